Source: an optimization exercise on an open RTL-to-GDS flow (aim: small area). Production flows keep margins and buffers that such runs may drop. RTL that was checked went through simulation tests only; none was proved equivalent to the original. Order is by start time. A run may have started before the one above it ended, and the first run may already hold edits. The series may have gaps, and a smaller design here may also do less where the tests do not look. No functional check of the RTL was part of run 3. In runs 8 to 11 the design's own scripts or RTL, not TritonCTS, make the clock network. The clock input has no modelled driver; a real chip could not lean on it and would need a root buffer or a full tree. No activity file was given, so power comes from the tool's default toggle rates.

==> flow/constraint.sdc <==
create_clock -name core_clock -period 10.0 [get_ports {clk}]
set_input_delay 2.0000 -clock core_clock [delete_from_list [all_inputs] [get_ports {clk}]]
set_output_delay 2.0000 -clock core_clock [all_outputs]
set_load 0.01 [all_outputs]
==> flow/design.v <==
module div_clk #(
    parameter DIVISOR = 100
)(
    input wire clk_in,
    input wire rst,          
    output reg clk_out       
);
    reg [9:0] counter;
    always @(posedge clk_in) begin
        if (rst) begin
            counter <= 0;
            clk_out <= 0;
        end else begin
            if (counter == (DIVISOR/2 - 1)) begin
                clk_out <= ~clk_out;
                counter <= 0;
            end else begin
                counter <= counter + 1;
            end
        end
    end
endmodule
module debounce(
    input clk,
    input rst,
    input key,
    output reg key_pulse,
    output key_rise
);
    reg [3:0] cnt;
    reg flag ;
    reg key_pulse_d;
always @(posedge clk) begin
    if (rst) begin
        cnt <= 4'b0000;
        key_pulse <= 1'b0;
        flag <= 1'b0;
    end else if (key) begin
        if (cnt == 4'b1111 && flag == 1'b0 ) begin
            key_pulse <= 1'b1;
            flag <= 1'b1;
            cnt <= 4'b0000;
        end else if (cnt != 4'b1111) begin
            cnt <= cnt + 4'b0001;
            key_pulse <= 1'b0;
        end else begin
            key_pulse <= 1'b0;
            flag <= 1'b1;
        end
    end else begin
        flag <= 1'b0;
    end
end
always @(posedge clk) begin
    if (rst)
        key_pulse_d <= 1'b0;
    else
        key_pulse_d <= key_pulse;
end
assign key_rise = key_pulse & ~key_pulse_d;
endmodule
module key_input(
    input wire clk,
    input wire rst,
    input wire [3:0] row,
    output reg [3:0] col,
    output reg [3:0] key  
);
    reg [3:0] key_unconfirmed;
    reg [31:0] counter;
    reg [3:0] key_pre;
always @(posedge clk) begin
    if (rst)
        col <= 4'b1110;
    else
        col <= {col[2:0],col[3]};
end
always @(posedge clk) begin
    if (rst) begin
        key_unconfirmed <= 4'b1111;
    end else begin
    case(row)
        4'b1110: begin
            case(col)
                4'b1110: key_unconfirmed <= 4'b0000;
                4'b1101: key_unconfirmed <= 4'b0001;
                4'b1011: key_unconfirmed <= 4'b0010;
                4'b0111: key_unconfirmed <= 4'b0011;
            endcase
        end
        4'b1101: begin
            case(col)
                4'b1110: key_unconfirmed <= 4'b0100;
                4'b1101: key_unconfirmed <= 4'b0101;
                4'b1011: key_unconfirmed <= 4'b0110;
                4'b0111: key_unconfirmed <= 4'b0111;
            endcase
        end
        4'b1011: begin
            case(col)
                4'b1110: key_unconfirmed <= 4'b1000;
                4'b1101: key_unconfirmed <= 4'b1001;
                4'b1011: key_unconfirmed <= 4'b1010;
                4'b0111: key_unconfirmed <= 4'b1011;
            endcase
        end
        4'b0111: begin
            case(col)
                4'b1110: key_unconfirmed <= 4'b1100;
                4'b1101: key_unconfirmed <= 4'b1101;
                4'b1011: key_unconfirmed <= 4'b1110;
                4'b0111: key_unconfirmed <= 4'b1111;
            endcase
        end
        default: key_unconfirmed <= 4'b1111;
    endcase
    end
end
always @(posedge clk) begin
    if (rst) begin
        counter <= 0;
        key_pre <= 4'b1111;
        key <= 4'b1111;
    end else if (key_unconfirmed != 4'b1111) begin
        if (key_pre == key_unconfirmed) begin
            if (counter == 60) begin
                key <= key_unconfirmed;
                counter <= 0;
            end else begin
                counter <= counter + 1;
            end
        end else begin
            counter <= 0;
            key_pre <= key_unconfirmed;
        end
    end else begin
        key <= 4'b1111;
    end
end
endmodule
module kv_map(
    input [3:0] key,
    output reg [3:0] value   
);
always @(*) begin
    case(key)
        4'b0000: value = 4'b0000;  
        4'b1100: value = 4'b0001;  
        4'b1101: value = 4'b0010;  
        4'b1110: value = 4'b0011;  
        4'b1000: value = 4'b0100;  
        4'b1001: value = 4'b0101;  
        4'b1010: value = 4'b0110;  
        4'b0100: value = 4'b0111;  
        4'b0101: value = 4'b1000;  
        4'b0110: value = 4'b1001;  
        4'b0001: value = 4'b1010;  
        4'b0010: value = 4'b1011;  
        default: value = 4'b1111;
    endcase
end
endmodule
module select_disp (     
    input wire clk,
    input wire rst,        
    output reg [3:0] out
);
always @(posedge clk) begin
    if (rst) begin
        out <= 4'b0111;
    end else begin
        out <= {out[2:0], out[3]};  
    end
end
endmodule
module segment7(
	input [3:0] num,
    input dp_in,
	output reg [6:0] seg7,
    output reg dp
);
	always @(num) begin
		case(num)
			4'b0000:seg7=7'b1111110;
			4'b0001:seg7=7'b0110000;
			4'b0010:seg7=7'b1101101;
			4'b0011:seg7=7'b1111001;
			4'b0100:seg7=7'b0110011;
			4'b0101:seg7=7'b1011011;
			4'b0110:seg7=7'b1011111;
			4'b0111:seg7=7'b1110000;
			4'b1000:seg7=7'b1111111;
			4'b1001:seg7=7'b1111011;
			default:seg7=7'b0000001;
		endcase
	end
    always @(dp_in) begin
        dp = dp_in;
    end
endmodule
module led_disp(
    input clk,
    input rst,
    input [3:0] key,
    output [7:0] select,
    output [6:0] segment7x,
    output [7:0] number_out,
    output dp,
    input [1:0] Anime_state,
    input [2:0] state
);
    reg [3:0] num;
    reg [11:0] number;
    reg dp_in;
    wire [3:0] select_n;
    always @(posedge clk) begin
        if (rst) begin
            number <= 12'hfff;
        end else if (key != 4'b1111) begin
            if (key == 4'b1011) begin
                number <= 12'hfff;
            end else begin
                number <= {number[7:0],key};
            end
        end
    end
    select_disp slct(
        .clk(clk),
        .rst(rst),
        .out(select_n)
    );
    segment7 decoder(
        .dp_in(dp_in),
        .num(num),
        .seg7(segment7x),
        .dp(dp)
    );
    assign number_out = number[11:4];
    assign select = {select_n[3],4'b1111,select_n[2:0]};
    always @(*) begin
        case(select_n)
        4'b1110:begin
            num = number[3:0];
            dp_in = 1'b0;
        end
        4'b1101:begin
            num = number[7:4];
            dp_in = 1'b1;
        end
        4'b1011:begin
            num = number[11:8];
            dp_in = 1'b0;
        end
        4'b0111:begin
            if (state == 3'b111) begin
                case(Anime_state)
                2'b00:begin num = 4'b0001; dp_in = 1'b0;end
                2'b01:begin num = 4'b0010; dp_in = 1'b0;end
                2'b10:begin num = 4'b0011; dp_in = 1'b0;end
                default:begin num = 4'b1111; dp_in = 1'b0;end
                endcase
            end else begin
                num = 4'b1111;
                dp_in = 1'b0;
            end
        end
        default: begin num = 4'b1111; dp_in = 1'b0;end
        endcase
    end
endmodule
module controller(
    input wire clk,
    input wire rst,
    input [7:0] number,
    input wire btn0,
    output reg [2:0] state
);
    wire key;
    reg [6:0] integer_value;
    reg mode;  
    debounce dbs (
        .clk(clk),
        .rst(rst),
        .key(btn0),
        .key_pulse(),
        .key_rise(key)
    );
    always @(posedge clk) begin
        if (rst)
            mode <= 1'b0;
        else if (key)
            mode <= ~mode;
    end
    always @(*) begin
        integer_value = number[7:4] * 10 + number[3:0];
        if (mode && integer_value >= 14) begin
            state = 3'b111;
        end else begin
            if (integer_value < 6) begin
                state = 3'b000;
            end else if (integer_value < 8) begin
                state = 3'b001;
            end else if (integer_value < 10) begin
                state = 3'b010;
            end else if (integer_value < 12) begin
                state = 3'b011;
            end else if (integer_value < 13) begin
                state = 3'b100;
            end else if (integer_value < 14) begin
                state = 3'b101;
            end else begin
                state = 3'b110;
            end
        end
    end
endmodule
module digi_screen
(
    input wire clk,
    input wire rst,
    input [63:0] PICTURE_G,  
    input [63:0] PICTURE_R,  
    output reg [7:0] row,
    output reg [7:0] col_r,
    output reg [7:0] col_g
);
    always@(posedge clk) begin  
        if (rst)
            row <= 8'b0111_1111;
        else
            row <= {row[6:0], row[7]};
    end
    always@(posedge clk) begin  
        if (rst) begin
            col_r <= 8'h00;
            col_g <= 8'h00;
        end else begin
        case(row)
        8'b1111_1110: begin
            col_r <= PICTURE_R[15:8];
            col_g <= PICTURE_G[15:8];
        end
        8'b1111_1101: begin
            col_r <= PICTURE_R[23:16];
            col_g <= PICTURE_G[23:16];
        end
        8'b1111_1011: begin
            col_r <= PICTURE_R[31:24];
            col_g <= PICTURE_G[31:24];
        end
        8'b1111_0111: begin
            col_r <= PICTURE_R[39:32];
            col_g <= PICTURE_G[39:32];
        end
        8'b1110_1111: begin
            col_r <= PICTURE_R[47:40];
            col_g <= PICTURE_G[47:40];
        end
        8'b1101_1111: begin
            col_r <= PICTURE_R[55:48];
            col_g <= PICTURE_G[55:48];
        end
        8'b1011_1111: begin
            col_r <= PICTURE_R[63:56];
            col_g <= PICTURE_G[63:56];
        end
        8'b0111_1111: begin
            col_r <= PICTURE_R[7:0];
            col_g <= PICTURE_G[7:0];
        end
        default: begin
            col_r <= 8'h00;
            col_g <= 8'h00;
        end
        endcase
        end
    end
endmodule
module led_matrix( 
    input clk,
    input rst,
    input [2:0] state,
    input btn7,
    output [7:0] red_led,
    output [7:0] green_led,
    output [7:0] row,
    output reg beeper,
    output reg [1:0] Anime_state
);
    wire clk_div_r2;
    wire clk_low;
    wire clk_middle;
    wire clk_high;
    wire key_pulse;
    div_clk #(
        .DIVISOR(1000)
    )
    div_clk_low (
        .clk_in(clk),
        .rst(rst),
        .clk_out(clk_low)
    );
    debounce dbsa(
        .clk(clk),
        .rst(rst),
        .key(btn7),
        .key_pulse(),
        .key_rise(key_pulse)
    );
    div_clk #(
        .DIVISOR(500)
    )
    div_clk_mid (
        .clk_in(clk),
        .rst(rst),
        .clk_out(clk_middle)
    );
    div_clk #(
        .DIVISOR(250)
    )
    div_clk_high (
        .clk_in(clk),
        .rst(rst),
        .clk_out(clk_high)
    );
    div_clk #(
        .DIVISOR(500)
    ) div_clk_2Hz (
        .clk_in(clk),
        .rst(rst),
        .clk_out(clk_div_r2)
    );
    reg [63:0] r_led;
    reg [63:0] g_led;
    always@(posedge clk) begin
        if (rst)
            Anime_state <= 2'b00;
        else if (key_pulse) begin
            if (Anime_state == 2'b10)
                Anime_state <= 2'b00;
            else
                Anime_state <= Anime_state + 1;
        end
    end
    digi_screen digi_screen_red (
        .PICTURE_G(g_led),
        .PICTURE_R(r_led),
        .clk(clk),
        .rst(rst),
        .row(row),
        .col_r(red_led),
        .col_g(green_led)
    );
    always@(posedge clk)begin
        if (rst) begin
            g_led <= 64'h0; r_led <= 64'h0; beeper <= 1'b0;
        end else
        case(state)
            3'b000:begin g_led <=64'hffff000000000000;r_led <= 64'h0000000000000000; beeper <= 1'b0;end
            3'b001:begin g_led <=64'hffffff0000000000;r_led <= 64'hffffff0000000000; beeper <= 1'b1;end
            3'b010:begin g_led <=64'hffffffff00000000;r_led <= 64'hffffffff00000000; beeper <= 1'b1;end
            3'b011:begin g_led <=64'hffffffffff000000;r_led <= 64'hffffffffff000000; beeper <= 1'b1;end
            3'b100:begin g_led <=64'h0000000000000000;r_led <= 64'hffffffffffff0000; beeper <= 1'b1;end
            3'b101:begin g_led <=64'h0000000000000000;r_led <= 64'hffffffffffffff00; beeper <= 1'b1;end
            3'b110:begin 
                case(clk_div_r2)
                1'b0:begin g_led <=64'h0000000000000000;r_led <= 64'h0000000000000000; end
                1'b1:begin g_led <=64'h0000000000000000;r_led <= 64'hffffffffffffffff; end
                endcase
                beeper <= 1'b1;
                end
            3'b111:begin
                case(Anime_state)
                2'b00:begin 
                case(clk_low)
                    1'b0:begin g_led <=64'h0000000000000000;r_led <= 64'ha4e4ffe4e4bf1e3f; end
                    1'b1:begin g_led <=64'h0000000000000000;r_led <= 64'hb1eae4eaf1bf1e3f; end
                endcase
                beeper <= 1'b1;
                end
                2'b01:begin
                case(clk_middle)
                    1'b0:begin g_led <=64'h0000000000000000;r_led <= 64'ha4e4ffe4e4bf1e3f; end
                    1'b1:begin g_led <=64'h0000000000000000;r_led <= 64'hb1eae4eaf1bf1e3f; end
                endcase
                beeper <= 1'b1;
                end
                2'b10:begin
                case(clk_high)
                    1'b0:begin g_led <=64'h0000000000000000;r_led <= 64'ha4e4ffe4e4bf1e3f; end
                    1'b1:begin g_led <=64'h0000000000000000;r_led <= 64'hb1eae4eaf1bf1e3f; end
                endcase
                beeper <= 1'b1;
                end
                endcase
             end
        endcase
    end          
endmodule
module beep(
    input clk,
    input rst,
    input beep_en,
    input [2:0] state,
    output beep_out
);
wire beep_out_state0,beep_out_state1,beep_out_state2,beep_out_state3,beep_out_state4,beep_out_state5;
div_clk #(.DIVISOR(12)) div_clk_beep1 (.clk_in(clk),.rst(rst),.clk_out(beep_out_state0));
div_clk #(.DIVISOR(10)) div_clk_beep2 (.clk_in(clk),.rst(rst),.clk_out(beep_out_state1));
div_clk #(.DIVISOR(8)) div_clk_beep3 (.clk_in(clk),.rst(rst),.clk_out(beep_out_state2));
div_clk #(.DIVISOR(6)) div_clk_beep4 (.clk_in(clk),.rst(rst),.clk_out(beep_out_state3));
div_clk #(.DIVISOR(4)) div_clk_beep5 (.clk_in(clk),.rst(rst),.clk_out(beep_out_state4));
div_clk #(.DIVISOR(2)) div_clk_beep6 (.clk_in(clk),.rst(rst),.clk_out(beep_out_state5));
assign beep_out = (state == 3'b000) ? 1'b0 :
                  (state == 3'b001) ? beep_out_state0 :
                  (state == 3'b010) ? beep_out_state1 :
                  (state == 3'b011) ? beep_out_state2 :
                  (state == 3'b100) ? beep_out_state3 :
                  (state == 3'b101) ? beep_out_state4 :
                  (state == 3'b110) ? beep_out_state5 :
                  (state == 3'b111) ? beep_out_state5 :
                  1'b0;
endmodule
module water_detection(
    input wire clk,
    input wire rst,
    input btn7,
    input btn0,
    input [3:0] row_in,
    output [3:0] col,
    output [6:0] segment7,
    output [7:0] row,
    output [7:0] green_led,
    output [7:0] red_led,
    output [7:0] select,
    output beep,
	output dp
);
    wire [3:0] key;
    wire [3:0] value;
    wire [7:0] number;
    wire [2:0] state;
    wire [1:0] Anime_state;
    wire beeper;
key_input key_input1(
    .clk(clk),
    .rst(rst),
    .row(row_in),
    .col(col),
    .key(key)
);
kv_map kv_map1(
    .key(key),
    .value(value)
);
led_disp led_disp1(
    .clk(clk),
    .rst(rst),
    .key(value),
    .select(select),
    .segment7x(segment7),
    .number_out(number),
	.dp(dp),
    .Anime_state(Anime_state),
    .state(state)
);
controller controller1(
    .clk(clk),
    .rst(rst),
    .number(number),
    .btn0(btn0),
    .state(state)
);
led_matrix led_matrix1(
    .clk(clk),
    .rst(rst),
    .state(state),
    .btn7(btn7),
    .red_led(red_led),
    .green_led(green_led),
    .row(row),
    .beeper(beeper),
    .Anime_state(Anime_state)
);
beep beep1(
    .clk(clk),
    .rst(rst),
    .beep_en(beeper),
    .state(state),
    .beep_out(beep)
);
endmodule
==> flow/run.sh <==
#!/bin/bash
# synth_recipe.tcl (not shown) runs the flow's synth.tcl, then flattens the netlist and writes it again
# the make line also repeats each setting of config.mk as NAME=value (left out here)
make -C /OpenROAD-flow-scripts/flow DESIGN_CONFIG=/design/flow/config.mk WORK_HOME=/design/flow/orfs CLKGATE_MAP_FILE= SYNTH_SCRIPT=/design/flow/synth_recipe.tcl finish
==> flow/config.mk <==
export PLATFORM = sky130hd
export DESIGN_NAME = water_detection
export DESIGN_NICKNAME = water_detection
export VERILOG_FILES = /design/flow/design.v
export SDC_FILE = /design/flow/constraint.sdc
export NUM_CORES = 4
export LEC_CHECK = 0
export CAP_MARGIN = 20
export CORE_MARGIN = 2
export CORE_UTILIZATION = 40
export SLEW_MARGIN = 20
==> results of run 1 <==
[synthesized netlist by cell type, types with 12 or more instances]
cell type | n | area [sq um]
nor2_1 | 205 | 769
ha_1 | 45 | 563
nand2_1 | 71 | 267
o21ai_0 | 45 | 225
a31oi_1 | 13 | 81.3
buf_4 | 12 | 90.1
nor4_1 | 14 | 87.6
nor2b_1 | 17 | 106
xnor2_1 | 58 | 508
and3_1 | 16 | 100
nand3_1 | 83 | 415
nand2b_1 | 28 | 175
clkbuf_1 | 38 | 143
nor3_1 | 16 | 80.1
or2_2 | 15 | 93.8
xor2_1 | 69 | 604
nand4_1 | 19 | 119
or3_1 | 14 | 87.6
inv_1 | 54 | 203
a21oi_1 | 52 | 260
dfxtp_1 | 233 | 4660
[metrics by stage]
stage               std cells  setup slack, ns  cell area, sq um  utilization [%]  hold slack (ns)
finish                   1652             3.11             12400             46.1            0.449
global route             1652             2.72             12400             46.1            0.468
CTS                      1652             3.10             12400             46.1            0.452
detailed placement       1608             3.69             11600             43.2            0.442
global placement         1608             3.73             11600             43.2            0.429
floorplan                1270             4.67             11000                -            0.418
[final cells by class]
type / instances / area share (%)
clock inverter: 5 / 0.252
timing repair buffer: 51 / 4.03
inverter: 54 / 1.63
multi-input combinational: 929 / 46.9
tap: 341 / 3.43
sequential: 233 / 37.5
clock buffer: 39 / 6.20
[placed cells by master (no fill, tap or decap), drive strengths merged, types with 10 or more instances in the layout]
cell type	count
a211oi	11
a21oi	52
a31oi	13
and3	16
and4	10
clkbuf	39
clkdlybuf4s50	47
dfxtp	233
ha	45
inv	55
mux2i	10
nand2	71
nand2b	28
nand3	83
nand3b	10
nand4	20
nor2	205
nor2b	17
nor3	16
nor3b	11
nor4	16
o211ai	10
o21ai	45
or2	15
or3	14
xnor2	58
xor2	69
[power groups by stage]
stage	sequential, mW	combinational (mW)	clock, mW
2_1_floorplan	0.988	0.0894	0
3_3_place_gp	0.994	0.119	0
3_5_place_dp	0.994	0.121	0
4_1_cts	0.974	0.122	0.922
5_1_grt	0.977	0.137	0.960
6_report	0.974	0.120	0.895
[layer usage]
metal / routed length [microns] / part of all wire [%]
met4: 340 / 1.6
met2: 9130 / 42
met1: 11200 / 52
met3: 925 / 4.3
met5: 0 / 0
[worst min-delay path by stage]
| stage | startpoint | to | slack, ns | cells after the start |
|---|---|---|---|---|
| after floorplan | led_matrix1.div_clk_low.counter[0] | led_matrix1.div_clk_low.counter[0] | 0.42 | 1 |
| after global placement | led_matrix1.div_clk_low.counter[0] | led_matrix1.div_clk_low.counter[0] | 0.43 | 1 |
| after detailed placement | led_matrix1.div_clk_low.counter[0] | led_matrix1.div_clk_low.counter[0] | 0.44 | 1 |
| after CTS | led_matrix1.div_clk_low.counter[0] | led_matrix1.div_clk_low.counter[0] | 0.45 | 1 |
| after global routing | led_matrix1.div_clk_low.counter[0] | led_matrix1.div_clk_low.counter[0] | 0.47 | 1 |
| final | led_matrix1.div_clk_low.counter[0] | led_matrix1.div_clk_low.counter[0] | 0.45 | 1 |
[kinds of logic (layout without fill, tap and decap cells)]
| kind of cell | Yosys count | in the layout | share of synthesized area [%] |
|---|---|---|---|
| multiplexers | 10 | 10 | 0.914 |
| buffers and inverters | 108 | 149 | 4.26 |
| adder cells (fa/ha/maj) | 47 | 47 | 5.50 |
| XOR/XNOR | 127 | 127 | 10.2 |
| AO/OA/AOI/OAI | 188 | 188 | 11.3 |
| other | 1 | 4 | 0.0342 |
| flip-flops | 233 | 233 | 42.6 |
| AND/OR/NAND/NOR | 553 | 553 | 25.3 |
[critical path, stage by stage (launching register included)]
cell and delay (ns):
dfxtp_1 0.43, ha_1 0.27, ha_1 0.21, fa_1 0.37, xor2_1 0.19, or3_1 0.36
o31ai_1 0.62, nor3b_1 0.13, o21ai_0 0.35, inv_1 0.17, ha_1 0.23, a21o_1 0.15
a21oi_1 0.28, clkdlybuf4s50_1 0.61
==> results.txt, run 1 <==
- Outcome: no timing/DRC/antenna violations
- CP Class: register to output port
- Antenna diodes: 0
- NumNets Final: 1351
- Worst r2r src: led_disp1.number[9]
- CP Capture Type: output port
- Ports: 53
- Required @ worst endpoint: ~8 ns
- Largest net degree at the start of global routing: 71
- Comb power frac: 6.0%
- Largest registers: key_input1.counter: 32 flops, led_matrix1.r_led: 18 flops, led_disp1.number: 12 flops
- FF+latch area: 4660 sq um
- CTS Buf Count: 27
- Final TNS setup: 0 ns
- Seq pwr share: 49.0%
- Layout cell share with drive strength beyond 1: 5.42%
- Syn Area/Cell: 8.65 sq um
- Post-synth EDFFs: 0
- Max IR drop VDD: 0.000104 V
- Yosys reg bits: 233
- Reg2Reg Capture Point: led_matrix1.g_led[62]
- Initial drt markers: 542
- Flip-flop count of the largest register after layout: 32
- Hold Vio Cnt, Final: 0
- RSZ-0062 raised after global routing: false
- Antenna violations before repair: 0
- Clk pwr share: 45.0%
- Met3 usage: approximately 2.4%
- Clock H-tree levels: 1
- R2R Setup Slk: 6.79 ns
- First-pass GRT wire length: 37.1 mm
- Total power: between 1.5 and 2 mW
- Worst-margin pin slew: 1.05 ns
- Yosys warnings: 18
- Fin crit share: 68.9%
- # fillers: 2608
- Global route overflow: 0
- Number of global-route vias before repair: ~7800
- # Post-CTS Setup Buffers: 0
- Period minus WS final: 6.89 ns
- CP Capture Point: segment7[4]
- Area occupied by multi-input gates: 5840 sq um
- Met2 global-route usage: 23.5%
- Core area: about 27000 sq um
- R2R depth: 10
- Final Skew: 0.0179 ns
- Clock latency (worst-skew pair): ~0.54 ns
- Initial Util: about 40%
- Highest fanout seen on the critical path: 7
- Top_reg_cell synth: dfxtp_1
- Sequential share of the synthesized area: 42.6%
- Fmax: 145 MHz
- Die height: 169 microns
- Max cap viols: 0
- P_int: approximately 1.5 mW
- DR vias: 8410
- Async set-reset flop share out of synthesis: 0%
- LEAKAGE: about 4.6 nW
- Synth cell types: 69
- Routed Antenna Nets: 0
- Total Routing Usage GR: 15.1%
- Psw: between 0.4 and 0.5 mW
- # clock sinks: 233
- Min-Delay Path Class: register to register
- DRC Markers: 0
- Chip width: 169 microns
- CTS tree: yes
- I/O Buffers: 48
- Synthesized area: 11000 sq um
- Area growth from synthesis to layout: 13.5%
- GRT busiest layer: met2
- Row cnt: 60
- Routability Congestion: 0.776
- Die ar.: 28700 sq um
- CP startpoint kind: register
- Hpwl dp: 15.1 mm
- Bufs on Longest Clock Path: 3
- Post-Route WL: 21.6 mm
- Power Dens Cells: ~160 nW/um^2
- Cells resized by post-CTS repair: 0
- Wire length per cell: 13.1 microns
- Switching Fraction: 23.2%
- Max-slew violation count: 0
- Hold-fix buffers at CTS: 0
- Critical Path Start: led_disp1.number[9]
- Clk pin slew, worst setup/hold paths: 0.06 ns
- Slew headroom: 30.3%
- Grt met1 use: about 22%
- Reg with most FFs: key_input1.counter
- Final setup viols: 0
- Via density: 5.09
- Arrival time worst endpoint: 4.89 ns
- Root Driver: clkbuf_16
- Post-synthesis cell count: 1267
- DR pass1 iterations: 5
==> run 2, diff against run 1 <==
==> flow/design.v (replaced) <==
module debounce(
    input  clk,
    input  rst,
    input  key,
    output rise
);
    reg [3:0] cnt;
    reg flag;
    always @(posedge clk) begin
        if (rst) begin
            cnt  <= 4'd0;
            flag <= 1'b0;
        end else if (key) begin
            if (&cnt) begin
                if (!flag) cnt <= 4'd0;
                flag <= 1'b1;
            end else begin
                cnt <= cnt + 4'd1;
            end
        end else begin
            flag <= 1'b0;
        end
    end
    assign rise = flag & (cnt == 4'd0);
endmodule
module water_detection(
    input wire clk,
    input wire rst,
    input btn7,
    input btn0,
    input [3:0] row_in,
    output [3:0] col,
    output [6:0] segment7,
    output [7:0] row,
    output [7:0] green_led,
    output [7:0] red_led,
    output [7:0] select,
    output beep,
    output dp
);
    reg [2:0] k;
    reg [1:0] m3;
    reg [2:0] r5;
    reg [4:0] q25;
    reg [2:0] j;
    wire r5_wrap = (r5 == 3'd4);
    wire q_wrap  = (q25 == 5'd24);
    always @(posedge clk) begin
        if (rst) begin
            k   <= 3'd0;
            m3  <= 2'd0;
            r5  <= 3'd0;
            q25 <= 5'd0;
            j   <= 3'd0;
        end else begin
            k  <= k + 3'd1;
            m3 <= (m3 == 2'd2) ? 2'd0 : m3 + 2'd1;
            r5 <= r5_wrap ? 3'd0 : r5 + 3'd1;
            if (r5_wrap) begin
                q25 <= q_wrap ? 5'd0 : q25 + 5'd1;
                if (q_wrap) j <= j + 3'd1;
            end
        end
    end
    wire [1:0] km1 = k[1:0] - 2'd1;
    wire [2:0] m   = k - 3'd1;           
    assign col = ~(4'b0001 << k[1:0]);
    wire [3:0] sel_n = ~(4'b0001 << km1);
    assign select = {sel_n[3], 4'b1111, sel_n[2:0]};
    assign row = ~(8'b0000_0001 << m);
    reg [3:0] ku;                        
    reg [2:0] rdec;
    always @(*) begin
        case (row_in)
            4'b1110: rdec = 3'b100;
            4'b1101: rdec = 3'b101;
            4'b1011: rdec = 3'b110;
            4'b0111: rdec = 3'b111;
            default: rdec = 3'b011;
        endcase
    end
    always @(posedge clk) begin
        if (rst)
            ku <= 4'hf;
        else
            ku <= rdec[2] ? {rdec[1:0], k[1:0]} : 4'hf;
    end
    reg [3:0] kv;
    always @(*) begin
        case (ku)
            4'b0000: kv = 4'd0;
            4'b1100: kv = 4'd1;
            4'b1101: kv = 4'd2;
            4'b1110: kv = 4'd3;
            4'b1000: kv = 4'd4;
            4'b1001: kv = 4'd5;
            4'b1010: kv = 4'd6;
            4'b0100: kv = 4'd7;
            4'b0101: kv = 4'd8;
            4'b0110: kv = 4'd9;
            4'b0001: kv = 4'd10;
            4'b0010: kv = 4'd11;
            default: kv = 4'd15;
        endcase
    end
    reg [3:0] kpre;
    reg [5:0] kcnt;
    reg [3:0] val;                       
    always @(posedge clk) begin
        if (rst) begin
            kcnt <= 6'd0;
            kpre <= 4'hf;
            val  <= 4'hf;
        end else if (ku != 4'hf) begin
            if (kpre == ku) begin
                if (kcnt == 6'd60) begin
                    val  <= kv;
                    kcnt <= 6'd0;
                end else begin
                    kcnt <= kcnt + 6'd1;
                end
            end else begin
                kcnt <= 6'd0;
                kpre <= ku;
            end
        end else begin
            val <= 4'hf;
        end
    end
    reg [11:0] number;
    always @(posedge clk) begin
        if (rst)
            number <= 12'hfff;
        else if (val != 4'hf)
            number <= (val == 4'hb) ? 12'hfff : {number[7:0], val};
    end
    wire b0_rise, b7_rise;
    debounce dbs0 (.clk(clk), .rst(rst), .key(btn0), .rise(b0_rise));
    debounce dbs7 (.clk(clk), .rst(rst), .key(btn7), .rise(b7_rise));
    reg mode;
    reg [1:0] anim;
    always @(posedge clk) begin
        if (rst) begin
            mode <= 1'b0;
            anim <= 2'd0;
        end else begin
            if (b0_rise) mode <= ~mode;
            if (b7_rise) anim <= (anim == 2'd2) ? 2'd0 : anim + 2'd1;
        end
    end
    wire [6:0] level = number[11:8] * 7'd10 + number[7:4];
    reg [2:0] state;
    always @(*) begin
        if (mode && level >= 14)      state = 3'd7;
        else if (level < 6)           state = 3'd0;
        else if (level < 8)           state = 3'd1;
        else if (level < 10)          state = 3'd2;
        else if (level < 12)          state = 3'd3;
        else if (level < 13)          state = 3'd4;
        else if (level < 14)          state = 3'd5;
        else                          state = 3'd6;
    end
    reg [3:0] digit;
    always @(*) begin
        case (k[1:0])
            2'd0: digit = (state == 3'd7 && anim != 2'd3) ? {2'b00, anim} + 4'd1 : 4'hf;
            2'd1: digit = number[3:0];
            2'd2: digit = number[7:4];
            default: digit = number[11:8];
        endcase
    end
    assign dp = (k[1:0] == 2'd2);
    reg [6:0] seg;
    always @(*) begin
        case (digit)
            4'd0: seg = 7'b1111110;
            4'd1: seg = 7'b0110000;
            4'd2: seg = 7'b1101101;
            4'd3: seg = 7'b1111001;
            4'd4: seg = 7'b0110011;
            4'd5: seg = 7'b1011011;
            4'd6: seg = 7'b1011111;
            4'd7: seg = 7'b1110000;
            4'd8: seg = 7'b1111111;
            4'd9: seg = 7'b1111011;
            default: seg = 7'b0000001;
        endcase
    end
    assign segment7 = seg;
    reg frame;
    always @(*) begin
        if (state[0]) begin
            case (anim)
                2'd0: frame = j[2];
                2'd1: frame = j[1];
                default: frame = j[0];
            endcase
        end else begin
            frame = j[1];
        end
    end
    reg [3:0] p1, p2;
    always @(posedge clk) begin
        if (rst) begin
            p1 <= 4'b1100;               
            p2 <= 4'b1100;
        end else begin
            p1 <= {state, frame};
            p2 <= p1;
        end
    end
    wire [2:0] ps = p2[3:1];
    wire pf = p2[0];
    reg [7:0] rbyte, gbyte;
    always @(*) begin
        gbyte = 8'h00;
        rbyte = 8'h00;
        case (ps)
            3'd0: gbyte = {8{m >= 3'd6}};
            3'd1: begin gbyte = {8{m >= 3'd5}}; rbyte = gbyte; end
            3'd2: begin gbyte = {8{m >= 3'd4}}; rbyte = gbyte; end
            3'd3: begin gbyte = {8{m >= 3'd3}}; rbyte = gbyte; end
            3'd4: rbyte = {8{m >= 3'd2}};
            3'd5: rbyte = {8{m >= 3'd1}};
            3'd6: rbyte = {8{pf}};
            default: begin
                if (!pf) begin
                    case (m)
                        3'd0: rbyte = 8'h3f;
                        3'd1: rbyte = 8'h1e;
                        3'd2: rbyte = 8'hbf;
                        3'd3: rbyte = 8'he4;
                        3'd4: rbyte = 8'he4;
                        3'd5: rbyte = 8'hff;
                        3'd6: rbyte = 8'he4;
                        default: rbyte = 8'ha4;
                    endcase
                end else begin
                    case (m)
                        3'd0: rbyte = 8'h3f;
                        3'd1: rbyte = 8'h1e;
                        3'd2: rbyte = 8'hbf;
                        3'd3: rbyte = 8'hf1;
                        3'd4: rbyte = 8'hea;
                        3'd5: rbyte = 8'he4;
                        3'd6: rbyte = 8'hea;
                        default: rbyte = 8'hb1;
                    endcase
                end
            end
        endcase
    end
    assign red_led = rbyte;
    assign green_led = gbyte;
    reg f3, f6;                          
    always @(*) begin
        case ({m3, k[1:0]})
            4'b00_00: {f6, f3} = 2'b00;    
            4'b01_01: {f6, f3} = 2'b00;    
            4'b10_10: {f6, f3} = 2'b00;    
            4'b00_11: {f6, f3} = 2'b01;    
            4'b01_00: {f6, f3} = 2'b01;    
            4'b10_01: {f6, f3} = 2'b01;    
            4'b00_10: {f6, f3} = 2'b10;    
            4'b01_11: {f6, f3} = 2'b10;    
            4'b10_00: {f6, f3} = 2'b10;    
            4'b00_01: {f6, f3} = 2'b11;    
            4'b01_10: {f6, f3} = 2'b11;    
            default:  {f6, f3} = 2'b11;    
        endcase
    end
    wire f5 = r5[0] ^ k[0];              
    reg bp;
    always @(*) begin
        case (state)
            3'd0: bp = 1'b0;
            3'd1: bp = f6;
            3'd2: bp = f5;
            3'd3: bp = k[2];
            3'd4: bp = f3;
            3'd5: bp = k[1];
            default: bp = k[0];
        endcase
    end
    assign beep = bp;
endmodule
==> run 2 against run 1 <==
Still clean. Clock skew is 0.0089 ns lower. Non-clock buffer count down 2. Synthesized cell count is 60% lower. Fmax increased by 15%. Critical endpoint is now segment7[6].
==> results.txt, run 2 <==
- Initial drt markers: 112 (-79%)
- R2R Setup Slk: 7.33 ns (+0.54 ns)
- Antenna diodes: 0 (unchanged)
- # clock sinks: 67 (-71%)
- I/O Buffers: 48 (unchanged)
- Hold-fix buffers at CTS: 0 (unchanged)
- CP startpoint kind: register
- CP Capture Type: output port
- CTS Buf Count: 9 (-67%)
- First-pass GRT wire length: 14.6 mm (-61%)
- Bufs on Longest Clock Path: 2 (-1)
- Sequential share of the synthesized area: 31.9% (-11 points)
- Total power: 0.678 mW (-66%)
- Reg with most FFs: number
- Area occupied by multi-input gates: 2560 sq um (-56%)
- Final setup viols: 0 (unchanged)
- Antenna violations before repair: 0 (unchanged)
- Wire length per cell: 12.7 microns (-3.3%)
- Core Util, Final: 47.9% (+1.7 points)
- CP max stage cell: clkdlybuf4s50_1
- CTS tree: yes
- LEAKAGE: 1.92 nW (-58%)
- Top_reg_cell synth: dfxtp_1
- Die ar.: 11400 sq um (-60%)
- Syn Area/Cell: 8.36 sq um (-3.3%)
- Cells resized by post-CTS repair: 0 (unchanged)
- Max cap viols: 0 (unchanged)
- Top cells by area, synth: dfxtp_1, ha_1, o21ai_0
- Most frequent cells in the layout: dfxtp_1, clkdlybuf4s50_1, nand2_1
- Outcome: no timing/DRC/antenna violations
- Most common cell after layout, fill and taps aside: dfxtp_1
- Max-slew violation count: 0 (unchanged)
- Hpwl dp: 6.22 mm (-59%)
- Root Driver: clkbuf_8
- FF+latch area: 1340 sq um (-71%)
- Final Skew: 0.00902 ns (-0.00888 ns)
- Min-Delay Path Class: register to register
- Yosys reg bits: 67 (-71%)
- Highest fanout seen on the critical path: 6 (-1)
- Arrival time worst endpoint: 4.02 ns (-0.87 ns)
- Chip width: 107 microns (-37%)
- Row cnt: 37 (-38%)
- Largest delay contributor family on the critical path: adder cells
- DR pass1 iterations: 6 (+1)
- Synthesized area: 4210 sq um (-62%)
- Global route overflow: 0 (unchanged)
- Routability Congestion: 0.926 (+19%)
- RSZ-0062 raised after global routing: false
- Initial Util: 40.9% (+0.28 points)
- Hold WS: 0.408 ns (-0.0411 ns)
- Final TNS setup: 0 ns (unchanged)
- Hold Vio Cnt, Final: 0 (unchanged)
- Synth cell types: 62 (-10%)
- Required @ worst endpoint: 8.00 ns (about the same)
- Number of global-route vias before repair: 3217 (-59%)
- # Post-CTS Setup Buffers: 0 (unchanged)
- Clk pin slew, worst setup/hold paths: 0.07 ns (about the same)
- DRC Markers: 0 (unchanged)
- Largest net degree at the start of global routing: 57 (-20%)
- # fillers: 996 (-62%)
- Non-filler cells in the finished layout: 675 (-59%)
- Slew headroom: 52.6% (+22 points)
- CP Class: register to output port
- Worst-path cell chain: ha_1 -> ha_1 -> fa_1 -> xnor2_1 -> nand2b_1 -> a21oi_4 -> o22ai_2 -> a31oi_2 -> inv_1 -> ha_1 -> mux2_4 -> o22ai_1 -> clkdlybuf4s50_1
- Post-Route WL: 8.54 mm (-60%)
- Count leader, synth: dfxtp_1
- Flip-flop count of the largest register after layout: 12 (-63%)
- NumNets Final: 584 (-57%)
- Worst path bufs/invs: 2 (unchanged)
- Dominant cell type by area after synthesis: dfxtp_1
- CP dominant cell by count: ha_1
- DR vias: 3412 (-59%)
- Commonest cells post-synth: dfxtp_1, nand2_1, nor2_1, ha_1
- Async set-reset flop share out of synthesis: 0% (unchanged)
- Largest registers: number: 12 flops, kcnt: 6 flops, q25: 5 flops
- Yosys warnings: 2 (-16)
- Die height: 107 microns (-37%)
- Clock H-tree levels: 3 (+2)
- Core area: 10300 sq um (-62%)
- CP max stage delay: 0.56 ns (-0.06 ns)
- Period minus WS final: 6.02 ns (-0.874 ns)
- Share of the synthesized area in the top cell type: 31.9% (-11 points)
- Total Routing Usage GR: 15.9% (+0.76 points)
- Worst-margin pin slew: 0.706 ns (-0.340 ns)
- Power Dens Cells: 138 nW/um^2 (-14%)
- Post-synth EDFFs: 0 (unchanged)
- Layout cell share with drive strength beyond 1: 6.86% (+1.4 points)
- Fin crit share: 60.2% (-8.7 points)
- Placed insts: 659 (-59%)
- Post-synthesis cell count: 503 (-60%)
- Max IR drop VDD: 0.0000691 V (-34%)
- Via density: 5.05 (-0.71%)
- Fmax: 166 MHz (+15%)
- Ports: 53 (unchanged)
- Clock latency (worst-skew pair): 0.34 ns (-0.20 ns)
- Routed Antenna Nets: 0 (unchanged)
- Area growth from synthesis to layout: 17.0%
==> run 2: stage by stage <==
step / setup slack (ns) / instance area [sq um]
floorplan: 5.07 / 4220
detailed placement: 4.37 / 4690
global route: 3.75 / 4920
CTS: 3.96 / 4920
global placement: 4.52 / 4690
finish: 3.98 / 4920
==> run 2: cells by family after synthesis <==
family | after synthesis | share of synthesized area (%)
buffers and inverters | 68 | 7.58
DFF | 67 | 31.9
AOI/OAI and AO/OA | 111 | 17.0
other | 1 | 0.0891
and+or+nand+nor | 170 | 20.8
adders and majority gates | 42 | 12.8
muxes | 15 | 3.78
xor gates and xnor gates | 29 | 6.04
==> run 2: per-layer routing <==
metal	track usage (%)	vias up	wire, microns	share of wire [%]
met5	0	-	0	0
met4	7.51	0	205	2.4
met3	3.25	18	283	3.3
met2	26.0	67	3830	45
met1	20.0	1550	4230	49
li1	-	1777	-	-
==> run 2: final timing paths <==
kind,endpoint,cells past startpoint,from
setup / recovery,segment7[6],13,number[9]
hold / removal,p2[3],1,p1[3]
setup reg to reg,p1[0],10,number[9]
hold reg to reg,p2[3],1,p1[3]
==> run 2: worst register-to-register path: stages, from the launching register on <==
cell and delay, ns:
dfxtp_1 0.43, ha_1 0.27, ha_1 0.21, fa_1 0.38, xnor2_1 0.26, nand2b_1 0.15, a21oi_4 0.18, nor2_1 0.10
a2bb2oi_2 0.18, or2_2 0.31, a21oi_1 0.13
==> run 2: power by group <==
part	internal (mW)	switching [mW]
sequential	0.275	0.0107
clock	0.154	0.102
combinational	0.0646	0.0727
total	0.493	0.185
==> run 2: area by class of cell <==
type                    count  share of cell area [%]
clock inverters             4                    1.48
multi-input cells         371                    52.0
well taps                 136                    3.46
inverters                  36                    2.75
clock buffers              12                    3.15
flip-flops and latches     67                    27.3
repair buffers             49                    9.92
==> run 3, diff against run 2 <==
--- a/flow/design.v
+++ b/flow/design.v
@@ -150,14 +150,9 @@
     end
-    wire [6:0] level = number[11:8] * 7'd10 + number[7:4];
-    reg [2:0] state;
-    always @(*) begin
-        if (mode && level >= 14)      state = 3'd7;
-        else if (level < 6)           state = 3'd0;
-        else if (level < 8)           state = 3'd1;
-        else if (level < 10)          state = 3'd2;
-        else if (level < 12)          state = 3'd3;
-        else if (level < 13)          state = 3'd4;
-        else if (level < 14)          state = 3'd5;
-        else                          state = 3'd6;
-    end
+    wire [3:0] la = number[11:8];
+    wire [3:0] lb = number[7:4];
+    wire high = la[3] | la[2] | la[1] | (la[0] & (lb[3] | lb[2])) | (lb[3] & lb[2]);
+    wire [2:0] state;
+    assign state[2] = high | (la[0] & lb[1]);
+    assign state[1] = high | (la[0] ? ~lb[1] : lb[3]);
+    assign state[0] = high ? mode : (la[0] ? (~lb[1] | lb[0]) : (lb[1] & (lb[3] | lb[2])));
     reg [3:0] digit;
==> flow/flow/run.sh (new file) <==
#!/bin/bash
# Standard ORFS layout, with the port buffers made of the smallest buffer
# cell instead of the one buffer_ports picks by default.
cp standard.sh standard_copy.log
export BUFFER_PORTS_ARGS="-buffer_cell sky130_fd_sc_hd__buf_1"
bash standard.sh > standard.log 2>&1
==> flow/standard.sh (new file) <==
#!/bin/bash
# synth_recipe.tcl (not shown) runs the flow's synth.tcl, then flattens the netlist and writes it again
# the make line also repeats each setting of config.mk as NAME=value (left out here)
make -C /OpenROAD-flow-scripts/flow DESIGN_CONFIG=/design/flow/config.mk WORK_HOME=/design/flow/orfs CLKGATE_MAP_FILE= SYNTH_SCRIPT=/design/flow/synth_recipe.tcl "${@:-finish}"
removed: flow/run.sh
==> run 3 against run 2 <==
Count of clock-buffer cells in the layout unchanged. Non-clock buffer count unchanged. Global-route usage down 0.78 points. Combinational power down 18%. Worst setup slack better by 0.93 ns. Power down 8.6%. Sequential power about the same. Register-to-register slack better by 0.52 ns. Cell count down 3.0%. Via count down 3.4%. Cell area down 11%. Clock power down 13%. Critical path type unchanged. Critical endpoint is now red_led[3].
==> results.txt, run 3 <==
- Outcome: no timing/DRC/antenna violations
- Wire length per cell: 12.1 microns (-4.5%)
- Hpwl dp: 5.78 mm (-7.0%)
- Period minus WS final: 5.09 ns (-0.928 ns)
- CP Capture Type: output port
- Clk pin slew, worst setup/hold paths: 0.08 ns (about the same)
- Top_reg_cell synth: dfxtp_1
- Post-synth EDFFs: 0 (unchanged)
- I/O Buffers: 48 (unchanged)
- CP max stage cell: xnor2_1
- Reg with most FFs: number
- Ports: 53 (unchanged)
- # clock sinks: 67 (unchanged)
- Post-Route WL: 7.92 mm (-7.3%)
- Clock latency (worst-skew pair): 0.33 ns (about the same)
- Total Routing Usage GR: 15.1% (-0.78 points)
- Count leader, synth: dfxtp_1
- Dominant cell type by area after synthesis: dfxtp_1
- Routed Antenna Nets: 0 (unchanged)
- Die ar.: 10800 sq um (-4.8%)
- Worst-path cell chain: inv_1 -> ha_1 -> xnor2_1 -> o21ai_0 -> mux2i_1 -> o21ai_0 -> buf_1
- Yosys reg bits: 67 (unchanged)
- CP startpoint kind: register
- Global route overflow: 0 (unchanged)
- Worst-margin pin slew: 0.777 ns (+0.0707 ns)
- RSZ-0062 raised after global routing: false
- Antenna diodes: 0 (unchanged)
- CP dominant cell by count: o21ai_0
- Top cells by area, synth: dfxtp_1, ha_1, nor2_1
- CTS Buf Count: 9 (unchanged)
- Number of global-route vias before repair: 3121 (-3.0%)
- Chip width: 104 microns (-2.4%)
- Worst path bufs/invs: 2 (unchanged)
- Final TNS setup: 0 ns (unchanged)
- DRC Markers: 0 (unchanged)
- Bufs on Longest Clock Path: 2 (unchanged)
- Initial Util: 41.1% (+0.14 points)
- Max cap viols: 0 (unchanged)
- Syn Area/Cell: 8.22 sq um (-1.7%)
- Core Util, Final: 45.0% (-2.9 points)
- Area growth from synthesis to layout: 9.55%
- NumNets Final: 558 (-4.5%)
- Clock H-tree levels: 3 (unchanged)
- Die height: 104 microns (-2.4%)
- Fmax: 196 MHz (+18%)
- CTS tree: yes
- LEAKAGE: 1.73 nW (-10%)
- Min-Delay Path Class: register to register
- Largest registers: number: 12 flops, kcnt: 6 flops, q25: 5 flops
- Layout cell share with drive strength beyond 1: 6.32% (-0.54 points)
- Max IR drop VDD: 0.0000855 V (+24%)
- DR vias: 3297 (-3.4%)
- Async set-reset flop share out of synthesis: 0% (unchanged)
- Non-filler cells in the finished layout: 655 (-3.0%)
- Max-slew violation count: 0 (unchanged)
- DR pass1 iterations: 4 (-2)
- First-pass GRT wire length: 14.0 mm (-4.5%)
- Synthesized area: 4000 sq um (-5.0%)
- FF+latch area: 1340 sq um (unchanged)
- Hold-fix buffers at CTS: 0 (unchanged)
- CP max stage delay: 0.65 ns (+0.09 ns)
- Placed insts: 639 (-3.0%)
- Initial drt markers: 166 (+48%)
- Core area: 9730 sq um (-5.3%)
- Row cnt: 36 (-2.7%)
- Largest net degree at the start of global routing: 57 (unchanged)
- Via density: 5.03 (-0.42%)
- Power Dens Cells: 142 nW/um^2 (+2.7%)
- Cells resized by post-CTS repair: 0 (unchanged)
- # Post-CTS Setup Buffers: 0 (unchanged)
- Hold Vio Cnt, Final: 0 (unchanged)
- Most frequent cells in the layout: dfxtp_1, buf_1, nor2_1
- Post-synthesis cell count: 486 (-3.4%)
- Final Skew: 0.00824 ns (-0.000782 ns)
- Synth cell types: 58 (-6.5%)
- Slew headroom: 47.8% (-4.7 points)
- Root Driver: clkbuf_8
- Fin crit share: 50.9% (-9.3 points)
- Largest delay contributor family on the critical path: XOR/XNOR gates
- Arrival time worst endpoint: 3.09 ns (-0.93 ns)
- Required @ worst endpoint: 8.00 ns (about the same)
- Antenna violations before repair: 0 (unchanged)
- Share of the synthesized area in the top cell type: 33.6% (+1.7 points)
- CP Class: register to output port
- Routability Congestion: 0.843 (-9.0%)
- Highest fanout seen on the critical path: 14 (+8)
- Most common cell after layout, fill and taps aside: dfxtp_1
- Flip-flop count of the largest register after layout: 12 (unchanged)
- Sequential share of the synthesized area: 33.6% (+1.7 points)
- Final setup viols: 0 (unchanged)
- Yosys warnings: 2 (unchanged)
- Area occupied by multi-input gates: 2340 sq um (-8.5%)
- # fillers: 992 (-0.40%)
- Commonest cells post-synth: dfxtp_1, nor2_1, inv_1, nand2_1, ha_1
==> run 3: cell types whose count changed in the layout (fill, tap and decap cells not counted), sizes merged, moves of 4 or more <==
cell,previous run,this run
ha,40,33
nand2,45,39
mux2,4,0
nand3,6,10
buf,1,48
nor2b,4,8
clkdlybuf4s50,48,0
o22ai,8,0
nor2,41,45
==> run 3: where the power goes <==
part	switching, mW	internal, mW	leakage, nW
sequential	0.0101	0.275	0.544
clock	0.101	0.122	0.0926
combinational	0.0669	0.0449	1.09
==> run 3: metrics by stage <==
stage | area, sq um | power, mW | hold slack [ns] | worst slack, ns
3_5_place_dp | 4180 | 0.403 | 0.399 | 5.27
3_3_place_gp | 4180 | 0.402 | 0.393 | 5.37
6_report | 4380 | 0.620 | 0.416 | 4.91
4_1_cts | 4380 | 0.628 | 0.418 | 4.90
2_1_floorplan | 4010 | 0.376 | 0.389 | 5.47
5_1_grt | 4380 | 0.654 | 0.432 | 4.57
==> run 3: path summary, 6_finish.rpt <==
path | start | end | slack (ns) | depth (start not counted)
max | k[0] | red_led[3] | 4.91 | 7
min | p1[2] | p2[2] | 0.42 | 1
max reg2reg | ku[3] | val[1] | 7.85 | 5
min reg2reg | p1[2] | p2[2] | 0.42 | 1
==> run 3: logic make-up (layout without fill, tap and decap cells) <==
family	count (synthesis)	after routing	synth area share, %
compound gates	99	99	16.2
xor+xnor	26	26	5.70
fa+ha+maj	34	34	10.6
buf+inv	71	104	8.17
flops	67	67	33.6
mux	10	10	2.50
other cells	1	4	0.0938
simple gates	178	178	23.2
==> run 3: layer usage <==
metal  up-vias  part of all wire [%]  GRT usage (%)
met3        10                   3.9           3.26
met2        66                    46           26.1
met4         0                   1.3           4.34
li1       1695                     -              -
met1      1526                    48           18.9
met5         -                     0              0
==> run 3: final cells by class <==
| cell class | count | share of cell area, % |
|---|---|---|
| multi-input cells | 351 | 53.4 |
| flip-flops and latches | 67 | 30.6 |
| repair buffers | 49 | 4.32 |
| well taps | 133 | 3.80 |
| inverters | 39 | 3.34 |
| clock buffers | 12 | 3.32 |
| clock inverters | 4 | 1.14 |
==> run 4, diff against run 3 <==
==> flow/design.v (replaced) <==
module debounce(
    input  clk,
    input  rst,
    input  key,
    output rise
);
    reg [3:0] cnt;
    reg flag;
    wire full = &cnt;
    wire inc = key & ~(full & flag);
    always @(posedge clk) begin
        if (rst) begin
            cnt  <= 4'd0;
            flag <= 1'b0;
        end else begin
            cnt  <= cnt + {3'd0, inc};
            flag <= key & (flag | full);
        end
    end
    assign rise = flag & (cnt == 4'd0);
endmodule
module water_detection(
    input wire clk,
    input wire rst,
    input btn7,
    input btn0,
    input [3:0] row_in,
    output [3:0] col,
    output [6:0] segment7,
    output [7:0] row,
    output [7:0] green_led,
    output [7:0] red_led,
    output [7:0] select,
    output beep,
    output dp
);
    reg [2:0] k;
    reg [1:0] m3;
    reg [2:0] r5;
    reg [4:0] q25;
    reg [2:0] j;
    wire r5_wrap = r5[2];                    
    wire q_wrap  = q25[4] & q25[3];          
    wire j_en    = r5_wrap & q_wrap;
    always @(posedge clk) begin
        if (rst) begin
            k   <= 3'd0;
            m3  <= 2'd0;
            r5  <= 3'd0;
            q25 <= 5'd0;
            j   <= 3'd0;
        end else begin
            k   <= k + 3'd1;
            m3  <= {m3[0], ~(m3[1] | m3[0])};
            r5  <= {r5[1] & r5[0], r5[1] ^ r5[0], ~(r5[2] | r5[0])};
            q25 <= q_wrap & r5_wrap ? 5'd0 : q25 + {4'd0, r5_wrap};
            j   <= j + {2'd0, j_en};
        end
    end
    wire [2:0] m = k - 3'd1;                 
    assign col = ~(4'b0001 << k[1:0]);
    assign select = {col[0], 4'b1111, col[3:1]};
    assign row = ~(8'b0000_0001 << m);
    wire rv = (row_in == 4'b1110) | (row_in == 4'b1101) |
              (row_in == 4'b1011) | (row_in == 4'b0111);
    wire [1:0] rix = {~(row_in[3] & row_in[2]), ~(row_in[3] & row_in[1])};
    reg [3:0] ku;                            
    always @(posedge clk) begin
        ku <= (rst | ~rv) ? 4'hf : {rix, k[1:0]};
    end
    wire valid = ~&ku;
    wire match = (kpre == ku);
    reg [3:0] kpre;                          
    reg [5:0] kcnt;                          
    reg [3:0] val;                           
    wire [5:0] kcnt_nx = {kcnt[4:0], ~(kcnt[5] ^ kcnt[4])};
    localparam [5:0] S60 = 6'd40;
    wire at60 = (kcnt == S60);
    wire acc = valid & match & at60;
    always @(posedge clk) begin
        if (rst) begin
            kcnt <= 6'd0;
            kpre <= 4'hf;
            val  <= 4'hf;
        end else begin
            if (valid) begin
                kcnt <= (match & ~at60) ? kcnt_nx : 6'd0;
                kpre <= ku;
            end
            if (~valid | acc) val <= ku;
        end
    end
    reg [11:0] number;                       
    always @(posedge clk) begin
        if (rst | (val == 4'b0010))
            number <= 12'hfff;
        else if (~(val[1] & val[0]))
            number <= {number[7:0], val};
    end
    wire b0_rise, b7_rise;
    debounce dbs0 (.clk(clk), .rst(rst), .key(btn0), .rise(b0_rise));
    debounce dbs7 (.clk(clk), .rst(rst), .key(btn7), .rise(b7_rise));
    reg mode;
    reg [1:0] anim;                          
    always @(posedge clk) begin
        if (rst) begin
            mode <= 1'b0;
            anim <= 2'd0;
        end else begin
            if (b0_rise) mode <= ~mode;
            if (b7_rise) anim <= {anim[0], ~(anim[1] | anim[0])};
        end
    end
    wire [3:0] a = number[11:8];
    wire [3:0] b = number[7:4];
    wire hi;
    wire [2:0] lo;
    assign hi = (b[1] & b[0]) | (a[0]) | (a[3] & ~a[2]) | (~a[3] & a[2]) | (a[1]) | (a[3] & ~b[3] & b[2]) | (a[2] & b[3] & ~b[2]) | (a[2] & ~b[3] & b[0]);
    assign lo[0] = (~b[3] & ~b[2] & b[0]) | (~b[3] & b[2] & ~b[1] & ~b[0]) | (~b[2] & b[1]) | (a[3] & ~b[0]);
    assign lo[1] = (~b[3] & b[0]) | (~b[3] & b[1]) | (a[3] & ~b[1] & ~b[0]);
    assign lo[2] = (a[3] & b[0]) | (a[3] & b[1]);
    wire [2:0] state = hi ? {2'b11, mode} : lo;
    wire s7 = hi & mode;
    reg [3:0] d;
    always @(*) begin
        case (k[1:0])
            2'd0: d = {2'b11, anim | {2{~s7}}};    
            2'd1: d = number[3:0];
            2'd2: d = number[7:4];
            default: d = number[11:8];
        endcase
    end
    assign dp = k[1] & ~k[0];
    wire [6:0] seg;
    assign seg[6] = (~d[3] & ~d[0]) | (d[1] & ~d[0]) | (d[3] & ~d[1] & d[0]) | (~d[3] & d[2]);
    assign seg[5] = (~d[1] & ~d[0]) | (d[2] & ~d[1]) | (d[2] & ~d[0]);
    assign seg[4] = (~d[0]) | (d[3] & ~d[2]) | (~d[3] & d[2]);
    assign seg[3] = (~d[3] & ~d[2] & ~d[0]) | (d[1] & ~d[0]) | (d[3] & ~d[2] & d[0]) | (d[2] & ~d[1] & d[0]);
    assign seg[2] = (~d[3] & ~d[2] & ~d[0]) | (~d[2] & d[1]) | (d[2] & ~d[1] & d[0]);
    assign seg[1] = (~d[2] & ~d[0]) | (d[3] & ~d[2]) | (~d[3] & d[2] & d[0]) | (~d[3] & d[1]);
    assign seg[0] = (d[0]) | (d[3] & ~d[2]) | (d[1]);
    assign segment7 = seg;
    reg frame;
    always @(*) begin
        if (state[0]) begin
            case (anim)
                2'd0: frame = j[2];
                2'd1: frame = j[1];
                default: frame = j[0];
            endcase
        end else begin
            frame = j[1];
        end
    end
    reg [3:0] p1, p2;
    always @(posedge clk) begin
        if (rst) begin
            p1 <= 4'b1100;               
            p2 <= 4'b1100;
        end else begin
            p1 <= {state, frame};
            p2 <= p1;
        end
    end
    wire [2:0] ps = p2[3:1];
    wire pf = p2[0];
    reg [7:0] rbyte;
    reg gbit;
    always @(*) begin
        gbit = 1'b0;
        rbyte = 8'h00;
        case (ps)
            3'd0: gbit = (m >= 3'd6);
            3'd1: begin gbit = (m >= 3'd5); rbyte = {8{gbit}}; end
            3'd2: begin gbit = (m >= 3'd4); rbyte = {8{gbit}}; end
            3'd3: begin gbit = (m >= 3'd3); rbyte = {8{gbit}}; end
            3'd4: rbyte = {8{m >= 3'd2}};
            3'd5: rbyte = {8{m >= 3'd1}};
            3'd6: rbyte = {8{pf}};
            default: begin
                case ({pf, m})
                    4'd0: rbyte = 8'h3f;
                    4'd1: rbyte = 8'h1e;
                    4'd2: rbyte = 8'hbf;
                    4'd3: rbyte = 8'he4;
                    4'd4: rbyte = 8'he4;
                    4'd5: rbyte = 8'hff;
                    4'd6: rbyte = 8'he4;
                    4'd7: rbyte = 8'ha4;
                    4'd8: rbyte = 8'h3f;
                    4'd9: rbyte = 8'h1e;
                    4'd10: rbyte = 8'hbf;
                    4'd11: rbyte = 8'hf1;
                    4'd12: rbyte = 8'hea;
                    4'd13: rbyte = 8'he4;
                    4'd14: rbyte = 8'hea;
                    default: rbyte = 8'hb1;
                endcase
            end
        endcase
    end
    assign red_led = rbyte;
    assign green_led = {8{gbit}};
    wire f3 = k[0] ^ m3[0];
    wire f6 = k[1] ^ m3[1] ^ (k[0] & ~m3[0]);
    wire f5 = r5[0] ^ k[0];
    reg bp;
    always @(*) begin
        case (state)
            3'd0: bp = 1'b0;
            3'd1: bp = f6;
            3'd2: bp = f5;
            3'd3: bp = k[2];
            3'd4: bp = f3;
            3'd5: bp = k[1];
            default: bp = k[0];
        endcase
    end
    assign beep = bp;
endmodule
==> flow/flow/run.sh (replaced) <==
#!/bin/bash
# Standard ORFS layout, with the port buffers made of the smallest buffer
# cell and a smaller clock tree without dummy loads.
cp standard.sh standard_copy.log
export BUFFER_PORTS_ARGS="-buffer_cell sky130_fd_sc_hd__buf_1"
export CTS_ARGS="-sink_clustering_enable -repair_clock_nets -dont_use_dummy_load -buf_list sky130_fd_sc_hd__clkbuf_4 -sink_clustering_size 24 -sink_clustering_max_diameter 60"
bash standard.sh > standard.log 2>&1
==> run 4 against run 3 <==
Still clean. Cell area shrank 15%. Register-to-register slack gained 0.14 ns. Non-clock buffer count is the same. Sequential cell count is the same. Fmax shrank 4.5%. Combinational power grew 17%. Power shrank 11%. Hold slack lost 0.0017 ns. Area after synthesis shrank 11%. First-iteration DRC count shrank 41%. Worst setup slack lost 0.24 ns. Largest power group unchanged. Highest routed layer unchanged.
==> results.txt, run 4 <==
- Outcome: no timing/DRC/antenna violations
- Yosys reg bits: 67 (unchanged)
- Routed Antenna Nets: 0 (unchanged)
- Min-Delay Path Class: register to register
- GRT busiest layer: met2
- Global route overflow: 0 (unchanged)
- Flip-flop count of the largest register after layout: 12 (unchanged)
- Synth cell types: 62 (+6.9%)
- Placed insts: 545 (-15%)
- Psw: 0.177 mW (-1.0%)
- CTS Buf Count: 9 (unchanged)
- Most common cell after layout, fill and taps aside: dfxtp_1
- Hpwl dp: 5.14 mm (-11%)
- Hold-fix buffers at CTS: 0 (unchanged)
- Worst-path cell chain: inv_1 -> ha_1 -> xnor2_2 -> a21oi_1 -> o31ai_1 -> a21oi_1 -> a21oi_1 -> o21ai_0 -> buf_1
- WP depth: 9 (+2)
- Arrival time worst endpoint: 3.33 ns (+0.24 ns)
- First-pass GRT wire length: 12.3 mm (-12%)
- Worst path bufs/invs: 2 (unchanged)
- Slew headroom: 57.1% (+9.3 points)
- Dominant cell type by area after synthesis: dfxtp_1
- Post-Route WL: 7.02 mm (-11%)
- Final Skew: 0.0364 ns (+0.0281 ns)
- Worst-margin pin slew: 0.640 ns (-0.136 ns)
- Final TNS setup: 0 ns (unchanged)
- Clock H-tree levels: 3 (unchanged)
- Final setup viols: 0 (unchanged)
- Required @ worst endpoint: 8.00 ns (about the same)
- Area growth from synthesis to layout: 4.95%
- Largest delay contributor family on the critical path: compound AO/OA/AOI/OAI gates
- Seq pwr share: 54.5% (+8.6 points)
- Placed Area: 3650 sq um (-13%)
- Setup ws final: 4.67 ns (-0.239 ns)
- Root Driver: clkbuf_4
- Layout cell share with drive strength beyond 1: 6.50% (+0.18 points)
- Number of global-route vias before repair: 2709 (-13%)
- Initial drt markers: 98 (-41%)
- Die height: 98.1 microns (-5.6%)
- Comb power frac: 23.8% (+5.8 points)
- Clk pwr share: 21.7% (-14 points)
- Max-slew violation count: 0 (unchanged)
- Sequential share of the synthesized area: 37.9% (+4.3 points)
- Highest fanout seen on the critical path: 11 (-3)
- Routability Congestion: 0.876 (+3.9%)
- I/O Buffers: 48 (unchanged)
- Row cnt: 34 (-5.6%)
- CP startpoint kind: register
- Total power: 0.552 mW (-11%)
- Bufs on Longest Clock Path: 2 (unchanged)
- CP max stage delay: 0.55 ns (-0.10 ns)
- Wire length per cell: 12.7 microns (+4.8%)
- Core area: 8640 sq um (-11%)
- Initial Util: 41.0% (-0.058 points)
- Max cap viols: 0 (unchanged)
- Total Routing Usage GR: 15.3% (+0.24 points)
- Yosys warnings: 2 (unchanged)
- Met2 global-route usage: 25.1% (-1.0 points)
- Post-synthesis cell count: 419 (-14%)
- Cells resized by post-CTS repair: 0 (unchanged)
- RSZ-0062 raised after global routing: false
- Grt met1 use: 19.9% (+1.1 points)
- CP dominant cell by count: a21oi_1
- Chip width: 98.1 microns (-5.6%)
- Hold WS: 0.414 ns (-0.00171 ns)
- Max IR drop VDD: 0.0000494 V (-42%)
- Fmax: 188 MHz (-4.5%)
- DR vias: 2899 (-12%)
- Design area: 3720 sq um (-15%)
- Largest net degree at the start of global routing: 53 (-7.0%)
- Syn Area/Cell: 8.45 sq um (+2.8%)
- Synthesized area: 3540 sq um (-11%)
- Commonest cells post-synth: dfxtp_1, nand2_1, nor2_1, o21ai_0
- CP max stage cell: dfxtp_1
- Largest registers: number: 12 flops, kcnt: 6 flops, q25: 5 flops
- Ports: 53 (unchanged)
- Share of the synthesized area in the top cell type: 37.9% (+4.3 points)
- Clock latency (worst-skew pair): 0.41 ns (+0.08 ns)
- Non-filler cells in the finished layout: 554 (-15%)
- Post-synth EDFFs: 0 (unchanged)
- Pre-CTS setup slack: 5.12 ns (-0.148 ns)
- Met3 usage: 3.87% (+0.61 points)
- Hold Vio Cnt, Final: 0 (unchanged)
- Clk pin slew, worst setup/hold paths: 0.10 ns (+0.02 ns)
- Antenna diodes: 0 (unchanged)
- P_int: 0.376 mW (-15%)
- R2R depth: 5 (unchanged)
- Async set-reset flop share out of synthesis: 0% (unchanged)
- Fin crit share: 53.3% (+2.4 points)
- Worst hold path depth: 1 (unchanged)
- Die ar.: 9620 sq um (-11%)
- CP Capture Type: output port
- CTS tree: yes
- Top_reg_cell synth: dfxtp_1
- Most frequent cells in the layout: dfxtp_1, nand2_1, buf_1
- Switching Fraction: 32.0% (+3.2 points)
- NumNets Final: 472 (-15%)
- Count leader, synth: dfxtp_1
- DRC Markers: 0 (unchanged)
- Power Dens Cells: 149 nW/um^2 (+4.9%)
- Top cells by area, synth: dfxtp_1, ha_1, nand2_1
- CP Class: register to output port
- Core Util, Final: 43.0% (-2.0 points)
- DR pass1 iterations: 4 (unchanged)
- Via density: 5.23 (+4.0%)
- Period minus WS final: 5.33 ns (+0.239 ns)
- Antenna violations before repair: 0 (unchanged)
- Reg with most FFs: number
- # clock sinks: 67 (unchanged)
- LEAKAGE: 1.47 nW (-15%)
- # Post-CTS Setup Buffers: 0 (unchanged)
## run 4: power by group through the flow
| stage | Sequential [mW] | Combinational (mW) | Clock, mW |
|---|---|---|---|
| detailed placement | 0.307 | 0.132 | 0 |
| CTS | 0.300 | 0.132 | 0.128 |
| global placement | 0.306 | 0.129 | 0 |
| global route | 0.304 | 0.149 | 0.140 |
| floorplan | 0.297 | 0.114 | 0 |
| finish | 0.301 | 0.131 | 0.120 |
## run 4: per-layer routing
layer / vias to the layer above / wire, microns
met4: 0 / 80
li1: 1489 / -
met2: 63 / 3160
met5: - / 0
met1: 1341 / 3440
met3: 6 / 337
## run 4: final timing paths
path                  start          to  slack (ns)
hold reg to reg       m3[1]       m3[0]        0.41
hold / removal        m3[1]       m3[0]        0.41
setup reg to reg  number[7]       p1[0]        7.99
setup / recovery       k[0]  red_led[3]        4.67
## run 4: cell type report
cell class | count | area (sq um)
repair buffers | 49 | 189
multi-input cells | 310 | 1940
well taps | 108 | 135
inverters | 11 | 41.3
clock buffers | 9 | 67.6
flip-flops and latches | 67 | 1340
fillers | 873 | 4920
## run 4: cell families after synthesis
logic type	count (synthesis)	synth area share [%]
adders and majority gates	16	5.65
xor gates and xnor gates	20	5.16
and+or+nand+nor	171	24.1
AOI/OAI and AO/OA	94	18.1
DFF	67	37.9
muxes	5	1.48
other	1	0.106
buffers and inverters	45	7.59
==> run 5, diff against run 4 <==
==> flow/flow/run.sh (replaced) <==
#!/bin/bash
# Standard ORFS layout, with the port buffers made of the smallest buffer
# cell instead of the one buffer_ports picks by default.
cp standard.sh standard_copy.log
export BUFFER_PORTS_ARGS="-buffer_cell sky130_fd_sc_hd__buf_1"
bash standard.sh > standard.log 2>&1
==> run 5 against run 4 <==
First-iteration DRC count up 19%. Register-to-register slack got worse by 0.04 ns. Still clean on timing, DRC and antenna. Global-route usage up 0.45 points. Fmax increased by 0.99%. Cell count rose by 1.3%.
==> results.txt, run 5 <==
- Period minus WS final: 5.28 ns (-0.0523 ns)
- CTS tree: yes
- Final TNS setup: 0 ns (unchanged)
- Fmax: 190 MHz (+0.99%)
- Top cells by area, synth: dfxtp_1, ha_1, nand2_1
- Sequential share of the synthesized area: 37.9% (unchanged)
- RSZ-0062 raised after global routing: false
- Hold Vio Cnt, Final: 0 (unchanged)
- CP dominant cell by count: a21oi_1
- Top_reg_cell synth: dfxtp_1
- Most frequent cells in the layout: dfxtp_1, nand2_1, buf_1
- Share of the synthesized area in the top cell type: 37.9% (unchanged)
- Post-synth EDFFs: 0 (unchanged)
- Routed Antenna Nets: 0 (unchanged)
- CP max stage cell: dfxtp_1
- DRC Markers: 0 (unchanged)
- Routability Congestion: 0.876 (unchanged)
- Highest fanout seen on the critical path: 11 (unchanged)
- Bufs on Longest Clock Path: 2 (unchanged)
- Clock latency (worst-skew pair): 0.36 ns (-0.05 ns)
- Largest registers: number: 12 flops, kcnt: 6 flops, q25: 5 flops
- Psw: 0.209 mW (+18%)
- Max IR drop VDD: 0.0000669 V (+35%)
- CP Capture Type: output port
- Yosys reg bits: 67 (unchanged)
- Switching Fraction: 31.7% (-0.28 points)
- Max cap viols: 0 (unchanged)
- Wire length per cell: 12.7 microns (+0.38%)
- Hold-fix buffers at CTS: 0 (unchanged)
- Initial drt markers: 117 (+19%)
- CTS Buf Count: 9 (unchanged)
- Hpwl dp: 5.14 mm (unchanged)
- Antenna diodes: 0 (unchanged)
- Comb power frac: 19.9% (-3.9 points)
- Required @ worst endpoint: 8.00 ns (about the same)
- Via density: 5.17 (-1.2%)
- Worst-path cell chain: inv_1 -> ha_1 -> xnor2_2 -> a21oi_1 -> o31ai_1 -> a21oi_1 -> a21oi_1 -> o21ai_0 -> buf_1
- Syn Area/Cell: 8.45 sq um (unchanged)
- CP Class: register to output port
- Hold WS: 0.420 ns (+0.00586 ns)
- DR vias: 2900 (+0.034%)
- Clock H-tree levels: 3 (unchanged)
- Row cnt: 34 (unchanged)
- Antenna violations before repair: 0 (unchanged)
- Most common cell after layout, fill and taps aside: dfxtp_1
- First-pass GRT wire length: 12.5 mm (+1.3%)
- Ports: 53 (unchanged)
- DR pass1 iterations: 4 (unchanged)
- Total Routing Usage GR: 15.8% (+0.45 points)
- Layout cell share with drive strength beyond 1: 7.95% (+1.4 points)
- Post-Route WL: 7.13 mm (+1.7%)
- Cells resized by post-CTS repair: 0 (unchanged)
- Root Driver: clkbuf_8
- Global route overflow: 0 (unchanged)
- Clk pwr share: 34.5% (+13 points)
- Initial Util: 41.0% (unchanged)
- # Post-CTS Setup Buffers: 0 (unchanged)
- Outcome: no timing/DRC/antenna violations
- Arrival time worst endpoint: 3.28 ns (-0.05 ns)
- Seq pwr share: 45.6% (-8.9 points)
- Worst-margin pin slew: 0.644 ns (+0.00336 ns)
- Fin crit share: 52.8% (-0.52 points)
- Largest delay contributor family on the critical path: compound AO/OA/AOI/OAI gates
- Async set-reset flop share out of synthesis: 0% (unchanged)
- Synth cell types: 62 (unchanged)
- I/O Buffers: 48 (unchanged)
- Commonest cells post-synth: dfxtp_1, nand2_1, nor2_1, o21ai_0
- Clk pin slew, worst setup/hold paths: 0.08 ns (-0.02 ns)
- Core area: 8640 sq um (unchanged)
- CP startpoint kind: register
- Max-slew violation count: 0 (unchanged)
- Chip width: 98.1 microns (unchanged)
- Yosys warnings: 2 (unchanged)
- Final setup viols: 0 (unchanged)
- Post-synthesis cell count: 419 (unchanged)
- # clock sinks: 67 (unchanged)
- P_int: 0.450 mW (+20%)
- Die ar.: 9620 sq um (unchanged)
- Reg with most FFs: number
- Min-Delay Path Class: register to register
- Count leader, synth: dfxtp_1
- LEAKAGE: 1.53 nW (+3.7%)
- Synthesized area: 3540 sq um (unchanged)
- Worst path bufs/invs: 2 (unchanged)
- Dominant cell type by area after synthesis: dfxtp_1
- Slew headroom: 56.9% (-0.22 points)
- Number of global-route vias before repair: 2724 (+0.55%)
- NumNets Final: 472 (unchanged)
- Power Dens Cells: 171 nW/um^2 (+15%)
- Largest net degree at the start of global routing: 53 (unchanged)
- CP max stage delay: 0.55 ns (about the same)
- Flip-flop count of the largest register after layout: 12 (unchanged)
- Die height: 98.1 microns (unchanged)
- Final Skew: 0.0105 ns (-0.0259 ns)
- Area growth from synthesis to layout: 8.69%
run 5: changes by cell type in the layout (fill, tap and decap cells not counted):
cell,change
clkbuf_4,-9
clkinvlp_4,+2
clkinv_4,+1
inv_6,+2
bufinv_16,+1
clkinv_2,+1
clkbuf_8,+9
run 5: layer usage:
metal / share of wire, % / GRT usage [%]
met1: 50 / 20.1
met2: 44 / 25.2
met3: 4.3 / 3.65
met4: 1.9 / 7.69
met5: 0 / 0
run 5: layout make-up:
cell class	count	area [sq um]
Clock inverter	7	76.3
Clock buffer	9	124
Sequential cell	67	1340
Timing Repair Buffer	49	189
Tap cell	108	135
Multi-Input combinational cell	310	1940
Inverter	11	41.3
Fill cell	862	4790
run 5: cells by family (layout without fill, tap and decap cells):
family	Yosys count	in the layout	synth area share, %
AOI/OAI and AO/OA	94	94	18.1
xor gates and xnor gates	20	20	5.16
buffers and inverters	45	76	7.59
and+or+nand+nor	171	171	24.1
muxes	5	5	1.48
DFF	67	67	37.9
other	1	4	0.106
adders and majority gates	16	16	5.65
run 5: power groups by stage:
stage	sequential (mW)	clock, mW	combinational (mW)
final	0.301	0.227	0.131
after detailed placement	0.307	0	0.132
after CTS	0.300	0.236	0.132
after global placement	0.306	0	0.129
after floorplan	0.297	0	0.114
after global routing	0.303	0.247	0.149
run 5: worst paths after layout:
check | start | end | slack (ns) | depth (start not counted)
setup reg to reg | number[7] | p1[0] | 7.95 | 5
setup / recovery | k[0] | red_led[3] | 4.72 | 9
hold reg to reg | p1[2] | p2[2] | 0.42 | 1
hold / removal | p1[2] | p2[2] | 0.42 | 1
run 5: worst reg2reg max path: stages (launching register included):
cell,delay (ns)
dfxtp_1,0.41
or3_4,0.43
a311o_1,0.45
o21ai_0,0.37
a21oi_1,0.12
a211oi_1,0.20
run 5: through the flow:
step                setup slack (ns)  util (%)  std cells  total power, mW  area, sq um
finish                          4.72      44.6        561            0.659         3850
global route                    4.32      44.6        561            0.700         3850
CTS                             4.73      44.6        561            0.668         3850
detailed placement              5.12      42.3        545            0.438         3650
global placement                5.26      42.3        545            0.435         3650
floorplan                       5.49         -        422            0.411         3550
==> run 6, diff against run 5 <==
==> flow/flow/run.sh (replaced) <==
#!/bin/bash
# Own layout flow:
#  1. the standard synthesis, unchanged (standard.sh synth);
#  2. the combinational logic between the registers is re-optimised for
#     area by ABC (the flip-flop instances are kept as they are, as black
#     boxes, so every register keeps its name and cell);
#  3. the rest of the standard ORFS flow, with the port buffers made of the
#     smallest buffer cell.
# Every tool's output goes to a log file of its own in this folder.
set -euo pipefail
HERE=$(pwd)
RES=$HERE/orfs/results/$FLOW_PLATFORM/water_detection/base
LIB=$FLOW_HOME/platforms/$FLOW_PLATFORM/lib/sky130_fd_sc_hd__tt_025C_1v80.lib
YOSYS=$(command -v yosys || echo $FLOW_HOME/../tools/install/yosys/bin/yosys)
export BUFFER_PORTS_ARGS="-buffer_cell sky130_fd_sc_hd__buf_1"

bash standard.sh synth > 1_standard_synth.log 2>&1

cp $RES/1_2_yosys.v $HERE/1_2_yosys_standard.v
python3 flow/mkmodels.py $LIB $HERE/cell_models.v > mkmodels.log 2>&1
DONT_USE=$(sed -n 's/^export DONT_USE_CELLS *+\?= *//p' $FLOW_HOME/platforms/$FLOW_PLATFORM/config.mk | head -1)
cat > resyn.abc <<'EOA'
strash
&get -n
&deepsyn -T 20
&put
&get -n
&dch -f
&nf -R 1000
&put
topo
EOA
DU=""
for c in $(sed -n '/^export DONT_USE_CELLS/,/^$/p' $FLOW_HOME/platforms/$FLOW_PLATFORM/config.mk | tr -d '\\' | grep -o 'sky130_fd_sc_hd__[a-z0-9_]*'); do DU="$DU -dont_use $c"; done
cat > resyn.ys <<EOY
read_liberty -lib $LIB
read_verilog -overwrite $HERE/cell_models.v
read_verilog $HERE/1_2_yosys_standard.v
hierarchy -top $FLOW_TOP
flatten
opt -purge
techmap
opt -purge
abc -liberty $LIB -script $HERE/resyn.abc $DU
opt_clean -purge
hilomap -singleton -hicell sky130_fd_sc_hd__conb_1 HI -locell sky130_fd_sc_hd__conb_1 LO
splitnets
opt_clean -purge
tee -o $HERE/resyn_stat.txt stat -liberty $LIB
write_verilog -noattr -noexpr -nohex -nodec $HERE/1_2_yosys_resyn.v
EOY
$YOSYS -s resyn.ys > resyn_yosys.log 2>&1
cp $HERE/1_2_yosys_resyn.v $RES/1_2_yosys.v
rm -f $RES/1_synth.odb $RES/1_synth.sdc

bash standard.sh finish > standard_finish.log 2>&1
==> flow/flow/mkmodels.py (new file) <==
# Writes Verilog models of the sky130hd combinational cells from the liberty
# 'function' attributes, so a mapped netlist can be re-optimised by ABC.
import re, sys
lib = open(sys.argv[1]).read()
out = []
for m in re.finditer(r'\n\s*cell\s*\(\s*"?(\w+)"?\s*\)\s*\{', lib):
    name = m.group(1)
    # find the body of the cell by brace matching
    i = m.end(); depth = 1
    while depth:
        c = lib[i]
        if c == '{': depth += 1
        elif c == '}': depth -= 1
        i += 1
    body = lib[m.end():i]
    if re.search(r'\b(ff|latch|statetable)\s*\(', body): continue
    pins = re.findall(r'\bpin\s*\(\s*"?(\w+)"?\s*\)\s*\{(.*?)\n\s*\}', body, re.S)
    ins = []; outs = []
    for pn, pb in pins:
        d = re.search(r'direction\s*:\s*"?(\w+)"?', pb)
        if not d: continue
        if d.group(1) == 'input': ins.append(pn)
        elif d.group(1) == 'output':
            f = re.search(r'function\s*:\s*"([^"]*)"', pb)
            if not f: break
            outs.append((pn, f.group(1)))
    else:
        if not outs: continue
        def conv(f):
            f = f.replace('!', '~').replace('+', '|').replace('*', '&').replace('^', '^')
            # implicit AND: "A B" -> "A & B"
            f = re.sub(r'(\w|\))\s+(?=[\w~(])', r'\1 & ', f)
            return f
        ports = ins + [o for o, _ in outs]
        s = 'module %s(%s);\n' % (name, ', '.join(ports))
        for p in ins: s += '  input %s;\n' % p
        for o, f in outs: s += '  output %s;\n  assign %s = %s;\n' % (o, o, conv(f))
        s += 'endmodule\n'
        out.append(s)
open(sys.argv[2], 'w').write('\n'.join(out))
==> run 6 against run 5 <==
Die area is 21% lower. Cell area is 15% lower. Synthesized cell count is 26% lower. Sequential share of layout area is 6.3 points higher. Hold slack worse by 0.0011 ns. Global-route usage is 1.1 points higher. Combinational power is 75% lower. Register-to-register slack better by 0.13 ns. Largest power group unchanged.
==> results.txt, run 6 <==
- First-pass GRT wire length: 10.2 mm (-18%)
- Cells resized by post-CTS repair: 0 (unchanged)
- Arrival time worst endpoint: 3.04 ns (-0.24 ns)
- Slew headroom: 59.0% (+2.1 points)
- Final Skew: 0.00905 ns (-0.00141 ns)
- CP Capture Type: output port
- Fmax: 198 MHz (+4.7%)
- Synthesized area: 2760 sq um (-22%)
- Met2 global-route usage: 26.8% (+1.6 points)
- Yosys warnings: 2 (unchanged)
- LEAKAGE: 1.18 nW (-23%)
- Max IR drop VDD: 0.0000695 V (+3.9%)
- RSZ-0062 raised after global routing: false
- Period minus WS final: 5.04 ns (-0.239 ns)
- GRT busiest layer: met2
- Hold-fix buffers at CTS: 0 (unchanged)
- Routed Antenna Nets: 0 (unchanged)
- NumNets Final: 383 (-19%)
- Initial Util: 41.1% (+0.044 points)
- CTS Buf Count: 9 (unchanged)
- Global route overflow: 0 (unchanged)
- Clock H-tree levels: 3 (unchanged)
- Post-synthesis cell count: 312 (-26%)
- CP startpoint kind: register
- Design area: 3260 sq um (-15%)
- Worst hold path depth: 1 (unchanged)
- Seq pwr share: 51.7% (+6.1 points)
- Worst-margin pin slew: 0.609 ns (-0.0352 ns)
- Critical Path Start: k[0]
- Hold Path End: p2[3]
- CTS tree: yes
- Setup ws final: 4.96 ns (+0.239 ns)
- DR pass1 iterations: 4 (unchanged)
- CP Class: register to output port
- Clk pin slew, worst setup/hold paths: 0.06 ns (-0.02 ns)
- Total Routing Usage GR: 16.9% (+1.1 points)
- I/O Buffers: 48 (unchanged)
- Die height: 87.1 microns (-11%)
- Die ar.: 7580 sq um (-21%)
- Grt met1 use: 22.0% (+1.8 points)
- Pre-CTS setup slack: 5.35 ns (+0.230 ns)
- Final setup viols: 0 (unchanged)
- Initial drt markers: 126 (+7.7%)
- Fin crit share: 50.4% (-2.4 points)
- Max cap viols: 0 (unchanged)
- Final TNS setup: 0 ns (unchanged)
- Hpwl dp: 4.24 mm (-18%)
- Clk pwr share: 42.1% (+7.6 points)
- R2R depth: 6 (+1)
- Area growth from synthesis to layout: 18.2%
- Flip-flop count of the largest register after layout: 12 (unchanged)
- Comb power frac: 6.2% (-14 points)
- Min-Delay Path Class: register to register
- P_int: 0.412 mW (-8.4%)
- R2R Setup Slk: 8.08 ns (+0.13 ns)
- Syn Area/Cell: 8.84 sq um (+4.6%)
- Placed Area: 3060 sq um (-16%)
- Bufs on Longest Clock Path: 2 (unchanged)
- Layout cell share with drive strength beyond 1: 4.21% (-3.7 points)
- DRC Markers: 0 (unchanged)
- Most frequent cells in the layout: dfxtp_1, buf_1, nor2_1
- Reg2Reg Capture Point: p1[0]
- Wire length per cell: 13.0 microns (+2.2%)
- Largest registers: number: 12 flops, kcnt: 6 flops, q25: 5 flops
- Psw: 0.128 mW (-39%)
- Highest fanout seen on the critical path: 14 (+3)
- Post-Route WL: 5.98 mm (-16%)
- Max-slew violation count: 0 (unchanged)
- Required @ worst endpoint: 8.00 ns (about the same)
- Outcome: no timing/DRC/antenna violations
- Via density: 5.41 (+4.6%)
- Row cnt: 30 (-12%)
- Min-delay src: p1[3]
- Antenna diodes: 0 (unchanged)
- Ports: 53 (unchanged)
- Routability Congestion: 0.846 (-3.4%)
- Core area: 6720 sq um (-22%)
- Clock latency (worst-skew pair): 0.34 ns (-0.02 ns)
- Met3 usage: 4.36% (+0.71 points)
- DR vias: 2487 (-14%)
- Power Dens Cells: 166 nW/um^2 (-3.2%)
- Root Driver: clkbuf_8
- Reg with most FFs: number
- Switching Fraction: 23.7% (-8.0 points)
- Number of global-route vias before repair: 2247 (-18%)
- Worst r2r src: number[4]
- Most common cell after layout, fill and taps aside: dfxtp_1
- # Post-CTS Setup Buffers: 0 (unchanged)
- Chip width: 87.1 microns (-11%)
- Antenna violations before repair: 0 (unchanged)
- Hold Vio Cnt, Final: 0 (unchanged)
- Largest net degree at the start of global routing: 29 (-45%)
- # clock sinks: 67 (unchanged)
==> run 6: worst max path at each step <==
stage	depth (start not counted)	to	slack, ns
6_report	13	red_led[5]	4.96
5_1_grt	13	red_led[5]	4.63
4_1_cts	13	red_led[5]	4.96
3_5_place_dp	13	red_led[5]	5.35
3_3_place_gp	13	red_led[5]	5.50
2_1_floorplan	12	red_led[5]	5.60
==> run 6: worst max-delay path, cell delays in order, from the launching register on <==
cell	delay, ns
dfxtp_1	0.43
nor2_1	0.31
clkinv_1	0.22
o221ai_1	0.21
a21o_1	0.16
nor2_1	0.05
a21oi_1	0.22
a21oi_1	0.12
a31oi_1	0.31
a41o_1	0.17
nor2_1	0.07
o21a_1	0.11
or2_0	0.19
buf_1	0.13
==> run 6: stage by stage <==
step	std cells	utilization (%)	hold slack (ns)	power, mW
floorplan	315	-	0.391	0.306
global placement	444	45.5	0.400	0.319
detailed placement	444	45.5	0.405	0.319
CTS	460	48.5	0.420	0.548
global route	460	48.5	0.447	0.564
finish	460	48.5	0.419	0.541
==> run 6: layout make-up <==
| cell class | instances | area (sq um) |
|---|---|---|
| clock buffer | 12 | 155 |
| clock inverter | 4 | 48.8 |
| fill | 666 | 3460 |
| inverter | 7 | 26.3 |
| multi-input combinational | 241 | 1400 |
| sequential | 67 | 1340 |
| tap | 80 | 100 |
| timing repair buffer | 49 | 188 |
==> run 6: layer usage <==
layer / vias to the layer above / part of all wire, %
met1: 1135 / 51
met2: 62 / 44
met5: - / 0
met4: 0 / 1.6
met3: 8 / 4.3
li1: 1282 / -
==> run 6: power by group through the flow <==
stage | logic [mW] | registers, mW | clock network, mW
finish | 0.0334 | 0.280 | 0.228
global route | 0.0379 | 0.281 | 0.245
CTS | 0.0336 | 0.280 | 0.235
detailed placement | 0.0334 | 0.286 | 0
global placement | 0.0333 | 0.286 | 0
floorplan | 0.0219 | 0.284 | 0
==> run 7, diff against run 6 <==
--- a/flow/design.v
+++ b/flow/design.v
@@ -66,11 +66,14 @@
     wire [1:0] rix = {~(row_in[3] & row_in[2]), ~(row_in[3] & row_in[1])};
-    reg [3:0] ku;                            
-    always @(posedge clk) begin
-        ku <= (rst | ~rv) ? 4'hf : {rix, k[1:0]};
-    end
-    wire valid = ~&ku;
-    wire match = (kpre == ku);
+    reg       ku_v;
+    reg [1:0] ku_r;
+    always @(posedge clk) begin
+        ku_v <= ~rst & rv;
+        ku_r <= rix;
+    end
+    wire [1:0] km1 = k[1:0] - 2'd1;
+    wire [3:0] ku = {ku_r, km1};
+    wire valid = ku_v & ~&ku;
     reg [3:0] kpre;                          
     reg [5:0] kcnt;                          
-    reg [3:0] val;                           
+    wire match = (kpre == ku);
     wire [5:0] kcnt_nx = {kcnt[4:0], ~(kcnt[5] ^ kcnt[4])};
@@ -79,2 +82,3 @@
     wire acc = valid & match & at60;
+    reg [1:0] vt;
     always @(posedge clk) begin
@@ -83,3 +87,3 @@
             kpre <= 4'hf;
-            val  <= 4'hf;
+            vt   <= 2'd0;
         end else begin
@@ -89,3 +93,8 @@
             end
-            if (~valid | acc) val <= ku;
+            if (~valid)
+                vt <= 2'd0;
+            else if (acc)
+                vt <= (ku == 4'b0010) ? 2'd1 : (ku[1] & ku[0]) ? 2'd0 : 2'd2;
+            else if (vt == 2'd2)
+                vt <= 2'd3;
         end
@@ -94,6 +103,6 @@
     always @(posedge clk) begin
-        if (rst | (val == 4'b0010))
+        if (rst | (vt == 2'd1))
             number <= 12'hfff;
-        else if (~(val[1] & val[0]))
-            number <= {number[7:0], val};
+        else if (vt[1])
+            number <= {number[7:0], vt[0] ? number[3:0] : kpre};
     end
--- a/flow/flow/run.sh
+++ b/flow/flow/run.sh
@@ -15,2 +15,3 @@
 export BUFFER_PORTS_ARGS="-buffer_cell sky130_fd_sc_hd__buf_1"
+export CTS_ARGS="${CTS_ARGS_OVERRIDE:--sink_clustering_enable -repair_clock_nets -dont_use_dummy_load -root_buf sky130_fd_sc_hd__clkbuf_8 -buf_list sky130_fd_sc_hd__clkbuf_4}"
 
@@ -20,3 +21,2 @@
 python3 flow/mkmodels.py $LIB $HERE/cell_models.v > mkmodels.log 2>&1
-DONT_USE=$(sed -n 's/^export DONT_USE_CELLS *+\?= *//p' $FLOW_HOME/platforms/$FLOW_PLATFORM/config.mk | head -1)
 cat > resyn.abc <<'EOA'
==> run 7 against run 6 <==
Wire length is 0.10% higher. Critical path depth is 4 lower. Largest power group unchanged. Sequential power is 5% lower. Still clean on timing, DRC and antenna. Register-to-register slack worse by 0.10 ns. Combinational power hardly changed. Largest cell class unchanged. Sequential share of layout area up 0.46 points. Critical path type unchanged.
==> results.txt, run 7 <==
- Outcome: no timing/DRC/antenna violations
- Number of global-route vias before repair: 2080 (-7.4%)
- CP Class: register to output port
- DR pass1 iterations: 4 (unchanged)
- Clk pin slew, worst setup/hold paths: 0.06 ns (about the same)
- R2R Setup Slk: 7.98 ns (-0.10 ns)
- Chip width: 85.6 microns (-1.7%)
- Core area: 6390 sq um (-5.0%)
- Reg2Reg Capture Point: vt[1]
- Root Driver: clkbuf_8
- Hold-fix buffers at CTS: 0 (unchanged)
- Hold Vio Cnt, Final: 0 (unchanged)
- Arrival time worst endpoint: 2.73 ns (-0.31 ns)
- Row cnt: 29 (-3.3%)
- Hpwl dp: 4.25 mm (+0.18%)
- Initial drt markers: 102 (-19%)
- Die height: 85.6 microns (-1.7%)
- Routability Congestion: 0.835 (-1.4%)
- CTS Buf Count: 9 (unchanged)
- Antenna violations before repair: 0 (unchanged)
- First-pass GRT wire length: 10.0 mm (-1.6%)
- Final TNS setup: 0 ns (unchanged)
- NumNets Final: 376 (-1.8%)
- # fillers: 627 (-5.9%)
- Max cap viols: 0 (unchanged)
- Area growth from synthesis to layout: 15.7%
- RSZ-0062 raised after global routing: false
- I/O Buffers: 48 (unchanged)
- Worst r2r src: k[0]
- Worst hold path depth: 1 (unchanged)
- Final setup viols: 0 (unchanged)
- Antenna diodes: 0 (unchanged)
- CP Capture Type: output port
- Cells resized by post-CTS repair: 0 (unchanged)
- Most common cell after layout, fill and taps aside: dfxtp_1
- Required @ worst endpoint: 8.00 ns (about the same)
- Power Dens Cells: 150 nW/um^2 (-9.5%)
- # Post-CTS Setup Buffers: 0 (unchanged)
- Bufs on Longest Clock Path: 2 (unchanged)
- Post-Route WL: 5.98 mm (+0.10%)
- Fin crit share: 47.3% (-3.1 points)
- Total Routing Usage GR: 17.5% (+0.59 points)
- Clock latency (worst-skew pair): 0.34 ns (about the same)
- Area occupied by multi-input gates: 1350 sq um (-3.7%)
- CTS tree: yes
- Final Skew: 0.00875 ns (-0.000305 ns)
- Initial Util: 41.7% (+0.63 points)
- Flip-flop count of the largest register after layout: 12 (unchanged)
- Yosys warnings: 2 (unchanged)
- CP startpoint kind: register
- Largest net degree at the start of global routing: 29 (unchanged)
- Worst-margin pin slew: 0.612 ns (+0.00364 ns)
- DR vias: 2440 (-1.9%)
- R2R depth: 8 (+2)
- Min-delay src: p1[3]
- Layout cell share with drive strength beyond 1: 2.73% (-1.5 points)
- Largest registers: number: 12 flops, kcnt: 6 flops, q25: 5 flops
- Synthesized area: 2660 sq um (-3.5%)
- Setup ws final: 5.27 ns (+0.313 ns)
- Ports: 53 (unchanged)
- Most frequent cells in the layout: dfxtp_1, buf_1, nor2_1
- Reg with most FFs: number
- Global route overflow: 0 (unchanged)
- # clock sinks: 64 (-4.5%)
- Syn Area/Cell: 8.73 sq um (-1.3%)
- Max-slew violation count: 0 (unchanged)
- Min-Delay Path Class: register to register
- Routed Antenna Nets: 0 (unchanged)
- Hold Path End: p2[3]
- DRC Markers: 0 (unchanged)
- LEAKAGE: 1.07 nW (-9.1%)
- Highest fanout seen on the critical path: 8 (-6)
- Fmax: 212 MHz (+6.6%)
- Die ar.: 7320 sq um (-3.3%)
- Slew headroom: 58.9% (-0.13 points)
- FF+latch area: 1280 sq um (-4.5%)
- Via density: 5.51 (+1.9%)
- Post-synthesis cell count: 305 (-2.2%)
- Period minus WS final: 4.73 ns (-0.313 ns)
- Total power: 0.463 mW (-14%)
- Pre-CTS setup slack: 5.66 ns (+0.308 ns)
- Core Util, Final: 48.3% (-0.29 points)
- Max IR drop VDD: 0.0000715 V (+2.8%)
- Wire length per cell: 13.5 microns (+3.9%)
- Clock H-tree levels: 3 (unchanged)
- Hold WS: 0.412 ns (-0.00677 ns)
-- run 7: area by class of cell --
class                   count  share of cell area, %
flip-flops and latches     64                   41.6
repair buffers             49                   6.09
multi-input cells         233                   43.8
clock buffers               9                   4.02
well taps                  77                   3.13
inverters                  11                   1.34
-- run 7: worst max-delay path: stages, from the launching register on --
cell	delay [ns]
dfxtp_1	0.47
and2_0	0.33
clkinv_1	0.32
o221ai_1	0.45
nand2_1	0.15
a21o_1	0.20
nand2_1	0.06
nand2_1	0.07
a21oi_1	0.17
buf_1	0.16
-- run 7: through the flow --
stage          instances  cell area (sq um)
5_1_grt              443               3080
4_1_cts              443               3080
3_5_place_dp         434               2960
6_report             443               3080
2_1_floorplan        308               2670
3_3_place_gp         434               2960
-- run 7: report_power, final --
part           total, mW  switching (mW)  internal, mW
clock              0.164          0.0836        0.0799
sequential         0.265         0.00543         0.260
combinational     0.0335          0.0221        0.0114
-- run 7: worst max-delay path by stage --
stage | cells past startpoint | start | endpoint | slack (ns)
floorplan | 4 | k[1] | green_led[0] | 5.23
global placement | 7 | k[0] | segment7[1] | 5.72
detailed placement | 9 | k[0] | segment7[3] | 5.66
CTS | 9 | k[0] | segment7[3] | 5.28
global route | 9 | k[0] | segment7[3] | 4.99
finish | 9 | k[0] | segment7[3] | 5.27
-- run 7: metal layers --
layer  vias to the layer above  routed length (microns)  track usage [%]
met5                         -                        0                0
met3                        13                      389             3.46
met4                         0                      137             10.1
met2                        94                     2480             25.9
met1                      1100                     2980             23.6
li1                       1233                        -                -
==> run 8, diff against run 7 <==
--- a/flow/flow/run.sh
+++ b/flow/flow/run.sh
@@ -15,3 +15,4 @@
 export BUFFER_PORTS_ARGS="-buffer_cell sky130_fd_sc_hd__buf_1"
-export CTS_ARGS="${CTS_ARGS_OVERRIDE:--sink_clustering_enable -repair_clock_nets -dont_use_dummy_load -root_buf sky130_fd_sc_hd__clkbuf_8 -buf_list sky130_fd_sc_hd__clkbuf_4}"
+export PRE_CTS_TCL=$HERE/flow/cts_pre.tcl
+export MANUAL_CTS_DIR=$HERE/flow
 
==> flow/flow/cts_pre.tcl (new file) <==
# PRE_CTS hook: build the clock tree by hand (flow/manual_cts.tcl) and turn
# the clock_tree_synthesis call that follows in cts.tcl into a no-op.
source $::env(MANUAL_CTS_DIR)/manual_cts.tcl
manual_clock_tree sky130_fd_sc_hd__clkbuf_8 2
proc clock_tree_synthesis { args } {
  puts "clock_tree_synthesis skipped: clock tree built by manual_clock_tree"
}
set_propagated_clock [all_clocks]
==> flow/flow/manual_cts.tcl (new file) <==
# Clock distribution without TritonCTS: the flip-flops are split into
# 2^levels equal groups by recursive bisection of their positions, and each
# group gets one clock buffer at its centre, driven from the clock port.
proc mcts_split { sinks levels axis } {
  if { $levels == 0 } { return [list $sinks] }
  set idx [expr { $axis == 0 ? 1 : 2 }]
  set s [lsort -integer -index $idx $sinks]
  set h [expr { [llength $s] / 2 }]
  set a [lrange $s 0 [expr { $h - 1 }]]
  set b [lrange $s $h end]
  return [concat [mcts_split $a [expr { $levels - 1 }] [expr { 1 - $axis }]] \
                 [mcts_split $b [expr { $levels - 1 }] [expr { 1 - $axis }]]]
}
proc manual_clock_tree { cell levels } {
  set db [ord::get_db]
  set block [[$db getChip] getBlock]
  set clknet [[$block findBTerm clk] getNet]
  set master [$db findMaster $cell]
  set sinks {}
  foreach it [$clknet getITerms] {
    set inst [$it getInst]
    set box [$inst getBBox]
    set x [expr { ([$box xMin] + [$box xMax]) / 2 }]
    set y [expr { ([$box yMin] + [$box yMax]) / 2 }]
    lappend sinks [list $it $x $y]
  }
  set xspan [expr { [lindex [lsort -integer -index 1 $sinks] end 1] - [lindex [lsort -integer -index 1 $sinks] 0 1] }]
  set yspan [expr { [lindex [lsort -integer -index 2 $sinks] end 2] - [lindex [lsort -integer -index 2 $sinks] 0 2] }]
  set groups [mcts_split $sinks $levels [expr { $xspan >= $yspan ? 0 : 1 }]]
  set c 0
  foreach g $groups {
    set buf [odb::dbInst_create $block $master clkbuf_leaf_$c]
    set net [odb::dbNet_create $block clknet_leaf_$c]
    $net setSigType CLOCK
    set sx 0; set sy 0
    foreach s $g {
      set it [lindex $s 0]
      $it disconnect
      $it connect $net
      set sx [expr { $sx + [lindex $s 1] }]
      set sy [expr { $sy + [lindex $s 2] }]
    }
    set n [llength $g]
    [$buf findITerm A] connect $clknet
    [$buf findITerm X] connect $net
    $buf setLocation [expr { $sx / $n }] [expr { $sy / $n }]
    $buf setPlacementStatus PLACED
    puts "manual_clock_tree: clkbuf_leaf_$c ($cell) drives $n clock pins"
    incr c
  }
}
==> run 8 against run 7 <==
Highest routed layer unchanged. Area after synthesis unchanged. First-iteration DRC count increased by 2.0%. Global-route usage decreased by 1.9 points. Critical path depth unchanged. Critical path type unchanged. Power decreased by 14%. Cell count decreased by 1.1%.
==> results.txt, run 8 <==
- Fin crit share: 45.7% (-1.5 points)
- LEAKAGE: 1.03 nW (-3.4%)
- Hpwl dp: 4.25 mm (unchanged)
- Post-Route WL: 5.88 mm (-1.8%)
- Clock latency (worst-skew pair): 0.15 ns (-0.19 ns)
- Metal-1 WL: 2.94 mm (-1.2%)
- # fillers: 630 (+0.48%)
- Fmax: 219 MHz (+3.3%)
- Cells resized by post-CTS repair: 0 (unchanged)
- Worst-margin pin slew: 0.628 ns (+0.0159 ns)
- Via density: 5.47 (-0.64%)
- Comb power frac: 8.4% (+1.2 points)
- Critical Path Start: k[0]
- Syn Area/Cell: 8.73 sq um (unchanged)
- Min-delay src: p1[3]
- Area growth from synthesis to layout: 13.2%
- WP depth: 9 (unchanged)
- Arrival time worst endpoint: 2.57 ns (-0.16 ns)
- Post-synthesis cell count: 305 (unchanged)
- Final TNS setup: 0 ns (unchanged)
- Chip width: 85.6 microns (unchanged)
- CP startpoint kind: register
- Hold-fix buffers at CTS: 0 (unchanged)
- DR pass1 iterations: 6 (+2)
- CP max stage cell: dfxtp_1
- Reg2Reg Capture Point: vt[1]
- Clk pin slew, worst setup/hold paths: 0.09 ns (+0.03 ns)
- Routed Antenna Nets: 0 (unchanged)
- Switching Fraction: 22.7% (-1.3 points)
- Total Routing Usage GR: 15.6% (-1.9 points)
- Number of global-route vias before repair: 2063 (-0.82%)
- Global route overflow: 0 (unchanged)
- Synthesized area: 2660 sq um (unchanged)
- Core area: 6390 sq um (unchanged)
- Max IR drop VDD: 0.0000592 V (-17%)
- Largest delay contributor family on the critical path: compound AO/OA/AOI/OAI gates
- Flip-flop count of the largest register after layout: 12 (unchanged)
- # Post-CTS Setup Buffers: 0 (unchanged)
- R2R Setup Slk: 7.93 ns (-0.05 ns)
- R2R depth: 8 (unchanged)
- DR vias: 2397 (-1.8%)
- Wire length per cell: 13.4 microns (-0.67%)
- Most frequent cells in the layout: dfxtp_1, buf_1, nor2_1
- Psw: 0.0905 mW (-19%)
- RSZ-0062 raised after global routing: false
- Min-Delay Path Class: register to register
- Outcome: no timing/DRC/antenna violations
- Worst r2r src: k[0]
- CP Class: register to output port
- Worst-path cell chain: and2_0 -> clkinv_1 -> o221ai_1 -> nand2_1 -> a21o_1 -> nand2_1 -> nand2_1 -> a21oi_1 -> buf_1
- Period minus WS final: 4.57 ns (-0.151 ns)
- Reg with most FFs: number
- Antenna diodes: 0 (unchanged)
- First-pass GRT wire length: 9.74 mm (-2.9%)
- Max cap viols: 0 (unchanged)
- Met3 routed WL: 358 microns (-8.0%)
- Yosys warnings: 2 (unchanged)
- Metal2 WL: 2.49 mm (+0.44%)
- Largest net degree at the start of global routing: 29 (unchanged)
- I/O Buffers: 48 (unchanged)
- P_int: 0.308 mW (-12%)
- Seq pwr share: 66.5% (+9.1 points)
- Ports: 53 (unchanged)
- Row cnt: 29 (unchanged)
- Worst path bufs/invs: 2 (unchanged)
- Largest registers: number: 12 flops, kcnt: 6 flops, q25: 5 flops
- Power Dens Cells: 132 nW/um^2 (-12%)
- Die ar.: 7320 sq um (unchanged)
- Max-slew violation count: 0 (unchanged)
- CP dominant cell by count: nand2_1
- Non-filler cells in the finished layout: 438 (-1.1%)
- Final Skew: 0.00439 ns (-0.00436 ns)
- Slew headroom: 57.8% (-1.1 points)
- DRC Markers: 0 (unchanged)
- Hold Vio Cnt, Final: 0 (unchanged)
- Final setup viols: 0 (unchanged)
- Placed insts: 434 (unchanged)
- Clk pwr share: 25.1% (-10 points)
- NumNets Final: 371 (-1.3%)
- Initial Util: 41.7% (unchanged)
- Layout cell share with drive strength beyond 1: 1.39% (-1.3 points)
- Die height: 85.6 microns (unchanged)
- CP Capture Type: output port
- Required @ worst endpoint: 8.00 ns (about the same)
- Highest fanout seen on the critical path: 8 (unchanged)
- Top routing layer in use: met4
- Routability Congestion: 0.835 (unchanged)
- Antenna violations before repair: 0 (unchanged)
- Initial drt markers: 104 (+2.0%)
- CP max stage delay: 0.49 ns (+0.02 ns)
- CP Capture Point: segment7[3]
- Most common cell after layout, fill and taps aside: dfxtp_1
## run 8: cell type report
class                   instances  area, sq um  share of cell area (%)
plain buffers                   4         55.1                    1.83
well taps                      77         96.3                    3.20
inverters                      11         41.3                    1.37
flip-flops and latches         64         1280                    42.5
multi-input cells             233         1350                    44.9
repair buffers                 49          188                    6.23
## run 8: per-layer routing
layer / vias up / GRT usage (%)
met3: 7 / 1.54
met1: 1093 / 22.6
met4: 0 / 1.88
li1: 1225 / -
met5: - / 0
met2: 72 / 25.9
## run 8: worst reg2reg max path, cell delays in order (launching register included)
cell,delay [ns]
dfxtp_1,0.40
nor2_1,0.52
nor2_1,0.17
xor2_1,0.17
nand4_1,0.13
or2_0,0.28
nor2_1,0.17
a22oi_1,0.08
nor2_1,0.09
## run 8: worst min-delay path by stage
stage	end	slack (ns)	depth (start not counted)
floorplan	p2[2]	0.39	1
global placement	p2[3]	0.40	1
detailed placement	p2[3]	0.40	1
CTS	p2[3]	0.43	1
global route	p2[3]	0.45	1
finish	p2[3]	0.42	1
## run 8: power by group through the flow
stage	sequential, mW	combinational [mW]	clock, mW
after floorplan	0.270	0.0221	0
after global placement	0.271	0.0335	0
after detailed placement	0.271	0.0336	0
after CTS	0.265	0.0338	0.104
after global routing	0.266	0.0379	0.113
final	0.265	0.0334	0.100
## run 8: stage by stage
stage	utilization [%]	setup slack (ns)	total power [mW]	hold slack [ns]	area [sq um]
floorplan	-	5.23	0.292	0.391	2670
global placement	46.3	5.72	0.304	0.395	2960
detailed placement	46.3	5.66	0.305	0.404	2960
CTS	47.2	5.45	0.403	0.427	3010
global route	47.2	5.16	0.417	0.445	3010
finish	47.2	5.43	0.399	0.422	3010
==> run 9, diff against run 8 <==
--- a/flow/flow/run.sh
+++ b/flow/flow/run.sh
@@ -7,3 +7,4 @@
 #  3. the rest of the standard ORFS flow, with the port buffers made of the
-#     smallest buffer cell.
+#     smallest buffer cell, one tie cell for the constant outputs, and a
+#     clock tree of four buffers built by flow/manual_cts.tcl.
 # Every tool's output goes to a log file of its own in this folder.
@@ -17,2 +18,3 @@
 export MANUAL_CTS_DIR=$HERE/flow
+export SKIP_REPAIR_TIE_FANOUT=1
 
@@ -22,6 +24,12 @@
 python3 flow/mkmodels.py $LIB $HERE/cell_models.v > mkmodels.log 2>&1
-cat > resyn.abc <<'EOA'
+DU=""
+for c in $(sed -n '/^export DONT_USE_CELLS/,/^$/p' $FLOW_HOME/platforms/$FLOW_PLATFORM/config.mk | tr -d '\\' | grep -o 'sky130_fd_sc_hd__[a-z0-9_]*'); do DU="$DU -dont_use $c"; done
+# ABC's deepsyn is randomised; run it with several seeds and keep the
+# smallest result.
+resyn() {
+  local S=$1
+  cat > resyn_s$S.abc <<EOA
 strash
 &get -n
-&deepsyn -T 20
+&deepsyn -T 20 -S $S
 &put
@@ -33,5 +41,3 @@
 EOA
-DU=""
-for c in $(sed -n '/^export DONT_USE_CELLS/,/^$/p' $FLOW_HOME/platforms/$FLOW_PLATFORM/config.mk | tr -d '\\' | grep -o 'sky130_fd_sc_hd__[a-z0-9_]*'); do DU="$DU -dont_use $c"; done
-cat > resyn.ys <<EOY
+  cat > resyn_s$S.ys <<EOY
 read_liberty -lib $LIB
@@ -44,3 +50,3 @@
 opt -purge
-abc -liberty $LIB -script $HERE/resyn.abc $DU
+abc -liberty $LIB -script $HERE/resyn_s$S.abc $DU
 opt_clean -purge
@@ -49,6 +55,19 @@
 opt_clean -purge
-tee -o $HERE/resyn_stat.txt stat -liberty $LIB
-write_verilog -noattr -noexpr -nohex -nodec $HERE/1_2_yosys_resyn.v
+tee -o $HERE/resyn_s$S.stat stat -liberty $LIB
+write_verilog -noattr -noexpr -nohex -nodec $HERE/1_2_yosys_resyn_s$S.v
 EOY
-$YOSYS -s resyn.ys > resyn_yosys.log 2>&1
+  $YOSYS -s resyn_s$S.ys > resyn_s$S.log 2>&1
+}
+for batch in "0 1 2 3" "4 5 6 7"; do
+  for S in $batch; do resyn $S & done
+  wait
+done
+BEST=$(for S in 0 1 2 3 4 5 6 7; do
+  if [[ -f resyn_s$S.stat ]]; then
+    echo "$(grep 'Chip area' resyn_s$S.stat | awk '{print $NF}') $S"
+  fi
+done | sort -g | head -1 | awk '{print $2}')
+echo "best seed $BEST" > resyn_best.log
+cat resyn_s*.stat | grep "Chip area" >> resyn_best.log
+cp $HERE/1_2_yosys_resyn_s$BEST.v $HERE/1_2_yosys_resyn.v
 cp $HERE/1_2_yosys_resyn.v $RES/1_2_yosys.v
==> run 9 against run 8 <==
Critical endpoint is now segment7[1]. Sequential power barely moved. Wire length fell by 0.65%. Clock skew rose by 0.0041 ns. Combinational power barely moved. Register-to-register slack improved by 0.04 ns. Clock power barely moved. Area after synthesis did not move. Worst setup slack improved by 0.019 ns. Global-route usage barely moved. Cell count fell by 0.68%. Largest cell class unchanged.
==> results.txt, run 9 <==
- Area occupied by multi-input gates: 1340 sq um (-0.83%)
- Row cnt: 29 (unchanged)
- Hold WS: 0.414 ns (-0.00744 ns)
- Fmax: 220 MHz (+0.41%)
- Initial Util: 41.7% (unchanged)
- Antenna violations before repair: 0 (unchanged)
- Final setup viols: 0 (unchanged)
- # Post-CTS Setup Buffers: 0 (unchanged)
- Flip-flop count of the largest register after layout: 12 (unchanged)
- Final Skew: 0.00849 ns (+0.00411 ns)
- Highest fanout seen on the critical path: 8 (unchanged)
- Total Routing Usage GR: 15.6% (about the same)
- Fin crit share: 45.6% (-0.19 points)
- Clk pin slew, worst setup/hold paths: 0.10 ns (about the same)
- Max IR drop VDD: 0.0000873 V (+47%)
- Period minus WS final: 4.56 ns (-0.0188 ns)
- DR pass1 iterations: 4 (-2)
- Synthesized area: 2660 sq um (unchanged)
- CP max stage cell: nor3b_1
- Cells resized by post-CTS repair: 0 (unchanged)
- Worst-margin pin slew: 0.671 ns (+0.0429 ns)
- CP max stage delay: 0.50 ns (about the same)
- R2R depth: 8 (unchanged)
- Max-slew violation count: 0 (unchanged)
- Largest registers: number: 12 flops, kcnt: 6 flops, q25: 5 flops
- Layout cell share with drive strength beyond 1: 1.40% (+0.012 points)
- CP Capture Type: output port
- CP Capture Point: segment7[1]
- Via density: 5.45 (-0.49%)
- DRC Markers: 0 (unchanged)
- Outcome: no timing/DRC/antenna violations
- Arrival time worst endpoint: 2.56 ns (about the same)
- FF+latch area: 1280 sq um (unchanged)
- Ports: 53 (unchanged)
- Most common cell after layout, fill and taps aside: dfxtp_1
- Syn Area/Cell: 8.73 sq um (unchanged)
- Total power: 0.399 mW (+0.11%)
- LEAKAGE: 1.02 nW (-0.94%)
- Initial drt markers: 138 (+33%)
- Worst-path cell chain: and2_0 -> clkinv_1 -> o22a_1 -> o21ai_0 -> nor3b_1 -> a21oi_1 -> buf_1
- Max cap viols: 0 (unchanged)
- Power Dens Cells: 133 nW/um^2 (+0.48%)
- Clock latency (worst-skew pair): 0.16 ns (about the same)
- Core Util, Final: 47.0% (-0.18 points)
- WP depth: 7 (-2)
- Number of global-route vias before repair: 2074 (+0.53%)
- Worst path bufs/invs: 2 (unchanged)
- Placed insts: 431 (-0.69%)
- Non-filler cells in the finished layout: 435 (-0.68%)
- Chip width: 85.6 microns (unchanged)
- Area growth from synthesis to layout: 12.7%
- Wire length per cell: 13.4 microns (about the same)
- Routability Congestion: 0.931 (+12%)
- Die height: 85.6 microns (unchanged)
- Most frequent cells in the layout: dfxtp_1, buf_1, nor2_1
- CP Class: register to output port
- Antenna diodes: 0 (unchanged)
- Post-synthesis cell count: 305 (unchanged)
- Routed Antenna Nets: 0 (unchanged)
- Min-Delay Path Class: register to register
- Largest net degree at the start of global routing: 29 (unchanged)
- Required @ worst endpoint: 8.00 ns (about the same)
- Hold-fix buffers at CTS: 0 (unchanged)
- Die ar.: 7320 sq um (unchanged)
- DR vias: 2369 (-1.2%)
- Yosys warnings: 2 (unchanged)
- Global route overflow: 0 (unchanged)
- Core area: 6390 sq um (unchanged)
- Final TNS setup: 0 ns (unchanged)
- I/O Buffers: 48 (unchanged)
- Critical Path Start: k[0]
- CP startpoint kind: register
- Worst r2r src: k[0]
- Reg with most FFs: number
- Slew headroom: 54.9% (-2.9 points)
- R2R Setup Slk: 7.97 ns (+0.04 ns)
- RSZ-0062 raised after global routing: false
- Reg2Reg Capture Point: vt[1]
- # fillers: 620 (-1.6%)
- Post-Route WL: 5.84 mm (-0.65%)
- First-pass GRT wire length: 9.71 mm (-0.35%)
- NumNets Final: 368 (-0.81%)
- Largest delay contributor family on the critical path: simple AND/OR/NAND/NOR gates
- Hold Vio Cnt, Final: 0 (unchanged)
- Hpwl dp: 4.22 mm (-0.75%)
==> run 9: worst min-delay path by stage <==
stage / from / to / slack, ns / cells past startpoint
floorplan: p1[2] / p2[2] / 0.39 / 1
global placement: p1[3] / p2[3] / 0.40 / 1
detailed placement: p1[2] / p2[2] / 0.40 / 1
CTS: p1[2] / p2[2] / 0.42 / 1
global route: p1[3] / p2[3] / 0.45 / 1
finish: p1[2] / p2[2] / 0.41 / 1
==> run 9: report_power, final <==
part	total, mW	internal, mW	switching, mW
sequential	0.265	0.260	0.00551
combinational	0.0335	0.0114	0.0221
clock	0.100	0.0371	0.0633
total	0.399	0.308	0.0909
==> run 9: routing by layer <==
metal | wire length (microns) | share of wire, % | GRT usage, %
met1 | 2940 | 50 | 22.3
met2 | 2560 | 44 | 26.8
met4 | 59 | 1.0 | 1.15
met3 | 275 | 4.7 | 1.35
met5 | 0 | 0 | 0
==> run 9: stage by stage <==
step | worst slack [ns] | instance area [sq um]
floorplan | 5.23 | 2660
global placement | 5.73 | 2950
detailed placement | 5.66 | 2950
CTS | 5.45 | 3000
global route | 5.12 | 3000
finish | 5.44 | 3000
==> run 9: area by class of cell <==
| cell class | instances | share of cell area (%) |
|---|---|---|
| multi-input cells | 230 | 44.6 |
| flip-flops and latches | 64 | 42.7 |
| repair buffers | 49 | 6.25 |
| well taps | 77 | 3.21 |
| plain buffers | 4 | 1.83 |
| inverters | 11 | 1.38 |
==> run 10, diff against run 9 <==
--- a/flow/flow/run.sh
+++ b/flow/flow/run.sh
@@ -60,3 +60,3 @@
 }
-for batch in "0 1 2 3" "4 5 6 7"; do
+for batch in "0 1 2 3" "4 5 6 7" "8 9 10 11" "12 13 14 15"; do
   for S in $batch; do resyn $S & done
@@ -64,3 +64,3 @@
 done
-BEST=$(for S in 0 1 2 3 4 5 6 7; do
+BEST=$(for S in $(seq 0 15); do
   if [[ -f resyn_s$S.stat ]]; then
==> run 10 against run 9 <==
Still clean. Cell area is essentially flat. Global-route usage is 0.17 points lower. Wire length down 1.3%. Clock skew increased by 0.0016 ns. Combinational power grew 4%. Register-to-register slack lost 0.26 ns. Utilization about the same. Sequential cell count stayed put. Hold slack improved by 0.015 ns. Cell count down 1.4%.
==> results.txt, run 10 <==
- Flip-flop count of the largest register after layout: 12 (unchanged)
- Core area: 6390 sq um (unchanged)
- Via density: 5.49 (+0.80%)
- Die ar.: 7320 sq um (about the same)
- Initial Util: 41.7% (about the same)
- Arrival time worst endpoint: 2.52 ns (-0.04 ns)
- Final setup viols: 0 (unchanged)
- Post-Route WL: 5.76 mm (-1.3%)
- CP Class: register to output port
- Clk pin slew, worst setup/hold paths: 0.10 ns (about the same)
- Clock latency (worst-skew pair): 0.16 ns (about the same)
- Worst-margin pin slew: 0.508 ns (-0.163 ns)
- Comb power frac: 8.7% (+0.3 points)
- Global route overflow: 0 (unchanged)
- Min-Delay Path Class: register to register
- P_int: 0.309 mW (+0.20%)
- Most common cell after layout, fill and taps aside: dfxtp_1
- Wire length per cell: 13.4 microns (+0.11%)
- Total Routing Usage GR: 15.4% (-0.17 points)
- Final Skew: 0.0101 ns (+0.00163 ns)
- Required @ worst endpoint: 8.00 ns (about the same)
- LEAKAGE: 1.03 nW (+1.1%)
- Outcome: no timing/DRC/antenna violations
- Max-slew violation count: 0 (unchanged)
- Syn Area/Cell: 8.90 sq um (+2.0%)
- Min-delay src: p1[2]
- Max IR drop VDD: 0.000115 V (+32%)
- Clk pwr share: 24.8% (-0.4 points)
- Highest fanout seen on the critical path: 12 (+4)
- Core Util, Final: 47.0% (about the same)
- Row cnt: 29 (unchanged)
- NumNets Final: 362 (-1.6%)
- Number of global-route vias before repair: 2161 (+4.2%)
- Slew headroom: 66.1% (+11 points)
- Switching Fraction: 22.9% (+0.12 points)
- Hpwl dp: 4.28 mm (+1.6%)
- Reg with most FFs: number
- Ports: 53 (unchanged)
- DRC Markers: 0 (unchanged)
- Power Dens Cells: 133 nW/um^2 (+0.40%)
- Antenna violations before repair: 0 (unchanged)
- Chip width: 85.6 microns (about the same)
- DR vias: 2355 (-0.59%)
- Hold Vio Cnt, Final: 0 (unchanged)
- Critical Path Start: k[0]
- Area growth from synthesis to layout: 12.7% (about the same)
- Cells resized by post-CTS repair: 0 (unchanged)
- Seq pwr share: 66.5% (about the same)
- DR pass1 iterations: 4 (unchanged)
- Layout cell share with drive strength beyond 1: 1.42% (+0.024 points)
- Fin crit share: 45.2% (-0.33 points)
- I/O Buffers: 48 (unchanged)
- Largest registers: number: 12 flops, kcnt: 6 flops, q25: 5 flops
- Period minus WS final: 4.52 ns (-0.0333 ns)
- # Post-CTS Setup Buffers: 0 (unchanged)
- Max cap viols: 0 (unchanged)
- Most frequent cells in the layout: dfxtp_1, buf_1, nor2_1
- Largest net degree at the start of global routing: 29 (unchanged)
- CP Capture Type: output port
- Routability Congestion: 0.786 (-16%)
- Antenna diodes: 0 (unchanged)
- Initial drt markers: 118 (-14%)
- Yosys warnings: 2 (unchanged)
- Fmax: 221 MHz (+0.74%)
- Psw: 0.0917 mW (+0.90%)
- Hold-fix buffers at CTS: 0 (unchanged)
- First-pass GRT wire length: 9.76 mm (+0.49%)
- Routed Antenna Nets: 0 (unchanged)
- Synthesized area: 2660 sq um (about the same)
- Die height: 85.6 microns (about the same)
- Post-synthesis cell count: 299 (-2.0%)
- CP startpoint kind: register
- RSZ-0062 raised after global routing: false
- Worst r2r src: k[0]
- Final TNS setup: 0 ns (unchanged)
[run 10: stage by stage]
| step | power (mW) | hold slack [ns] | worst slack, ns | instances | area (sq um) |
|---|---|---|---|---|---|
| floorplan | 0.293 | 0.391 | 5.54 | 299 | 2660 |
| global placement | 0.307 | 0.416 | 5.78 | 425 | 2950 |
| detailed placement | 0.307 | 0.420 | 5.67 | 425 | 2950 |
| CTS | 0.404 | 0.442 | 5.49 | 429 | 3000 |
| global route | 0.420 | 0.460 | 5.20 | 429 | 3000 |
| finish | 0.400 | 0.429 | 5.48 | 429 | 3000 |
[run 10: cell type report]
cell class	instances	area (sq um)
inverter	9	33.8
buffer	4	55.1
tap	77	96.3
timing repair buffer	49	188
fill	616	3390
multi-input combinational	226	1350
sequential	64	1280
[run 10: layer usage]
metal,vias up,share of wire [%],GRT usage [%]
li1,1212,-,-
met1,1117,47,20.4
met2,20,48,27.1
met3,6,3.4,2.21
met4,0,1.1,2.45
met5,-,0,0
[run 10: path summary, 6_finish.rpt]
path	end	slack [ns]	cells past startpoint
worst min-delay path	p2[2]	0.43	1
worst max register to register	vt[1]	7.71	9
worst min register to register	p2[2]	0.43	1
worst max-delay path	red_led[0]	5.48	10
[run 10: power by group through the flow]
stage                     registers (mW)  logic, mW  clock network (mW)
after global placement             0.272     0.0347                   0
after detailed placement           0.272     0.0348                   0
after global routing               0.267     0.0391               0.114
final                              0.266     0.0348              0.0994
after floorplan                    0.271     0.0228                   0
after CTS                          0.266     0.0349               0.103
[run 10: critical path: stages (launching register included)]
cell and delay, ns:
dfxtp_1 0.57, nor2_1 0.21, clkinv_1 0.17, o221ai_1 0.13, a21o_1 0.21, o21ai_0 0.20, o21ai_0 0.17, and2_0 0.22
a31oi_1 0.18, nor2b_1 0.15, buf_1 0.16
==> run 11, diff against run 10 <==
--- a/flow/flow/run.sh
+++ b/flow/flow/run.sh
@@ -19,2 +19,3 @@
 export SKIP_REPAIR_TIE_FANOUT=1
+export MANUAL_CTS_GROUPS=${MANUAL_CTS_GROUPS:-4}
 
--- a/flow/flow/cts_pre.tcl
+++ b/flow/flow/cts_pre.tcl
@@ -3,3 +3,3 @@
 source $::env(MANUAL_CTS_DIR)/manual_cts.tcl
-manual_clock_tree sky130_fd_sc_hd__clkbuf_8 2
+manual_clock_tree sky130_fd_sc_hd__clkbuf_8 $::env(MANUAL_CTS_GROUPS)
 proc clock_tree_synthesis { args } {
--- a/flow/flow/manual_cts.tcl
+++ b/flow/flow/manual_cts.tcl
@@ -1,15 +1,16 @@
 # Clock distribution without TritonCTS: the flip-flops are split into
-# 2^levels equal groups by recursive bisection of their positions, and each
+# ngroups equal groups by recursive bisection of their positions, and each
 # group gets one clock buffer at its centre, driven from the clock port.
-proc mcts_split { sinks levels axis } {
-  if { $levels == 0 } { return [list $sinks] }
+proc mcts_split { sinks ngroups axis } {
+  if { $ngroups <= 1 } { return [list $sinks] }
   set idx [expr { $axis == 0 ? 1 : 2 }]
   set s [lsort -integer -index $idx $sinks]
-  set h [expr { [llength $s] / 2 }]
+  set na [expr { $ngroups / 2 }]
+  set h [expr { [llength $s] * $na / $ngroups }]
   set a [lrange $s 0 [expr { $h - 1 }]]
   set b [lrange $s $h end]
-  return [concat [mcts_split $a [expr { $levels - 1 }] [expr { 1 - $axis }]] \
-                 [mcts_split $b [expr { $levels - 1 }] [expr { 1 - $axis }]]]
+  return [concat [mcts_split $a $na [expr { 1 - $axis }]] \
+                 [mcts_split $b [expr { $ngroups - $na }] [expr { 1 - $axis }]]]
 }
-proc manual_clock_tree { cell levels } {
+proc manual_clock_tree { cell ngroups } {
   set db [ord::get_db]
@@ -28,3 +29,3 @@
   set yspan [expr { [lindex [lsort -integer -index 2 $sinks] end 2] - [lindex [lsort -integer -index 2 $sinks] 0 2] }]
-  set groups [mcts_split $sinks $levels [expr { $xspan >= $yspan ? 0 : 1 }]]
+  set groups [mcts_split $sinks $ngroups [expr { $xspan >= $yspan ? 0 : 1 }]]
   set c 0
--- a/flow/config.mk
+++ b/flow/config.mk
@@ -10,2 +10,3 @@
 export CORE_UTILIZATION = 40
+export PLACE_DENSITY = 0.85
 export SLEW_MARGIN = 20
==> run 11 against run 10 <==
Sequential share of layout area is the same. Clock skew shrank 0.0025 ns. Highest routed layer unchanged. Register-to-register slack lost 0.13 ns. Largest cell class unchanged. Largest power group unchanged. Combinational power is essentially flat.
==> results.txt, run 11 <==
- Initial Util: 41.7% (unchanged)
- Hold WS: 0.423 ns (-0.00649 ns)
- Fmax: 212 MHz (-4.3%)
- Period minus WS final: 4.73 ns (+0.205 ns)
- CP Capture Type: output port
- Most frequent cells in the layout: dfxtp_1, buf_1, nor2_1
- Min-Delay Path Class: register to register
- Wire length per cell: 13.4 microns (-0.26%)
- Via density: 5.73 (+4.5%)
- DR vias: 2460 (+4.5%)
- Design area: 3000 sq um (unchanged)
- Area growth from synthesis to layout: 12.7% (unchanged)
- Final Skew: 0.00766 ns (-0.00246 ns)
- Largest net degree at the start of global routing: 29 (unchanged)
- Die ar.: 7320 sq um (unchanged)
- NumNets Final: 362 (unchanged)
- Max cap viols: 0 (unchanged)
- Highest fanout seen on the critical path: 12 (unchanged)
- Cells resized by post-CTS repair: 0 (unchanged)
- LEAKAGE: 1.03 nW (unchanged)
- Reg with most FFs: number
- # Post-CTS Setup Buffers: 0 (unchanged)
- Power Dens Cells: 133 nW/um^2 (-0.46%)
- Hold-fix buffers at CTS: 0 (unchanged)
- Routability Congestion: 0.980 (+25%)
- Final TNS setup: 0 ns (unchanged)
- CP startpoint kind: register
- Hold Vio Cnt, Final: 0 (unchanged)
- Post-synthesis cell count: 299 (unchanged)
- Max IR drop VDD: 0.000122 V (+5.9%)
- Setup ws final: 5.27 ns (-0.205 ns)
- Comb power frac: 8.7% (about the same)
- P_int: 0.309 mW (about the same)
- Post-Route WL: 5.75 mm (-0.26%)
- Worst-margin pin slew: 0.542 ns (+0.0338 ns)
- Core area: 6390 sq um (unchanged)
- Max-slew violation count: 0 (unchanged)
- Chip width: 85.6 microns (unchanged)
- DRC Markers: 0 (unchanged)
- I/O Buffers: 48 (unchanged)
- Clk pwr share: 24.5% (-0.3 points)
- Final setup viols: 0 (unchanged)
- Syn Area/Cell: 8.90 sq um (unchanged)
- Switching Fraction: 22.6% (-0.34 points)
- Required @ worst endpoint: 8.00 ns (about the same)
- Row cnt: 29 (unchanged)
- Arrival time worst endpoint: 2.73 ns (+0.21 ns)
- Layout cell share with drive strength beyond 1: 1.42% (unchanged)
- Pre-CTS setup slack: 5.57 ns (-0.105 ns)
- Synthesized area: 2660 sq um (unchanged)
- RSZ-0062 raised after global routing: false
- Slew headroom: 63.8% (-2.4 points)
- DR pass1 iterations: 4 (unchanged)
- Routed Antenna Nets: 0 (unchanged)
- Outcome: no timing/DRC/antenna violations
- Global route overflow: 0 (unchanged)
- Placed Area: 2950 sq um (unchanged)
- Clock latency (worst-skew pair): 0.16 ns (about the same)
- Yosys warnings: 2 (unchanged)
- First-pass GRT wire length: 9.31 mm (-4.6%)
- Most common cell after layout, fill and taps aside: dfxtp_1
- Initial drt markers: 83 (-30%)
- CP Class: register to output port
- Antenna violations before repair: 0 (unchanged)
- Hpwl dp: 4.25 mm (-0.79%)
- Number of global-route vias before repair: 2083 (-3.6%)
- Ports: 53 (unchanged)
- Flip-flop count of the largest register after layout: 12 (unchanged)
- Largest registers: number: 12 flops, kcnt: 6 flops, q25: 5 flops
- Total Routing Usage GR: 14.7% (-0.68 points)
- Clk pin slew, worst setup/hold paths: 0.10 ns (about the same)
- Fin crit share: 47.3% (+2.0 points)
- Psw: 0.0900 mW (-1.9%)
- Antenna diodes: 0 (unchanged)
- Seq pwr share: 66.9% (+0.4 points)
- Die height: 85.6 microns (unchanged)
==> run 11: routing by layer <==
layer	wire [microns]	vias to the layer above	global-route usage, %
met4	68	0	2.89
li1	-	1215	-
met3	385	6	1.54
met2	2720	91	25.9
met1	2570	1148	19.7
met5	0	-	0
==> run 11: critical path: stages (launching register included) <==
cell,delay [ns]
dfxtp_1,0.46
nor2_1,0.50
clkinv_1,0.30
o221ai_1,0.25
a21o_1,0.17
o21ai_0,0.12
o21ai_0,0.14
and2_0,0.27
a31oi_1,0.08
nor2b_1,0.14
buf_1,0.13
==> run 11: power groups by stage <==
| stage | Combinational (mW) | Clock, mW | Sequential [mW] |
|---|---|---|---|
| 2_1_floorplan | 0.0228 | 0 | 0.271 |
| 3_3_place_gp | 0.0334 | 0 | 0.272 |
| 3_5_place_dp | 0.0345 | 0 | 0.272 |
| 4_1_cts | 0.0345 | 0.101 | 0.266 |
| 5_1_grt | 0.0387 | 0.109 | 0.268 |
| 6_report | 0.0346 | 0.0975 | 0.267 |
==> run 11: through the flow <==
stage | instances | total power [mW] | util, %
after CTS | 429 | 0.402 | 47.0
after floorplan | 299 | 0.293 | -
after detailed placement | 425 | 0.307 | 46.1
after global routing | 429 | 0.415 | 47.0
after global placement | 425 | 0.305 | 46.1
final | 429 | 0.399 | 47.0
==> run 11: area by class of cell <==
cell class / instances / area [sq um]
sequential: 64 / 1280
timing repair buffer: 49 / 188
inverter: 9 / 33.8
fill: 618 / 3390
multi-input combinational: 226 / 1350
tap: 77 / 96.3
buffer: 4 / 55.1
==> run 11: path summary, 6_finish.rpt <==
kind / startpoint / end / slack (ns) / cells after the start
max: k[0] / red_led[0] / 5.27 / 10
min: p1[2] / p2[2] / 0.42 / 1
max reg2reg: k[0] / vt[1] / 7.58 / 9
min reg2reg: p1[2] / p2[2] / 0.42 / 1

[separate check: timing with driven ports]
In the flow no input, the clock included, has a driving cell. The finished layouts below were timed again as built, in two steps.
Step 1 (the two cells are an assumption about what drives the block):
set clk [get_ports {clk}]
set_driving_cell -lib_cell sky130_fd_sc_hd__clkbuf_16 $clk
set_driving_cell -lib_cell sky130_fd_sc_hd__buf_2 [delete_from_list [all_inputs] $clk]
Step 2 also shifts input and output timing later by t, the mid clock arrival at the registers, as if the neighbouring blocks saw the same clock.
a / b / c = ideal / step 1 / step 2; a / b = the first two.
run | t, ns | setup slack, ns | hold slack, ns | worst setup path at the end | worst data-port slew with drivers (ns)
run 1 | 0.574 | 3.108 / 3.062 / 3.636 | 0.449 / 0.449 / 0.449 | register to output | 0.03
run 2 | 0.367 | 3.982 / 3.952 / 4.320 | 0.408 / 0.408 / 0.408 | register to output | 0.03
run 3 | 0.355 | 4.910 / 4.881 / 5.236 | 0.416 / 0.416 / 0.416 | register to output | 0.03
run 4 | 0.415 | 4.671 / 4.643 / 5.059 | 0.414 / 0.414 / 0.414 | register to output | 0.03
run 5 | 0.382 | 4.723 / 4.693 / 5.075 | 0.420 / 0.420 / 0.420 | register to output | 0.03
run 6 | 0.359 | 4.962 / 4.935 / 5.294 | 0.419 / 0.419 / 0.419 | register to output | 0.03
run 7 | 0.358 | 5.275 / 5.246 / 5.604 | 0.412 / 0.412 / 0.412 | register to output | 0.03
run 8 | 0.209 | 5.426 / 5.369 / 5.578 | 0.422 / 0.422 / 0.422 | register to output | 0.03
run 9 | 0.210 | 5.445 / 5.387 / 5.597 | 0.414 / 0.414 / 0.414 | register to output | 0.03
run 10 | 0.213 | 5.478 / 5.416 / 5.629 | 0.429 / 0.429 / 0.429 | register to output | 0.03
run 11 | 0.205 | 5.273 / 5.220 / 5.425 | 0.423 / 0.423 / 0.423 | register to output | 0.03
After both steps every run listed still meets setup and hold.
